Source: an optimization exercise on an open RTL-to-GDS flow (aim: small area). Production flows keep margins and buffers that such runs may drop.
Only simulation tests tie the RTL to the original design; equivalence was not proved.
Runs are listed by start time; runs that overlapped did not see each other's results, and the first one shown may already differ from the original design.
Some runs may be left out. An edit can pass the tests and still lose a function that they never use.
Power and IR drop assume default switching activity.

File: design/flow/run.sh
#!/bin/bash
# synth_recipe.tcl (not shown) runs the flow's synth.tcl, then flattens the netlist and writes it again
# the make line also repeats each setting of config.mk as NAME=value (left out here)
make -C /OpenROAD-flow-scripts/flow DESIGN_CONFIG=/design/flow/config.mk WORK_HOME=/design/flow/orfs CLKGATE_MAP_FILE= SYNTH_SCRIPT=/design/flow/synth_recipe.tcl finish
File: design/flow/config.mk
export PLATFORM = sky130hd
export DESIGN_NAME = BRANCH_PREDICTOR
export DESIGN_NICKNAME = BRANCH_PREDICTOR
export VERILOG_FILES = /design/flow/design.v
export SDC_FILE = /design/flow/constraint.sdc
export NUM_CORES = 4
export LEC_CHECK = 0
export CAP_MARGIN = 30
export CORE_MARGIN = 2
export CORE_UTILIZATION = 35
export PLACE_DENSITY = 0.45
export SLEW_MARGIN = 45
File: design/flow/constraint.sdc
create_clock -name core_clock -period 12.0 [get_ports {clk}]
set_input_delay 2.4000 -clock core_clock [delete_from_list [all_inputs] [get_ports {clk}]]
set_output_delay 2.4000 -clock core_clock [all_outputs]
set_load 0.01 [all_outputs]
File: design/flow/design.v
module FSM
    #(parameter WIDTH = 1024,
      parameter INDEX = 10)
    (input clk,
    input reset,
    input stall,
    input [INDEX - 1:0] pred_sel,
    input [INDEX - 1:0] update_sel,
    input update,
    input up_down,
    output reg pred);
    integer i;
    reg                 A [WIDTH - 1:0];
    reg                 B [WIDTH - 1:0];
    always @(posedge clk or negedge reset) begin
        if(!reset) begin
            for(i = 0; i < WIDTH; i = i + 1) begin
                A[i] <= 0;
                B[i] <= 0;
            end
        end
        else if(!stall) begin
            if (update) begin
                A[update_sel] <= (A[update_sel] & B[update_sel]) | (A[update_sel] & up_down) | (B[update_sel] & up_down);
                B[update_sel] <= (A[update_sel] & ~B[update_sel]) | (A[update_sel] & up_down) | (~B[update_sel] & up_down);
            end
        end
    end
    always @ * begin
        pred = A[pred_sel];
    end
endmodule
module GBP
    #(parameter DELAY = 7,
      parameter HBITS = 8)
    (input clk,
    input reset,
    input stall,
    input [31:0] if_pc,
    input [31:0] id_pc,
    input is_branch,
    input is_taken,
    output reg pred);
    integer i;
    reg   [HBITS - 1:0]  history;
    reg   [HBITS - 1:0]  past_histories [DELAY - 1:0];
    wire          fsm_pred;
    FSM #(.WIDTH(1 << HBITS), .INDEX(HBITS)) GBP_FSM (
        .clk(clk),
        .reset(reset),
        .stall(stall),
        .pred_sel(history),
        .update_sel(past_histories[0]),
        .update(is_branch),
        .up_down(is_taken),
        .pred(fsm_pred));
    always @(posedge clk or negedge reset) begin
        if(!reset) begin
            history <= 0;
            for(i = 0; i < DELAY; i = i + 1) begin
                past_histories[i]   <= 0;
            end
        end
        else if(!stall) begin
            history <= is_branch ? {is_taken, history[HBITS - 1:1]} : history;
            past_histories[DELAY - 1]     <= history;
            for(i = 0; i < DELAY - 1; i = i + 1) past_histories[i]   <= past_histories[i + 1];
        end
    end
    always @ * begin
        pred = fsm_pred;
    end
endmodule
module LBP
    #(parameter DELAY = 7,
      parameter ENTRIES = 64,
      parameter IBITS = 6,
      parameter HBITS = 8)
    (input clk,
    input reset,
    input stall,
    input [31:0] if_pc,
    input [31:0] id_pc,
    input is_branch,
    input is_taken,
    output reg pred);
    integer i;
        wire fsm_pred;
        wire  [IBITS - 1:0] pred_idx;
        wire  [IBITS - 1:0] update_idx;
        reg   [HBITS - 1:0] branch_history [ENTRIES - 1:0];
        wire  [HBITS - 1:0] history;
        reg   [HBITS - 1:0] past_histories [DELAY - 1:0];
        wire  [HBITS - 1:0] past_history;
        reg   [31:0] instr_histories [DELAY - 1:0];
    FSM #(.WIDTH(1 << HBITS), .INDEX(HBITS)) LBP_FSM(
        .clk(clk),
        .reset(reset),
        .stall(stall),
        .pred_sel(history),
        .update_sel(past_history),
        .update(is_branch),
        .up_down(is_taken),
        .pred(fsm_pred));
        assign pred_idx = if_pc[IBITS + 1:2];
        assign update_idx = instr_histories[0][IBITS + 1:2];
        assign history = branch_history[pred_idx];
        assign past_history = past_histories[0];
    always @(posedge clk or negedge reset) begin
        if(!reset) begin
            for(i = 0; i < ENTRIES; i = i + 1) begin
                branch_history[i] <= 0;
            end
            for(i = 0; i < DELAY; i = i + 1) begin
                past_histories[i]   <= 0;
                instr_histories[i]  <= 0;
            end
        end
        else if(!stall)begin
            instr_histories[DELAY - 1]    <= if_pc;
            for(i = 0; i < DELAY - 1; i = i + 1) instr_histories[i]  <= instr_histories[i + 1];
            past_histories[DELAY - 1]     <= history;
            for(i = 0; i < DELAY - 1; i = i + 1) past_histories[i]   <= past_histories[i + 1];
            branch_history[update_idx]    <= is_branch ? {is_taken, past_history[HBITS - 1:1]} : branch_history[update_idx];
        end
    end
    always @ * begin
        pred = fsm_pred;
    end
endmodule
module META
    #(parameter DELAY = 7,
      parameter IBITS = 6)
    (input clk,
    input reset,
    input stall,
    input [31:0] if_pc,
    input [31:0] id_pc,
    input is_branch,
    input is_taken,
    input gbp_pred,
    input lbp_pred,
    output reg take);
    integer i;
    wire fsm_pred;
    wire up_down;
    wire update;
    reg [31:0] instr_histories[DELAY - 1:0];
    wire [31:0] past_instr;
    reg gbp_histories[DELAY - 1:0];
    reg lbp_histories[DELAY - 1:0];
    wire past_gbp;
    wire past_lbp;
    FSM #(.WIDTH(1 << IBITS), .INDEX(IBITS)) META_FSM(
        .clk(clk),
        .reset(reset),
        .stall(stall),
        .pred_sel(if_pc[IBITS + 1:2]),
        .update_sel(past_instr[IBITS + 1:2]),
        .update(is_branch & update),
        .up_down(up_down),
        .pred(fsm_pred));
    assign past_instr = instr_histories[0];
    assign past_gbp   = gbp_histories[0];
    assign past_lbp   = lbp_histories[0];
    assign update     = past_gbp ^ past_lbp;
    assign up_down    = is_taken ? past_gbp : past_lbp;
    always @(posedge clk, negedge reset) begin
        if(!reset) begin
            for(i = 0; i < DELAY; i = i + 1) begin
                instr_histories[i]  <= 0;
                gbp_histories[i]    <= 0;
                lbp_histories[i]    <= 0;
            end
        end
        else if(!stall) begin
            instr_histories[DELAY - 1]   <= if_pc;
            for(i = 0; i < DELAY - 1; i = i + 1) instr_histories[i] <= instr_histories[i + 1];
            gbp_histories[DELAY - 1]     <= gbp_pred;
            for(i = 0; i < DELAY - 1; i = i + 1) gbp_histories[i]   <= gbp_histories[i + 1];
            lbp_histories[DELAY - 1]     <= lbp_pred;
            for(i = 0; i < DELAY - 1; i = i + 1) lbp_histories[i]   <= lbp_histories[i + 1];
        end
    end
    always @ * begin
        take = fsm_pred ? gbp_pred : lbp_pred;
    end
endmodule
module BTB
    #(parameter DELAY = 7,
      parameter IBITS = 4,
      parameter TBITS = 30 - IBITS,
      parameter WAY = 1 + TBITS + 32)
    (input clk,
    input reset,
    input stall,
    input [31:0] if_pc,
    input [31:0] id_pc,
    input [31:0] alt_address,
    input is_branch,
    input is_taken,
    output reg hit,
    output reg [31:0] alt_pc);
    integer i;
    reg                 lru_bits [(1 << IBITS) - 1:0];
    reg                 valid_1  [(1 << IBITS) - 1:0];
    reg                 valid_0  [(1 << IBITS) - 1:0];
    reg   [WAY - 2:0]   way_1    [(1 << IBITS) - 1:0];    
    reg   [WAY - 2:0]   way_0    [(1 << IBITS) - 1:0];    
    wire  [IBITS - 1:0] if_idx;                       
    wire  [TBITS - 1:0] if_tag;                       
    reg   [31:0]  instr_histories [DELAY - 1:0];
    wire  [IBITS - 1:0] past_idx;
    wire tag_1_match;
    wire tag_2_match;
    wire update;
    wire lru;
    assign past_idx     = instr_histories[0][IBITS + 1:2];
    assign lru          = lru_bits[past_idx];
    assign if_idx       = if_pc[IBITS + 1:2];
    assign if_tag       = if_pc[31:IBITS + 2];
    assign tag_1_match  = (way_1[if_idx][WAY - 2:32] == if_tag) & valid_1[if_idx];
    assign tag_2_match  = (way_0[if_idx][WAY - 2:32] == if_tag) & valid_0[if_idx];
    assign update       = is_branch & is_taken;
    always @(posedge clk or negedge reset) begin
        if(!reset) begin
            for(i = 0; i < (1 << IBITS); i = i + 1) begin
                lru_bits[i] <= 0;
                valid_1[i]  <= 0;
                valid_0[i]  <= 0;
            end
            for(i = 0; i < DELAY; i = i + 1) begin
                instr_histories[i] <= 0;
            end
        end
        else if(!stall) begin
            instr_histories[DELAY - 1]    <= if_pc;
            for(i = 0; i < DELAY - 1; i = i + 1) instr_histories[i]  <= instr_histories[i + 1];
            valid_1[past_idx] <= update ? (lru ? valid_1[past_idx] : 1'b1) : valid_1[past_idx];
            valid_0[past_idx] <= update ? (lru ? 1'b1 : valid_0[past_idx]) : valid_0[past_idx];
            lru_bits[past_idx] <= ~lru;
            lru_bits[if_idx] <= tag_1_match ? 1 : (tag_2_match ? 0 : lru_bits[if_idx]);
        end
    end
    always @(posedge clk) begin
        if(!stall) begin
            way_1[past_idx] <= update ? (lru ? way_1[past_idx] : {id_pc[31:IBITS + 2], alt_address}) : way_1[past_idx];
            way_0[past_idx] <= update ? (lru ? {id_pc[31:IBITS + 2], alt_address} : way_0[past_idx]) : way_0[past_idx];
        end
    end
    always @ * begin
        hit     = tag_1_match || tag_2_match;
        alt_pc  = tag_1_match ? way_1[if_idx][31:0] : way_0[if_idx][31:0];
    end
endmodule
module STACK
    #(parameter SIZE = 8,
      parameter WIDTH = 32)
    (input clk,
    input reset,
    input stall,
    input pop,
    input push,
    input [WIDTH - 1:0] data,
    output reg [WIDTH - 1:0] top);
    integer i;
    integer pointer;
    wire [31:0] increment;
    reg [WIDTH - 1:0] stack [SIZE - 1:0];
    wire push_val;
    wire pop_val;
    assign push_val   = (pointer < SIZE) ? push : 0;
    assign pop_val    = (pointer > 0) ? (0 - pop) : 0;
    assign increment  = 0 + {31'b0, push_val} - {31'b0, pop_val};
    always @(posedge clk or negedge reset) begin
        if(!reset) begin
            for(i = 0; i < SIZE; i = i + 1) begin
                stack[i]  <= 0;
            end
            pointer <= 0;
        end
        else if(!stall) begin
            pointer <= pointer + increment;
            if(push) begin
                if(pointer < SIZE) begin
                    stack[pointer] <= data;
                end
                else begin
                    stack[SIZE - 1]   <= data;
                    for(i = 0; i < SIZE - 1; i = i + 1) stack[i] <= stack[i + 1];
                end
            end
        end
    end
    always @ * begin
        top = (pointer > 0) ? stack[pointer - 1] : 0;
    end
endmodule
module RAS
    #(parameter SIZE = 8)
    (input clk,
    input reset,
    input stall,
    input [31:0] if_pc,
    input [31:0] if_instr,
    input [31:0] id_pc,
    input is_link,
    output reg hit,
    output reg [31:0] alt_pc);
       	wire [5:0] opcode;
    wire [5:0] funct;
    wire [4:0] rs;
    wire [31:0] top;
    wire push;
    wire pop;
    wire special;
    wire available;
    STACK #(.SIZE(SIZE)) RAS_STACK(
        .clk(clk),
        .reset(reset),
        .stall(stall),
        .push(push),
        .pop(pop),
        .data(id_pc + 32'd8),
        .top(top));
    assign opcode   = if_instr[31:26];
	  assign funct    = if_instr[5:0];
    assign rs       = if_instr[25:21];
    assign special  = is_link & hit;           
    assign push     = special ? 0 : is_link;
    assign pop      = special ? 0 : hit;
    assign available = top != 32'b0;
    always @(posedge clk or negedge reset) begin
        if(!reset) begin
        end
        else begin
        end
    end
    always @ * begin
        hit     = (opcode == 6'b000000) & (funct == 6'b001000) & (rs == 5'b11111) & available;
        alt_pc  = special ? id_pc + 32'd8 : top;
    end
endmodule
module BRANCH_PREDICTOR
    #(parameter DELAY = 7)
    (input clk,
    input reset,
    input stall,
    input [31:0] if_pc,
    input [31:0] if_instr,
    input [31:0] id_pc,
    input [31:0] alt_address,
    input is_link,
    input is_branch,
    input is_taken,
    output reg take,
    output reg flush,
    output reg [31:0] alt_pc);
    integer i;
    wire gbp_pred;
    wire lbp_pred;
    wire meta_pred;
    wire btb_hit;
    wire ras_hit;
    wire [31:0] btb_alt_pc;
    wire [31:0] ras_alt_pc;
    wire req_alt;
    wire [31:0] req_alt_pc;
    reg past_decisions [DELAY - 1:0];
    reg [31:0] past_pcs [DELAY - 1:0];
    wire mispred;
    assign req_alt      = (btb_hit & meta_pred) | ras_hit;
    assign req_alt_pc   = ras_hit ? ras_alt_pc : btb_alt_pc;
    assign mispred      = is_branch ? (is_taken ? ~(past_pcs[0] == alt_address) : ~(past_pcs[0] == id_pc + 32'd4)) : 0;
    always @(posedge clk or negedge reset) begin
        if(!reset) begin
            for(i = 0; i < DELAY; i = i + 1) begin
                past_decisions[i] <= 0;
                past_pcs[i]       <= 0;
            end
            take    <= 0;
            flush   <= 0;
            alt_pc  <= 0;
        end
        else if(!stall) begin
            if(!flush) begin
                past_decisions[DELAY - 1]   <= req_alt | mispred;
                for(i = 0; i < DELAY - 1; i = i + 1) past_decisions[i] <= past_decisions[i + 1];
                past_pcs[DELAY - 1]         <= mispred ? (is_taken ? alt_address : id_pc + 32'd8) : (req_alt ? req_alt_pc : if_pc + 32'd4);
                for(i = 0; i < DELAY - 1; i = i + 1) past_pcs[i]       <= past_pcs[i + 1];
                take    <= req_alt | mispred;
                flush   <= mispred;
                alt_pc  <= mispred ? (is_taken ? alt_address : id_pc + 32'd8) : (req_alt ? req_alt_pc : if_pc + 32'd4);
            end
            else begin
                take    <= 0;
                flush   <= mispred;
                alt_pc  <= 0;
            end
        end
    end
    META META(
        .clk(clk),
        .reset(reset),
        .stall(stall),
        .if_pc(if_pc),
        .id_pc(id_pc),
        .is_branch(is_branch),
        .is_taken(is_taken),
        .gbp_pred(gbp_pred),
        .lbp_pred(lbp_pred),
        .take(meta_pred));
    GBP GBP(
        .clk(clk),
        .reset(reset),
        .stall(stall),
        .if_pc(if_pc),
        .id_pc(id_pc),
        .is_branch(is_branch),
        .is_taken(is_taken),
        .pred(gbp_pred));
    LBP LBP(
        .clk(clk),
        .reset(reset),
        .stall(stall),
        .if_pc(if_pc),
        .id_pc(id_pc),
        .is_branch(is_branch),
        .is_taken(is_taken),
        .pred(lbp_pred));
    BTB BTB(
        .clk(clk),
        .reset(reset),
        .stall(stall),
        .if_pc(if_pc),
        .id_pc(id_pc),
        .alt_address(alt_address),
        .is_branch(is_branch),
        .is_taken(is_taken),
        .hit(btb_hit),
        .alt_pc(btb_alt_pc));
    RAS RAS(
        .clk(clk),
        .reset(reset),
        .stall(stall),
        .if_pc(if_pc),
        .if_instr(if_instr),
        .id_pc(id_pc),
        .is_link(is_link),
        .hit(ras_hit),
        .alt_pc(ras_alt_pc));
endmodule
==> metrics.md, run 1 <==
| Metric | Value |
|---|---|
| Ys flop type | `dfrtp_1` |
| DRC Markers | `0` |
| Synthesized net count | `16.3k` |
| GPL Wtd Cong | `around 1.0` |
| Warnings from Yosys | `28` |
| Startpoint type of the worst setup path | `primary input` |
| Crit Path Class | `in -> reg` |
| Layout fillers | `52.3k` |
| CTS root buf | `clkbuf_16` |
| Clock Path Buffers | `4` |
| Crit Path Max Fanout | `48` |
| Synth Instances | `16.2k` |
| Largest net degree at the start of global routing | `136` |
| TritonRoute pass-1 iters | `11` |
| Most common cell in the netlist | `nand2_1` |
| VDD IR-drop max | `0.414 mV` |
| Crit path time final | `between 9 and 10 ns` |
| Site row count | `273` |
| Adder-cell share of the synthesized area | `0.281%` |
| Status | `timing/DRC/antenna clean` |
| Via count | `about 150k` |
| Post-Route WL | `about 900000 um` |
| Worst Clk Skew | `0.105 ns` |
| Max-slew violations | `0` |
| Initial drt markers | `20.1k` |
| Max Clk Rate | `104 MHz` |
| Clk sinks | `4290` |
| Die Ht | `748 um` |
| Number of synthesized flops with an enable pin | `between 1.5k and 2k` |
| Crit. Startpoint | `if_pc[3]` |
| TNS Setup | `0 ns` |
| Post-Synth Simple-Gate Area | `11.7%` |
| Synthesized area | `194000 um2` |
| Core ar. | `between 500000 and 600000 um2` |
| Hold Slack | `0.437 ns` |
| Setup Fix Bufs, Post-CTS | `0` |
| Max_cap viols | `0` |
| Pleak | `around 0.086 uW` |
| Total routing usage reported by global routing | `31.0%` |
| Final Cycle Share | `80.5%` |
| Layout Nets | `16.5k` |
| Global-route wire length before repair | `1220000 um` |
| Area share of the largest cell type after synthesis | `31.4%` |
| Post-DP HPWL | `583000 um` |
| Critical Path Max Stage Delay | `0.71 ns` |
| Compound-Gate Fraction of Synth Area | `11.7%` |
| Power per standard cell area | `202 nW/um2` |
| Layout cells sized above 1 | `around 20%` |
| Clock latency on the worst-skew pair | `1.10 ns` |
| Hold Buf Count CTS | `0` |
| Kind of cell adding the most delay to the critical path | `simple AND/OR/NAND/NOR gates` |
| XOR/XNOR share of the synthesized area | `0.904%` |
| Area occupied by multi-input gates | `74000 um2` |
| Mux contribution to synthesized area | `12.6%` |
| CP Buf/Inv Count | `9` |
| Critical Path AT | `10.55 ns` |
| Number of port buffers | `152` |
| ANT nets after route | `0` |
| Top cells by area, synth | `dfrtp_1 31%, edfxtp_1 29%, mux4_2 7.0%, mux2_2 5.1%, nand2_1 5.1%` |
| Mean Syn Cell Area | `12.0 um2` |
| Worst Tran Pin Value | `0.911 ns` |
| # resized after CTS | `0` |
| Post-synth top cells | `2612 x nand2_1, 2434 x dfrtp_1, 1856 x edfxtp_1, 1458 x o21ai_0, 903 x nor2_1` |
| RSZ-0062 raised after global routing | `no` |
| Reg2Reg Launch Point | `RAS.RAS_STACK.pointer[0]$_DFFE_PN0N_` |
| Area leader, netlist | `dfrtp_1` |
| Vias in the first global route | `between 100k and 150k` |
| Crit-path most repeated cell | `buf_4` |
| Die area | `around 560000 um2` |
| Hold Fails Final Rpt | `0` |
| Largest family of logic cells by synthesized area | `multiplexers` |
| Yosys reg bits | `4290` |
| Area delta synth->final | `15.6%` |
| Initial antenna violation count | `57` |
| Die W | `around 750 um` |
| Post-synth ARST share | `56.7%` |
| Sequential-to-total area share from yosys stat | `60.2%` |
| # H-tree levels | `5` |
| Total CTS buffers | `about 480` |
| Total gr overflow | `0` |
| Hold Crit Start | `past_pcs[5][18]$_DFFE_PN0P_` |
| Initial core utilization | `roughly a third` |
| Distinct cells, synth | `95` |
| Final setup viols | `0` |
| Worst-path clk slew | `roughly 0.060 ns` |
| Critical Path Sink Type | `flip-flop` |
| CTS tree | `built` |
| Hold crit path type | `reg -> reg` |
| Worst path slowest cell | `or4_1` |
| Slew headroom | `around two fifths` |
| Avg WL per Cell | `36.9 um` |
| Data required time of the critical path | `12.89 ns` |
| FF+latch area | `117000 um2` |
| I/O pin total | `168` |
| Vias per inst | `a little over 6` |
## state kept, by name, indices dropped and copies added, names as in the netlist, 56 cells and up
signal,cells
GBP.GBP_FSM.A,256
LBP.past_histories,56
RAS.RAS_STACK.stack,256
META.META_FSM.B,64
BTB.way_1,928
past_pcs,224
LBP.branch_history,512
BTB.way_0,928
META.META_FSM.A,64
LBP.LBP_FSM.A,256
GBP.past_histories,56
LBP.LBP_FSM.B,256
GBP.GBP_FSM.B,256
## routing by layer
layer  GRT usage [%]  share of wire [%]
met1            41.7                 41
met2            45.9                 43
met3            8.06                9.5
met4            16.4                6.5
met5               0              0.043
## cell families (layout without fill, tap and decap cells)
logic type / Yosys count / in the layout
AO/OA/AOI/OAI: 3628 / 3628
adder cells (fa/ha/maj): 44 / 44
multiplexers: 1586 / 1586
flip-flops: 4290 / 4290
AND/OR/NAND/NOR: 5184 / 5184
other: 0 / 35
buffers and inverters: 1229 / 1803
XOR/XNOR: 200 / 200
## tightest hold or removal path: stages (launching register included)
cell     delay [ns]
dfrtp_1        0.34
nand2_1        0.05
nand2_1        0.04
## placed cells by master, fill, tap and decap left out, types with 483 or more instances in the layout
cell	instances
a21oi_1	587
a22oi_1	620
buf_4	599
clkbuf_16	483
dfrtp_1	2428
edfxtp_1	1856
mux2_2	871
mux4_2	599
nand2_1	2570
nand3_1	730
nor2_1	795
o21ai_0	1457
## cell type report
cell class | count | share of cell area [%]
Inverter | 34 | 0.0570
Antenna cell | 35 | 0.0391
Sequential cell | 4290 | 52.1
Tap cell | 7287 | 4.07
Clock inverter | 223 | 0.991
Clock buffer | 659 | 6.00
Timing Repair Buffer | 887 | 3.71
Multi-Input combinational cell | 10600 | 33.0
## worst paths after layout
| check | end | depth (start not counted) | slack [ns] |
|---|---|---|---|
| worst max-delay path | alt_pc[4]$_DFFE_PN0N_ | 26 | 2.34 |
| worst min-delay path | past_pcs[4][18]$_DFFE_PN0P_ | 2 | 0.44 |
| worst max register to register | RAS.RAS_STACK.pointer[30]$_DFFE_PN0N_ | 29 | 2.52 |
| worst min register to register | past_pcs[4][18]$_DFFE_PN0P_ | 2 | 0.44 |
| max in group asynchronous | past_pcs[1][1]$_DFFE_PN0P_ | 5 | 8.41 |
| min in group asynchronous | META.META_FSM.A[20]$_DFFE_PN0P_ | 1 | 1.23 |
## power by group
| part | switching, uW | total, uW | internal, uW | leakage, uW |
|---|---|---|---|---|
| sequential | 1730 | 18800 | 17100 | 0.0496 |
| combinational | 8660 | 11700 | 3040 | 0.0285 |
| clock | 6360 | 14900 | 8500 | 0.00769 |
## metrics by stage
step	area (um2)	setup slack, ns	power, uW	instances	util, %
floorplan	194000	3.06	24600	16200	-
CTS	223000	2.43	45200	24000	40.4
detailed placement	208000	1.73	30300	23100	37.6
global route	224000	2.01	47000	24000	40.5
global placement	206000	1.24	30000	23100	37.3
finish	224000	2.34	45300	24100	40.5
==> inputs of run 2 (changes only) <==
==> design/flow/design.v (replaced) <==
module BRANCH_PREDICTOR
    #(parameter DELAY = 7)
    (input clk,
    input reset,
    input stall,
    input [31:0] if_pc,
    input [31:0] if_instr,
    input [31:0] id_pc,
    input [31:0] alt_address,
    input is_link,
    input is_branch,
    input is_taken,
    output reg take,
    output reg flush,
    output reg [31:0] alt_pc);
    integer i;
    wire adv = ~stall;
    reg clr;
    always @(posedge clk or negedge reset)
        if (!reset) clr <= 1'b1;
        else        clr <= 1'b0;
    wire nclr  = ~clr;
    wire s_mv  = adv & nclr;       
    wire s_hld = stall & nclr;     
    reg  [41:0] ipc;
    always @(posedge clk)
        ipc <= ({{6{adv}}, {36{s_mv}}} & {if_pc[7:2], ipc[41:6]}) | ({42{s_hld}} & ipc);
    wire [5:0] u_idx = ipc[5:0] & {6{nclr}};
    reg  [14:0] ghr;
    reg  [6:0]  gbr;
    always @(posedge clk or negedge reset) begin
        if (!reset) begin
            ghr <= 15'd0;
            gbr <= 7'd0;
        end
        else if (adv) begin
            if (is_branch) ghr <= {is_taken, ghr[14:1]};
            gbr <= {is_branch, gbr[6:1]};
        end
    end
    wire [2:0] gnb = gbr[0] + gbr[1] + gbr[2] + gbr[3] + gbr[4] + gbr[5] + gbr[6];
    wire [14:0] gsh = ghr >> (3'd7 - gnb);
    wire [7:0] ghist = ghr[14:7];
    wire [7:0] gu    = gsh[7:0];
    reg  [255:0] GA, GB;
    wire g_pred = GA[ghist] & nclr;
    wire ga_u   = GA[gu] & nclr;
    wire gb_u   = GB[gu] & nclr;
    wire gna    = (ga_u & gb_u) | (ga_u & is_taken) | (gb_u & is_taken);
    wire gnb_   = (ga_u & ~gb_u) | (ga_u & is_taken) | (~gb_u & is_taken);
    wire [255:0] gdec = (adv & is_branch) ? (256'd1 << gu) : 256'd0;
    wire [255:0] gkeep = ~gdec & {256{nclr}};
    always @(posedge clk) begin
        GA <= (gdec & {256{gna}})  | (gkeep & GA);
        GB <= (gdec & {256{gnb_}}) | (gkeep & GB);
    end
    reg  [511:0] LH;                       
    wire [7:0] lh_rd = LH[if_pc[7:2] * 8 +: 8] & {8{nclr}};
    reg  [55:0] lpp;                       
    always @(posedge clk)
        lpp <= ({{8{adv}}, {48{s_mv}}} & {lh_rd, lpp[55:8]}) | ({56{s_hld}} & lpp);
    wire [7:0] lu = lpp[7:0] & {8{nclr}};
    wire [7:0] lh_new = {is_taken, lu[7:1]};
    wire [63:0] ldec = (adv & is_branch) ? (64'd1 << u_idx) : 64'd0;
    reg  [511:0] lh_d;
    always @* begin
        for (i = 0; i < 64; i = i + 1)
            lh_d[i*8 +: 8] = ({8{ldec[i]}} & lh_new) | ({8{~ldec[i] & nclr}} & LH[i*8 +: 8]);
    end
    always @(posedge clk) LH <= lh_d;
    reg  [255:0] LA, LB;
    wire l_pred = LA[lh_rd] & nclr;
    wire la_u   = LA[lu] & nclr;
    wire lb_u   = LB[lu] & nclr;
    wire lna    = (la_u & lb_u) | (la_u & is_taken) | (lb_u & is_taken);
    wire lnb    = (la_u & ~lb_u) | (la_u & is_taken) | (~lb_u & is_taken);
    wire [255:0] ltdec = (adv & is_branch) ? (256'd1 << lu) : 256'd0;
    wire [255:0] ltkeep = ~ltdec & {256{nclr}};
    always @(posedge clk) begin
        LA <= (ltdec & {256{lna}}) | (ltkeep & LA);
        LB <= (ltdec & {256{lnb}}) | (ltkeep & LB);
    end
    reg  [6:0] pg, pl;
    always @(posedge clk) begin
        pg <= ({adv, {6{s_mv}}} & {g_pred, pg[6:1]}) | ({7{s_hld}} & pg);
        pl <= ({adv, {6{s_mv}}} & {l_pred, pl[6:1]}) | ({7{s_hld}} & pl);
    end
    wire pg0 = pg[0] & nclr;
    wire pl0 = pl[0] & nclr;
    reg  [63:0] MA, MB;
    wire m_sel  = MA[if_pc[7:2]] & nclr;
    wire meta_pred = m_sel ? g_pred : l_pred;
    wire m_up   = is_taken ? pg0 : pl0;
    wire ma_u   = MA[u_idx] & nclr;
    wire mb_u   = MB[u_idx] & nclr;
    wire mna    = (ma_u & mb_u) | (ma_u & m_up) | (mb_u & m_up);
    wire mnb    = (ma_u & ~mb_u) | (ma_u & m_up) | (~mb_u & m_up);
    wire [63:0] mdec = (adv & is_branch & (pg0 ^ pl0)) ? (64'd1 << u_idx) : 64'd0;
    wire [63:0] mkeep = ~mdec & {64{nclr}};
    always @(posedge clk) begin
        MA <= (mdec & {64{mna}}) | (mkeep & MA);
        MB <= (mdec & {64{mnb}}) | (mkeep & MB);
    end
    reg  [15:0] lru;
    reg  [15:0] v1, v0;
    reg  [57:0] W1 [0:15];
    reg  [57:0] W0 [0:15];
    wire [3:0]  b_if = if_pc[5:2];
    wire [3:0]  b_up = u_idx[3:0];
    wire        lru_u = lru[b_up];
    wire        b_upd = adv & is_branch & is_taken;
    wire [57:0] w1_rd = W1[b_if];
    wire [57:0] w0_rd = W0[b_if];
    wire        t1 = (w1_rd[57:32] == if_pc[31:6]) & v1[b_if] & nclr;
    wire        t2 = (w0_rd[57:32] == if_pc[31:6]) & v0[b_if] & nclr;
    wire        btb_hit = t1 | t2;
    wire [31:0] btb_pc  = t1 ? w1_rd[31:0] : w0_rd[31:0];
    wire [15:0] bdec  = b_upd ? (16'd1 << b_up) : 16'd0;
    wire [15:0] bw1   = bdec & ~lru;
    wire [15:0] bw0   = bdec & lru;
    always @(posedge clk) begin
        v1 <= bw1 | (v1 & {16{nclr}});
        v0 <= bw0 | (v0 & {16{nclr}});
        for (i = 0; i < 16; i = i + 1) begin
            if (bw1[i]) W1[i] <= {id_pc[31:6], alt_address};
            if (bw0[i]) W0[i] <= {id_pc[31:6], alt_address};
        end
    end
    always @(posedge clk or negedge reset) begin
        if (!reset) lru <= 16'd0;
        else if (adv) begin
            for (i = 0; i < 16; i = i + 1) begin
                if (i == b_if) begin
                    if (t1)      lru[i] <= 1'b1;
                    else if (t2) lru[i] <= 1'b0;
                end
                else if (i == b_up) lru[i] <= ~lru[i];
            end
        end
    end
    reg  [31:0] RS [0:7];
    reg  [2:0]  rtp;
    reg  [3:0]  rn;
    wire [31:0] id8   = id_pc + 32'd8;
    wire [31:0] r_top = RS[rtp];
    wire        r_avail = (rn != 4'd0) & (r_top != 32'd0);
    wire        jr31  = (if_instr[31:26] == 6'b000000) & (if_instr[5:0] == 6'b001000) & (if_instr[25:21] == 5'b11111);
    wire        ras_hit = jr31 & r_avail;
    wire        r_push = is_link & ~ras_hit;
    wire        r_pop  = ras_hit & ~is_link;
    wire [31:0] ras_pc = is_link ? id8 : r_top;
    wire [2:0]  r_wp = rtp + 3'd1;
    always @(posedge clk)
        for (i = 0; i < 8; i = i + 1)
            if (adv & r_push & (r_wp == i)) RS[i] <= id8;
    always @(posedge clk or negedge reset) begin
        if (!reset) begin
            rtp <= 3'd0;
            rn  <= 4'd0;
        end
        else if (adv) begin
            if (r_push) begin
                rtp <= r_wp;
                if (rn != 4'd8) rn <= rn + 4'd1;
            end
            else if (r_pop) begin
                rtp <= rtp - 3'd1;
                rn  <= rn - 4'd1;
            end
        end
    end
    reg  [223:0] pp;
    wire padv = adv & ~flush;
    wire p_mv  = padv & nclr;
    wire p_hld = ~padv & nclr;
    wire [31:0] pp0 = pp[31:0] & {32{nclr}};
    wire [31:0] id4 = id_pc + 32'd4;
    wire mispred = is_branch & (is_taken ? (pp0 != alt_address) : (pp0 != id4));
    wire req_alt = (btb_hit & meta_pred) | ras_hit;
    wire [31:0] req_pc = ras_hit ? ras_pc : btb_pc;
    wire [31:0] next_pc = mispred ? (is_taken ? alt_address : id8) :
                          (req_alt ? req_pc : if_pc + 32'd4);
    always @(posedge clk)
        pp <= ({{32{padv}}, {192{p_mv}}} & {next_pc, pp[223:32]}) | ({224{p_hld}} & pp);
    always @(posedge clk or negedge reset) begin
        if (!reset) begin
            take   <= 1'b0;
            flush  <= 1'b0;
            alt_pc <= 32'd0;
        end
        else if (adv) begin
            if (!flush) begin
                take   <= req_alt | mispred;
                flush  <= mispred;
                alt_pc <= next_pc;
            end
            else begin
                take   <= 1'b0;
                flush  <= mispred;
                alt_pc <= 32'd0;
            end
        end
    end
endmodule
==> metrics.md, run 2 <==
| Metric | Value |
|---|---|
| Ys flop type | `edfxtp_1` |
| Initial core utilization | `35.2% (+0.080 points)` |
| Clock Path Buffers | `4 (unchanged)` |
| Most common cell in the netlist | `nand2_1` |
| TritonRoute pass-1 iters | `8 (-3)` |
| Core ar. | `510000 um2 (-7.7%)` |
| Number of synthesized flops with an enable pin | `2112 (+14%)` |
| Hold Buf Count CTS | `0 (unchanged)` |
| Status | `timing/DRC/antenna clean` |
| Area leader, netlist | `edfxtp_1` |
| Crit Path Max Fanout | `18 (-63%)` |
| GPL Wtd Cong | `0.862 (-17%)` |
| Most frequent cells in the layout | `2824 x nand2_1, 2112 x edfxtp_1, 2023 x dfxtp_1, 1326 x mux2i_1, 1130 x a21oi_1` |
| Mean Syn Cell Area | `10.9 um2 (-9.2%)` |
| Area occupied by multi-input gates | `68800 um2 (-7.0%)` |
| Max Clk Rate | `118 MHz (+14%)` |
| Total routing usage reported by global routing | `26.4% (-4.6 points)` |
| Warnings from Yosys | `4 (-86%)` |
| Data required time of the critical path | `12.91 ns (+0.02 ns)` |
| Distinct cells, synth | `111 (+17%)` |
| Post-synth ARST share | `1.89% (-55 points)` |
| Post-DP HPWL | `428000 um (-27%)` |
| Max-slew violations | `0 (unchanged)` |
| Leading cell type in the layout, fill and taps excluded | `nand2_1` |
| Post-Route WL | `711000 um (-20%)` |
| Largest registers | `W0: 928 flops, W1: 928 flops, LH: 512 flops` |
| Synthesized area | `179000 um2 (-7.5%)` |
| Total gr overflow | `0 (unchanged)` |
| Area delta synth->final | `14.6%` |
| CTS root buf | `clkbuf_16` |
| Initial drt markers | `13.5k (-33%)` |
| Die area | `518000 um2 (-7.5%)` |
| RSZ-0062 raised after global routing | `no` |
| Pleak | `0.0688 uW (-20%)` |
| Via count | `135k (-8.8%)` |
| Avg WL per Cell | `30.3 um (-18%)` |
| DRC Markers | `0 (unchanged)` |
| Post-synth top cells | `2833 x nand2_1, 2112 x edfxtp_1, 2032 x dfxtp_1, 1331 x mux2i_1, 1134 x a21oi_1` |
| ANT nets after route | `0 (unchanged)` |
| Final setup viols | `0 (unchanged)` |
| Sequential-to-total area share from yosys stat | `59.2% (-1.0 points)` |
| Largest net degree at the start of global routing | `128 (-5.9%)` |
| Hold crit path type | `reg -> reg` |
| Initial antenna violation count | `38 (-33%)` |
| Synth Instances | `16.5k (+1.9%)` |
| Vias in the first global route | `128k (-11%)` |
| Max_cap viols | `0 (unchanged)` |
| # resized after CTS | `0 (unchanged)` |
| Clk sinks | `4224 (-1.5%)` |
| Power per standard cell area | `171 nW/um2 (-16%)` |
| Die Ht | `720 um (-3.8%)` |
| Site row count | `262 (-4.0%)` |
| Slew headroom | `39.2% (+0.16 points)` |
| I/O pin total | `168 (unchanged)` |
| Critical Path AT | `9.36 ns (-1.19 ns)` |
| Non-filler cells, final | `23.5k (-2.5%)` |
| Total CTS buffers | `469 (-1.7%)` |
| Layout Nets | `16.5k (-0.15%)` |
| TNS Setup | `0 ns (unchanged)` |
| Die W | `720 um (-3.8%)` |
| Final Worst Setup Slack | `3.55 ns (+1.21 ns)` |
| Placed cells | `22.6k (-2.4%)` |
| DP Worst Slack | `2.59 ns (+0.860 ns)` |
| Layout cells sized above 1 | `11.3% (-8.6 points)` |
| VDD IR-drop max | `0.204 mV (-51%)` |
| Number of port buffers | `152 (unchanged)` |
| Layout Utilization | `40.3% (-0.24 points)` |
| Synthesized net count | `16.6k (+1.8%)` |
| CTS tree | `built` |
| Critical Path Sink Type | `flip-flop` |
| Crit path time final | `8.45 ns (-1.21 ns)` |
| Final Cycle Share | `70.4% (-10 points)` |
| Hold Fails Final Rpt | `0 (unchanged)` |
| Yosys reg bits | `4224 (-1.5%)` |
| FF+latch area | `106000 um2 (-9.0%)` |
| Crit Path Class | `in -> reg` |
| Top cells by area, synth | `edfxtp_1 35%, dfxtp_1 23%, mux2i_1 7.4%, nand2_1 5.9%, a21oi_1 3.2%` |
| Worst Clk Skew | `0.106 ns (+0.00112 ns)` |
| Startpoint type of the worst setup path | `primary input` |
| Global-route wire length before repair | `996000 um (-18%)` |
| Layout fillers | `49.0k (-6.3%)` |
| Clock latency on the worst-skew pair | `1.07 ns (-0.03 ns)` |
| Setup Fix Bufs, Post-CTS | `0 (unchanged)` |
| Area share of the largest cell type after synthesis | `35.4% (+3.9 points)` |
| Vias per inst | `5.75 (-6.5%)` |
| Worst Tran Pin Value | `0.909 ns (-0.00189 ns)` |
| # H-tree levels | `5 (unchanged)` |
| Worst-path clk slew | `0.06 ns (about the same)` |
==> run 2: cell types whose count changed in the layout (fill, tap and decap cells not counted), sizes merged, moves of 336 or more <==
cell / before / now
a21oi: 597 / 1134
a22oi: 620 / 284
dfrtp: 2434 / 79
dfxtp: 0 / 2032
mux2: 872 / 96
mux2i: 115 / 1331
mux4: 599 / 230
o21ai: 1467 / 1007
==> run 2: final cells by class <==
cell class / instances / area share [%]
tap: 6732 / 4.10
timing repair buffer: 694 / 3.14
clock inverter: 198 / 0.955
multi-input combinational: 10900 / 33.5
antenna: 16 / 0.0195
clock buffer: 665 / 6.54
sequential: 4224 / 51.7
inverter: 51 / 0.100
==> run 2: cell families after synthesis <==
group                    Yosys count  synth area share (%)
other                              1               0.00209
multiplexers                    1657                  10.9
flip-flops                      4224                  59.2
AND/OR/NAND/NOR                 5370                  12.8
XOR/XNOR                         149                 0.728
adder cells (fa/ha/maj)           29                 0.212
AO/OA/AOI/OAI                   3676                  13.0
buffers and inverters           1362                  3.09
==> run 2: final timing paths <==
| kind | from | end | slack, ns | cells past startpoint |
|---|---|---|---|---|
| setup / recovery | if_pc[6] | pp[215]$_DFF_P_ | 3.55 | 18 |
| hold / removal | pp[71]$_DFF_P_ | pp[39]$_DFF_P_ | 0.39 | 2 |
| setup reg to reg | gbr[4]$_DFFE_PN0N_ | GA[150]$_DFF_P_ | 3.60 | 25 |
| hold reg to reg | pp[71]$_DFF_P_ | pp[39]$_DFF_P_ | 0.39 | 2 |
| max in group asynchronous | reset | alt_pc[25]$_DFFE_PN0N_ | 9.52 | 2 |
| min in group asynchronous | reset | alt_pc[0]$_DFFE_PN0N_ | 1.37 | 1 |
==> run 2: power breakdown <==
group	total (uW)	internal (uW)	switching, uW
logic	5020	1480	3540
clock network	14600	8440	6180
registers	15500	15300	142
total	35100	25200	9860
==> run 2: metrics by stage <==
| stage | instance area [um2] | total power, uW | hold slack [ns] |
|---|---|---|---|
| finish | 205000 | 35100 | 0.393 |
| global route | 205000 | 36100 | 0.434 |
| CTS | 205000 | 35300 | 0.414 |
| detailed placement | 190000 | 20700 | 0.434 |
| global placement | 189000 | 20700 | 0.429 |
| floorplan | 179000 | 18600 | 0.421 |
==> run 2: worst max-delay path: stages <==
cell and delay, ns:
clkdlybuf4s50_1 0.79, inv_1 0.58, buf_4 0.51, nor3_1 0.16
or3_1 0.58, nand2_2 0.22, buf_4 0.42, mux2i_1 0.27
mux2i_1 0.13, a221oi_1 0.44, nand4_1 0.40, and3_1 0.49
or4b_4 0.67, o21ai_4 0.43, buf_8 0.23, buf_4 0.14
mux2i_1 0.32, nand2_1 0.10
==> run 2: routing by layer <==
layer	track usage, %	wire [um]	up-vias
met2	43.1	330000	4774
met3	3.39	43100	1147
met4	10.1	31300	12
li1	-	-	60500
met5	0	92	-
met1	35.6	306000	68300
==> inputs of run 3 (changes only) <==
--- a/design/flow/design.v
+++ b/design/flow/design.v
@@ -14,3 +14,3 @@
     output reg flush,
-    output reg [31:0] alt_pc);
+    output [31:0] alt_pc);
     integer i;
@@ -22,8 +22,11 @@
     wire nclr  = ~clr;
-    wire s_mv  = adv & nclr;       
-    wire s_hld = stall & nclr;     
+    reg  [6:0] va;
+    always @(posedge clk or negedge reset)
+        if (!reset)   va <= 7'd0;
+        else if (adv) va <= {1'b1, va[6:1]};
+    wire v0 = va[0];
     reg  [41:0] ipc;
     always @(posedge clk)
-        ipc <= ({{6{adv}}, {36{s_mv}}} & {if_pc[7:2], ipc[41:6]}) | ({42{s_hld}} & ipc);
-    wire [5:0] u_idx = ipc[5:0] & {6{nclr}};
+        if (adv) ipc <= {if_pc[7:2], ipc[41:6]};
+    wire [5:0] u_idx = ipc[5:0] & {6{v0}};
     reg  [14:0] ghr;
@@ -51,7 +54,9 @@
     wire [255:0] gdec = (adv & is_branch) ? (256'd1 << gu) : 256'd0;
-    wire [255:0] gkeep = ~gdec & {256{nclr}};
-    always @(posedge clk) begin
-        GA <= (gdec & {256{gna}})  | (gkeep & GA);
-        GB <= (gdec & {256{gnb_}}) | (gkeep & GB);
-    end
+    wire [255:0] gen  = gdec | {256{clr}};
+    always @(posedge clk)
+        for (i = 0; i < 256; i = i + 1)
+            if (gen[i]) begin
+                GA[i] <= gna;
+                GB[i] <= gnb_ & (nclr | ((i == 0) & gdec[0]));
+            end
     reg  [511:0] LH;                       
@@ -60,12 +65,10 @@
     always @(posedge clk)
-        lpp <= ({{8{adv}}, {48{s_mv}}} & {lh_rd, lpp[55:8]}) | ({56{s_hld}} & lpp);
-    wire [7:0] lu = lpp[7:0] & {8{nclr}};
+        if (adv) lpp <= {lh_rd, lpp[55:8]};
+    wire [7:0] lu = lpp[7:0] & {8{v0}};
     wire [7:0] lh_new = {is_taken, lu[7:1]};
     wire [63:0] ldec = (adv & is_branch) ? (64'd1 << u_idx) : 64'd0;
-    reg  [511:0] lh_d;
-    always @* begin
+    wire [63:0] lhen = ldec | {64{clr}};
+    always @(posedge clk)
         for (i = 0; i < 64; i = i + 1)
-            lh_d[i*8 +: 8] = ({8{ldec[i]}} & lh_new) | ({8{~ldec[i] & nclr}} & LH[i*8 +: 8]);
-    end
-    always @(posedge clk) LH <= lh_d;
+            if (lhen[i]) LH[i*8 +: 8] <= {lh_new[7] & (nclr | ((i == 0) & ldec[0])), lh_new[6:0]};
     reg  [255:0] LA, LB;
@@ -77,14 +80,17 @@
     wire [255:0] ltdec = (adv & is_branch) ? (256'd1 << lu) : 256'd0;
-    wire [255:0] ltkeep = ~ltdec & {256{nclr}};
-    always @(posedge clk) begin
-        LA <= (ltdec & {256{lna}}) | (ltkeep & LA);
-        LB <= (ltdec & {256{lnb}}) | (ltkeep & LB);
-    end
+    wire [255:0] lten  = ltdec | {256{clr}};
+    always @(posedge clk)
+        for (i = 0; i < 256; i = i + 1)
+            if (lten[i]) begin
+                LA[i] <= lna;
+                LB[i] <= lnb & (nclr | ((i == 0) & ltdec[0]));
+            end
     reg  [6:0] pg, pl;
-    always @(posedge clk) begin
-        pg <= ({adv, {6{s_mv}}} & {g_pred, pg[6:1]}) | ({7{s_hld}} & pg);
-        pl <= ({adv, {6{s_mv}}} & {l_pred, pl[6:1]}) | ({7{s_hld}} & pl);
-    end
-    wire pg0 = pg[0] & nclr;
-    wire pl0 = pl[0] & nclr;
+    always @(posedge clk)
+        if (adv) begin
+            pg <= {g_pred, pg[6:1]};
+            pl <= {l_pred, pl[6:1]};
+        end
+    wire pg0 = pg[0] & v0;
+    wire pl0 = pl[0] & v0;
     reg  [63:0] MA, MB;
@@ -98,9 +104,11 @@
     wire [63:0] mdec = (adv & is_branch & (pg0 ^ pl0)) ? (64'd1 << u_idx) : 64'd0;
-    wire [63:0] mkeep = ~mdec & {64{nclr}};
-    always @(posedge clk) begin
-        MA <= (mdec & {64{mna}}) | (mkeep & MA);
-        MB <= (mdec & {64{mnb}}) | (mkeep & MB);
-    end
+    wire [63:0] men  = mdec | {64{clr}};
+    always @(posedge clk)
+        for (i = 0; i < 64; i = i + 1)
+            if (men[i]) begin
+                MA[i] <= mna;
+                MB[i] <= mnb;
+            end
     reg  [15:0] lru;
-    reg  [15:0] v1, v0;
+    reg  [15:0] bv1, bv0;
     reg  [57:0] W1 [0:15];
@@ -113,4 +121,4 @@
     wire [57:0] w0_rd = W0[b_if];
-    wire        t1 = (w1_rd[57:32] == if_pc[31:6]) & v1[b_if] & nclr;
-    wire        t2 = (w0_rd[57:32] == if_pc[31:6]) & v0[b_if] & nclr;
+    wire        t1 = (w1_rd[57:32] == if_pc[31:6]) & bv1[b_if];
+    wire        t2 = (w0_rd[57:32] == if_pc[31:6]) & bv0[b_if];
     wire        btb_hit = t1 | t2;
@@ -120,5 +128,12 @@
     wire [15:0] bw0   = bdec & lru;
+    always @(posedge clk or negedge reset)
+        if (!reset) begin
+            bv1 <= 16'd0;
+            bv0 <= 16'd0;
+        end
+        else begin
+            bv1 <= bv1 | bw1;
+            bv0 <= bv0 | bw0;
+        end
     always @(posedge clk) begin
-        v1 <= bw1 | (v1 & {16{nclr}});
-        v0 <= bw0 | (v0 & {16{nclr}});
         for (i = 0; i < 16; i = i + 1) begin
@@ -172,6 +187,8 @@
     reg  [223:0] pp;
+    reg  [6:0]   vp;
     wire padv = adv & ~flush;
-    wire p_mv  = padv & nclr;
-    wire p_hld = ~padv & nclr;
-    wire [31:0] pp0 = pp[31:0] & {32{nclr}};
+    always @(posedge clk or negedge reset)
+        if (!reset)    vp <= 7'd0;
+        else if (padv) vp <= {1'b1, vp[6:1]};
+    wire [31:0] pp0 = pp[31:0] & {32{vp[0]}};
     wire [31:0] id4 = id_pc + 32'd4;
@@ -183,22 +200,17 @@
     always @(posedge clk)
-        pp <= ({{32{padv}}, {192{p_mv}}} & {next_pc, pp[223:32]}) | ({224{p_hld}} & pp);
-    always @(posedge clk or negedge reset) begin
-        if (!reset) begin
-            take   <= 1'b0;
-            flush  <= 1'b0;
-            alt_pc <= 32'd0;
-        end
-        else if (adv) begin
-            if (!flush) begin
-                take   <= req_alt | mispred;
-                flush  <= mispred;
-                alt_pc <= next_pc;
-            end
-            else begin
-                take   <= 1'b0;
-                flush  <= mispred;
-                alt_pc <= 32'd0;
-            end
-        end
-    end
+        if (padv) pp <= {next_pc, pp[223:32]};
+    reg az;
+    always @(posedge clk or negedge reset) begin
+        if (!reset) begin
+            take  <= 1'b0;
+            flush <= 1'b0;
+            az    <= 1'b1;
+        end
+        else if (adv) begin
+            take  <= ~flush & (req_alt | mispred);
+            flush <= mispred;
+            az    <= flush;
+        end
+    end
+    assign alt_pc = pp[223:192] & {32{~az}};
 endmodule
--- a/design/flow/config.mk
+++ b/design/flow/config.mk
@@ -9,4 +9,5 @@
 export CORE_MARGIN = 2
-export CORE_UTILIZATION = 35
-export PLACE_DENSITY = 0.45
+export CORE_UTILIZATION = 50
+export CTS_BUF_LIST = sky130_fd_sc_hd__clkbuf_8
+export PLACE_DENSITY = 0.6
 export SLEW_MARGIN = 45
==> metrics.md, run 3 <==
| Metric | Value |
|---|---|
| Die W | `590 um (-18%)` |
| Vias in the first global route | `110k (-14%)` |
| Setup Fix Bufs, Post-CTS | `0 (unchanged)` |
| Met2 WL post-DR | `261000 um (-21%)` |
| Clock latency on the worst-skew pair | `1.27 ns (+0.20 ns)` |
| Critical path cell sequence | `clkdlybuf4s50_1 -> nand4_1 -> or3_1 -> nor4_1 -> xnor2_1 -> a21boi_0 -> or4b_1 -> a21oi_1 -> nand4_1 -> o41ai_4 -> buf_4 -> and2_4 -> o211ai_1 -> mux2i_1 -> a21oi_1` |
| Yosys reg bits | `4207 (-0.40%)` |
| Post-synth top cells | `4112 x edfxtp_1, 1632 x nand2_1, 628 x clkbuf_1, 457 x o21ai_0, 445 x nor2_1` |
| TNS Setup | `0 ns (unchanged)` |
| Leading cell type in the layout, fill and taps excluded | `edfxtp_1` |
| Number of port buffers | `152 (unchanged)` |
| Area leader, netlist | `edfxtp_1` |
| Startpoint type of the worst setup path | `primary input` |
| Synthesized area | `172000 um2 (-4.1%)` |
| Sequential-to-total area share from yosys stat | `73.2% (+14 points)` |
| Clock Path Buffers | `4 (unchanged)` |
| Critical Path Sink Type | `flip-flop` |
| Die Ht | `590 um (-18%)` |
| # H-tree levels | `6 (+1)` |
| CTS root buf | `clkbuf_8` |
| Warnings from Yosys | `4 (unchanged)` |
| # resized after CTS | `0 (unchanged)` |
| Hold Buf Count CTS | `0 (unchanged)` |
| Total gr overflow | `0 (unchanged)` |
| Ys flop type | `edfxtp_1` |
| VDD IR-drop max | `0.435 mV (+110%)` |
| Layout Utilization | `56.2% (+16 points)` |
| DP Worst Slack | `2.40 ns (-0.193 ns)` |
| CP Buf/Inv Count | `2 (-4)` |
| Largest registers | `W0: 928 flops, W1: 928 flops, LH: 512 flops` |
| Hold Fails Final Rpt | `0 (unchanged)` |
| Post-DP HPWL | `328000 um (-23%)` |
| Power per standard cell area | `200 nW/um2 (+17%)` |
| Kind of cell adding the most delay to the critical path | `simple AND/OR/NAND/NOR gates` |
| Final Worst Setup Slack | `3.20 ns (-0.357 ns)` |
| RSZ-0062 raised after global routing | `no` |
| Crit path time final | `8.80 ns (+0.357 ns)` |
| TritonRoute pass-1 iters | `8 (unchanged)` |
| Met3 WL | `66000 um (+53%)` |
| Non-filler cells, final | `17.0k (-28%)` |
| Layout cells sized above 1 | `14.9% (+3.6 points)` |
| Core ar. | `343000 um2 (-33%)` |
| I/O pin total | `168 (unchanged)` |
| Crit Path Class | `in -> reg` |
| CTS tree | `built` |
| Die area | `349000 um2 (-33%)` |
| Top cells by area, synth | `edfxtp_1 72%, nand2_1 3.6%, mux4_2 2.9%, a22oi_1 1.7%, mux2i_1 1.4%` |
| Crit Path Max Fanout | `64 (+46)` |
| Worst-path clk slew | `0.06 ns (about the same)` |
| Final Cycle Share | `73.4% (+3.0 points)` |
| Synth Instances | `11.5k (-30%)` |
| Max Clk Rate | `114 MHz (-4.1%)` |
| Layout Nets | `12.0k (-27%)` |
| Post-synth ARST share | `2.26% (+0.36 points)` |
| Max-slew violations | `0 (unchanged)` |
| Max_cap viols | `0 (unchanged)` |
| Worst Tran Pin Value | `0.929 ns (+0.0200 ns)` |
| Critical Path AT | `9.73 ns (+0.37 ns)` |
| ANT nets after route | `0 (unchanged)` |
| Initial core utilization | `50.2% (+15 points)` |
| DRC Markers | `0 (unchanged)` |
| DR top layer | `met5` |
| Total CTS buffers | `676 (+44%)` |
| Post-Route WL | `569000 um (-20%)` |
| Most common cell in the netlist | `edfxtp_1` |
| Worst path slowest cell | `clkdlybuf4s50_1` |
| M1 wire length | `210000 um (-31%)` |
| Area delta synth->final | `11.9%` |
| Area share of the largest cell type after synthesis | `71.8% (+36 points)` |
| Avg WL per Cell | `33.5 um (+11%)` |
| Data required time of the critical path | `12.93 ns (+0.02 ns)` |
| Clk sinks | `4207 (-0.40%)` |
| Via count | `113k (-16%)` |
| Critical Path Max Stage Delay | `0.84 ns (+0.05 ns)` |
| Largest net degree at the start of global routing | `174 (+36%)` |
| Synthesized net count | `11.6k (-30%)` |
| Most frequent cells in the layout | `4112 x edfxtp_1, 1614 x nand2_1, 702 x clkbuf_8, 448 x o21ai_0, 418 x nor2_1` |
| GPL Wtd Cong | `0.922 (+7.0%)` |
| Initial antenna violation count | `30 (-21%)` |
| Hold Slack | `0.394 ns (+0.000979 ns)` |
| Pleak | `0.0644 uW (-6.4%)` |
| Placed cells | `15.7k (-30%)` |
| Final setup viols | `0 (unchanged)` |
| Mean Syn Cell Area | `15.0 um2 (+38%)` |
| Global-route wire length before repair | `802000 um (-20%)` |
| Initial drt markers | `16.6k (+23%)` |
| Number of synthesized flops with an enable pin | `4112 (+95%)` |
| Site row count | `215 (-18%)` |
| Vias per inst | `6.66 (+16%)` |
| Total routing usage reported by global routing | `32.0% (+5.6 points)` |
| Slew headroom | `37.5% (-1.7 points)` |
| Worst Clk Skew | `0.0888 ns (-0.0176 ns)` |
| Distinct cells, synth | `103 (-7.2%)` |
| Status | `timing/DRC/antenna clean` |
| Hold crit path type | `reg -> reg` |
==> run 3: changes by cell type in the layout (fill, tap and decap cells not counted), sizes merged, moves of 683 or more <==
cell / change
edfxtp: +2000
mux2i: -1082
a21oi: -967
nand3: -683
dfxtp: -2032
nand2: -1202
==> run 3: layout make-up <==
type | instances | area [um2]
antenna | 22 | 55.1
clock buffer | 701 | 9650
clock inverter | 504 | 2580
fill | 27300 | 150000
inverter | 64 | 270
multi-input combinational | 6362 | 43300
sequential | 4207 | 126000
tap | 4557 | 5700
timing repair buffer | 542 | 5020
==> run 3: metrics by stage <==
step / area (um2) / total power (uW)
after floorplan: 172000 / 24000
after global placement: 179000 / 26800
after detailed placement: 180000 / 27100
after CTS: 192000 / 38400
after global routing: 192000 / 39700
final: 192000 / 38400
==> run 3: worst paths after layout <==
path,startpoint,to,slack (ns),depth (start not counted)
hold reg to reg,lpp[35]$_DFFE_PN_,lpp[27]$_DFFE_PN_,0.39,0
setup / recovery,id_pc[16],pp[219]$_DFFE_PP_,3.20,15
min in group asynchronous,reset,bv1[13]$_DFF_PN0_,1.14,1
hold / removal,lpp[35]$_DFFE_PN_,lpp[27]$_DFFE_PN_,0.39,0
max in group asynchronous,reset,az$_DFFE_PN1N_,9.86,3
setup reg to reg,gbr[4]$_DFFE_PN0N_,GA[56]$_DFFE_PP_,4.23,22
==> run 3: power by group <==
group | total [uW] | internal, uW | leakage [uW] | switching [uW]
registers | 19300 | 18600 | 0.0401 | 627
clock network | 11400 | 5670 | 0.00707 | 5750
logic | 7740 | 2270 | 0.0172 | 5470
total | 38400 | 26600 | 0.0644 | 11800
==> run 3: worst reg2reg max path: stages, from the launching register on <==
cell and delay [ns]:
dfrtp_1 0.34, inv_1 0.06, fa_1 0.53, inv_1 0.04, ha_1 0.20, fa_1 0.46
ha_1 0.56, mux4_2 0.62, mux2i_4 0.20, buf_4 0.46, buf_4 0.64, nand2_1 0.15
and3_1 0.19, a311oi_1 0.27, a311oi_1 0.11, a311oi_1 0.59, a211oi_1 0.15, a31oi_1 0.18
a22o_1 0.19, or2_2 0.13, maj3_4 0.51, buf_12 0.29, buf_4 0.59
==> run 3: cells by family after synthesis <==
| kind of cell | after synthesis | share of synthesized area, % |
|---|---|---|
| flops | 4207 | 73.2 |
| compound gates | 2411 | 10.3 |
| other cells | 1 | 0.00218 |
| fa+ha+maj | 30 | 0.221 |
| mux | 569 | 4.99 |
| simple gates | 3218 | 8.39 |
| buf+inv | 918 | 2.23 |
| xor+xnor | 133 | 0.677 |
==> run 3: routing by layer <==
metal	track usage, %	vias to the layer above
li1	-	46500
met1	42.7	57200
met3	6.72	1523
met2	50.0	7796
met5	0	-
met4	15.9	18
==> inputs of run 4 (changes only) <==
--- a/design/flow/config.mk
+++ b/design/flow/config.mk
@@ -7,7 +7,8 @@
 export LEC_CHECK = 0
-export CAP_MARGIN = 30
+export CAP_MARGIN = 20
 export CORE_MARGIN = 2
 export CORE_UTILIZATION = 50
-export CTS_BUF_LIST = sky130_fd_sc_hd__clkbuf_8
+export CTS_CLUSTER_DIAMETER = 60
+export CTS_CLUSTER_SIZE = 24
 export PLACE_DENSITY = 0.6
-export SLEW_MARGIN = 45
+export SLEW_MARGIN = 20
==> metrics.md, run 4 <==
| Metric | Value |
|---|---|
| Total routing usage reported by global routing | `31.6% (-0.41 points)` |
| Layout cells sized above 1 | `12.2% (-2.8 points)` |
| Setup Fix Bufs, Post-CTS | `0 (unchanged)` |
| Clock Path Buffers | `4 (unchanged)` |
| CTS tree | `built` |
| Synth Instances | `11.5k (unchanged)` |
| Via count | `111k (-1.8%)` |
| Post-synth ARST share | `2.26% (unchanged)` |
| Initial drt markers | `17.3k (+4.1%)` |
| Die W | `590 um (unchanged)` |
| Vias per inst | `6.82 (+2.4%)` |
| Core ar. | `343000 um2 (unchanged)` |
| Ys flop type | `edfxtp_1` |
| RSZ-0062 raised after global routing | `no` |
| TNS Setup | `0 ns (unchanged)` |
| Vias in the first global route | `106k (-3.6%)` |
| CTS root buf | `clkbuf_16` |
| Worst Clk Skew | `0.0635 ns (-0.0253 ns)` |
| Post-Route WL | `561000 um (-1.3%)` |
| Global-route wire length before repair | `789000 um (-1.6%)` |
| Initial antenna violation count | `37 (+23%)` |
| Worst-path clk slew | `0.08 ns (+0.02 ns)` |
| Hold Slack | `0.395 ns (+0.00141 ns)` |
| # resized after CTS | `0 (unchanged)` |
| Synthesized area | `172000 um2 (unchanged)` |
| DP Worst Slack | `2.36 ns (-0.0376 ns)` |
| Layout Nets | `11.6k (-3.4%)` |
| Mean Syn Cell Area | `15.0 um2 (unchanged)` |
| TritonRoute pass-1 iters | `9 (+1)` |
| Top cells by area, synth | `edfxtp_1 72%, nand2_1 3.6%, mux4_2 2.9%, a22oi_1 1.7%, mux2i_1 1.4%` |
| Max-slew violations | `0 (unchanged)` |
| Largest registers | `W0: 928 flops, W1: 928 flops, LH: 512 flops` |
| Area leader, netlist | `edfxtp_1` |
| Max_cap viols | `0 (unchanged)` |
| Crit path time final | `9.15 ns (+0.348 ns)` |
| Site row count | `215 (unchanged)` |
| Worst Tran Pin Value | `1.28 ns (+0.346 ns)` |
| Layout fillers | `27.2k (-0.34%)` |
| Power per standard cell area | `199 nW/um2 (-0.11%)` |
| Area occupied by multi-input gates | `42900 um2 (-1.0%)` |
| Area delta synth->final | `10.2%` |
| Area share of the largest cell type after synthesis | `71.8% (unchanged)` |
| Final Cycle Share | `76.3% (+2.9 points)` |
| Avg WL per Cell | `34.5 um (+2.9%)` |
| Number of synthesized flops with an enable pin | `4112 (unchanged)` |
| Die Ht | `590 um (unchanged)` |
| Flop2flop setup slack | `3.96 ns (-0.27 ns)` |
| # H-tree levels | `5 (-1)` |
| Yosys reg bits | `4207 (unchanged)` |
| Crit Path Max Fanout | `64 (unchanged)` |
| Startpoint type of the worst setup path | `primary input` |
| Critical Path AT | `9.78 ns (+0.05 ns)` |
| GPL Wtd Cong | `0.922 (unchanged)` |
| Data required time of the critical path | `12.62 ns (-0.31 ns)` |
| Leading cell type in the layout, fill and taps excluded | `edfxtp_1` |
| Largest net degree at the start of global routing | `179 (+2.9%)` |
| Placed cells | `15.7k (-0.11%)` |
| Number of port buffers | `152 (unchanged)` |
| Most common cell in the netlist | `edfxtp_1` |
| Pleak | `0.0619 uW (-3.9%)` |
| Warnings from Yosys | `4 (unchanged)` |
| Clk sinks | `4207 (unchanged)` |
| Final setup viols | `0 (unchanged)` |
| Clock latency on the worst-skew pair | `0.97 ns (-0.30 ns)` |
| DRC Markers | `0 (unchanged)` |
| Total gr overflow | `0 (unchanged)` |
| ANT nets after route | `0 (unchanged)` |
| FF+latch area | `126000 um2 (about the same)` |
| Layout Utilization | `55.3% (-0.88 points)` |
| Post-synth top cells | `4112 x edfxtp_1, 1632 x nand2_1, 628 x clkbuf_1, 457 x o21ai_0, 445 x nor2_1` |
| Initial core utilization | `50.2% (unchanged)` |
| Status | `timing/DRC/antenna clean` |
| Hold Buf Count CTS | `0 (unchanged)` |
| Max Clk Rate | `109 MHz (-3.8%)` |
| Die area | `349000 um2 (unchanged)` |
| Non-filler cells, final | `16.3k (-4.1%)` |
| Hold Fails Final Rpt | `0 (unchanged)` |
| Slew headroom | `15.0% (-23 points)` |
| Most frequent cells in the layout | `4112 x edfxtp_1, 1624 x nand2_1, 457 x o21ai_0, 425 x nor2_1, 392 x a22oi_1` |
| Post-DP HPWL | `325000 um (-1.0%)` |
| Distinct cells, synth | `103 (unchanged)` |
| Final Worst Setup Slack | `2.85 ns (-0.348 ns)` |
| Hold crit path type | `reg -> reg` |
| VDD IR-drop max | `0.417 mV (-3.9%)` |
| Sequential-to-total area share from yosys stat | `73.2% (unchanged)` |
| Synthesized net count | `11.6k (unchanged)` |
| I/O pin total | `168 (unchanged)` |
| Crit Path Class | `in -> reg` |
| Total CTS buffers | `295 (-56%)` |
| Critical Path Sink Type | `flip-flop` |
run 4: cell counts after synthesis:
No cell type changed its count.
run 4: metal layers:
layer	GRT usage [%]	vias up	share of wire, %
met4	15.8	16	5.9
li1	-	45500	-
met5	0	-	0.019
met2	49.5	7587	46
met1	42.6	56400	37
met3	5.83	1465	11
run 4: power breakdown:
part	total, uW	switching [uW]	internal [uW]	leakage (uW)
registers	19200	642	18600	0.0401
logic	7610	5400	2200	0.0168
clock network	10900	5650	5270	0.00500
run 4: layout make-up:
cell class,instances,share of cell area (%)
clock buffer,317,4.02
timing repair buffer,517,2.30
antenna,29,0.0383
inverter,64,0.137
sequential,4207,66.4
multi-input combinational,6362,22.6
clock inverter,214,1.42
tap,4557,3.01
run 4: path summary, 6_finish.rpt:
path                                         start            endpoint  cells after the start
max in group asynchronous                    reset  rtp[2]$_DFFE_PN0P_                      2
worst max-delay path                     id_pc[10]   pp[219]$_DFFE_PP_                     13
worst min-delay path              pp[82]$_DFFE_PP_    pp[50]$_DFFE_PP_                      0
min in group asynchronous                    reset    bv1[3]$_DFF_PN0_                      1
worst max register to register  gbr[4]$_DFFE_PN0N_   GB[234]$_DFFE_PP_                     21
worst min register to register    pp[82]$_DFFE_PP_    pp[50]$_DFFE_PP_                      0
run 4: per-stage QoR:
step | area, um2 | total power [uW]
finish | 189000 | 37800
global route | 189000 | 39000
CTS | 189000 | 37800
detailed placement | 179000 | 27100
global placement | 179000 | 26800
floorplan | 172000 | 24000
run 4: worst max-delay path, cell delays in order:
cell and delay (ns):
clkdlybuf4s50_1 1.21, nand4_1 0.70, nor4_1 0.85, and4bb_2 0.47, a21oi_1 0.09, o21ai_0 0.86
a41oi_1 0.32, o41ai_4 0.38, buf_4 0.54, and2_4 0.68, o211ai_1 0.26, mux2i_1 0.73
a21oi_1 0.21
run 4: kinds of logic (layout without fill, tap and decap cells):
group           count (synthesis)  count (layout)  synth area share (%)
flops                        4207            4207                  73.2
simple gates                 3218            3218                  8.39
compound gates               2411            2411                  10.3
buf+inv                       918            1112                  2.23
mux                           569             569                  4.99
xor+xnor                      133             133                 0.677
fa+ha+maj                      30              30                 0.221
other cells                     1              30               0.00218
==> inputs of run 5 (changes only) <==
--- a/design/flow/config.mk
+++ b/design/flow/config.mk
@@ -10,4 +10,5 @@
 export CORE_UTILIZATION = 50
-export CTS_CLUSTER_DIAMETER = 60
-export CTS_CLUSTER_SIZE = 24
+export CTS_BUF_LIST = sky130_fd_sc_hd__clkbuf_8
+export CTS_CLUSTER_DIAMETER = 50
+export CTS_CLUSTER_SIZE = 20
 export PLACE_DENSITY = 0.6
==> metrics.md, run 5 <==
| Metric | Value |
|---|---|
| Slew headroom | `11.1% (-3.9 points)` |
| Max-slew violations | `0 (unchanged)` |
| Most common cell in the netlist | `edfxtp_1` |
| Status | `timing/DRC/antenna clean` |
| Initial drt markers | `17.1k (-1.3%)` |
| Number of synthesized flops with an enable pin | `4112 (unchanged)` |
| CTS tree | `built` |
| TritonRoute pass-1 iters | `7 (-2)` |
| Critical Path Sink Type | `flip-flop` |
| RSZ-0062 raised after global routing | `no` |
| Post-synth ARST share | `2.26% (unchanged)` |
| Layout Nets | `11.7k (+1.1%)` |
| Critical Path Max Stage Delay | `1.17 ns (-0.04 ns)` |
| Worst-path clk slew | `0.10 ns (+0.02 ns)` |
| VDD IR-drop max | `0.400 mV (-4.2%)` |
| Post-Route WL | `564000 um (+0.54%)` |
| Layout cells sized above 1 | `14.1% (+1.9 points)` |
| Critical path cell sequence | `clkdlybuf4s50_1 -> nand4_1 -> nor4_1 -> and4bb_2 -> a21oi_1 -> o21ai_0 -> a41oi_1 -> o41ai_4 -> buf_4 -> and2_4 -> o211ai_1 -> mux2i_1 -> a21oi_1` |
| Largest registers | `W0: 928 flops, W1: 928 flops, LH: 512 flops` |
| Final setup viols | `0 (unchanged)` |
| I/O pin total | `168 (unchanged)` |
| Global-route wire length before repair | `795000 um (+0.73%)` |
| Sequential-to-total area share from yosys stat | `73.2% (unchanged)` |
| Vias per inst | `6.74 (-1.2%)` |
| CTS root buf | `clkbuf_8` |
| Initial core utilization | `50.2% (unchanged)` |
| Clock Path Buffers | `4 (unchanged)` |
| Final Cycle Share | `74.2% (-2.0 points)` |
| Die W | `590 um (unchanged)` |
| Pleak | `0.0621 uW (+0.26%)` |
| Met3 GRT Util | `5.99% (+0.16 points)` |
| Largest net degree at the start of global routing | `179 (unchanged)` |
| DRC Markers | `0 (unchanged)` |
| Distinct cells, synth | `103 (unchanged)` |
| Die area | `349000 um2 (unchanged)` |
| Max Clk Rate | `112 MHz (+2.7%)` |
| Via count | `111k (+0.42%)` |
| ANT nets after route | `0 (unchanged)` |
| Clock latency on the worst-skew pair | `1.20 ns (+0.23 ns)` |
| Total CTS buffers | `427 (+45%)` |
| Area leader, netlist | `edfxtp_1` |
| Mean Syn Cell Area | `15.0 um2 (unchanged)` |
| Ys flop type | `edfxtp_1` |
| Power per standard cell area | `198 nW/um2 (-0.89%)` |
| Tot Pwr | `37400 uW (-0.95%)` |
| Post-synth top cells | `4112 x edfxtp_1, 1632 x nand2_1, 628 x clkbuf_1, 457 x o21ai_0, 445 x nor2_1` |
| Crit path time final | `8.91 ns (-0.244 ns)` |
| Leading cell type in the layout, fill and taps excluded | `edfxtp_1` |
| Yosys reg bits | `4207 (unchanged)` |
| # resized after CTS | `0 (unchanged)` |
| Area share of the largest cell type after synthesis | `71.8% (unchanged)` |
| Hold Buf Count CTS | `0 (unchanged)` |
| Avg WL per Cell | `34.1 um (-1.1%)` |
| DP Worst Slack | `2.36 ns (unchanged)` |
| Synth Instances | `11.5k (unchanged)` |
| Layout Utilization | `55.2% (about the same)` |
| Crit Path Max Fanout | `64 (unchanged)` |
| Initial antenna violation count | `36 (-2.7%)` |
| Hold crit path type | `reg -> reg` |
| Crit Path Class | `in -> reg` |
| Hold Fails Final Rpt | `0 (unchanged)` |
| Worst Tran Pin Value | `1.33 ns (+0.0585 ns)` |
| Synthesized area | `172000 um2 (unchanged)` |
| Core ar. | `343000 um2 (unchanged)` |
| Max_cap viols | `0 (unchanged)` |
| Synthesized net count | `11.6k (unchanged)` |
| Clk sinks | `4207 (unchanged)` |
| Crit-path most repeated cell | `a21oi_1` |
| Post-DP HPWL | `325000 um (unchanged)` |
| Most frequent cells in the layout | `4112 x edfxtp_1, 1625 x nand2_1, 456 x o21ai_0, 438 x clkbuf_8, 425 x nor2_1` |
| Total gr overflow | `0 (unchanged)` |
| Met2 Use GR | `49.6% (+0.055 points)` |
| Die Ht | `590 um (unchanged)` |
| Startpoint type of the worst setup path | `primary input` |
| Total routing usage reported by global routing | `31.8% (+0.22 points)` |
| Final Worst Setup Slack | `3.09 ns (+0.244 ns)` |
| Area delta synth->final | `10.1% (about the same)` |
| Top cells by area, synth | `edfxtp_1 72%, nand2_1 3.6%, mux4_2 2.9%, a22oi_1 1.7%, mux2i_1 1.4%` |
| Worst Clk Skew | `0.0864 ns (+0.0228 ns)` |
| Critical Path AT | `9.76 ns (-0.02 ns)` |
| Data required time of the critical path | `12.86 ns (+0.24 ns)` |
| Worst path slowest cell | `clkdlybuf4s50_1` |
| Setup Fix Bufs, Post-CTS | `0 (unchanged)` |
| # H-tree levels | `5 (unchanged)` |
| Site row count | `215 (unchanged)` |
| Vias in the first global route | `107k (+1.1%)` |
| Met1 usage | `42.9% (+0.31 points)` |
| Warnings from Yosys | `4 (unchanged)` |
| Number of port buffers | `152 (unchanged)` |
| Most Crowded Layer GR | `met2` |
| TNS Setup | `0 ns (unchanged)` |
| GPL Wtd Cong | `0.922 (unchanged)` |
[run 5: layer usage]
layer  up-vias  share of wire, %  wire length [um]
li1      45800                 -                 -
met1     56600                37            210000
met2      7489                46            258000
met3      1504                11             63400
met4        22               5.9             33500
met5         -             0.028               157
[run 5: per-stage QoR]
step / hold WS [ns] / cell area [um2] / std cells
finish: 0.402 / 189000 / 16500
global route: 0.406 / 189000 / 16500
CTS: 0.392 / 189000 / 16500
detailed placement: 0.405 / 179000 / 15700
global placement: 0.400 / 179000 / 15700
floorplan: 0.400 / 172000 / 11500
[run 5: where the power goes]
part           leakage (uW)  switching, uW  internal [uW]  total (uW)
Combinational        0.0168           5420           2200        7620
Clock               0.00516           5870           4680       10600
Sequential           0.0401            643          18600       19200
[run 5: final timing paths]
path / cells past startpoint / end / slack, ns / start
hold reg to reg: 0 / pp[113]$_DFFE_PP_ / 0.40 / pp[145]$_DFFE_PP_
hold / removal: 0 / pp[113]$_DFFE_PP_ / 0.40 / pp[145]$_DFFE_PP_
min in group asynchronous: 1 / bv1[3]$_DFF_PN0_ / 1.30 / reset
max in group asynchronous: 2 / ghr[8]$_DFFE_PN0P_ / 9.40 / reset
setup / recovery: 13 / pp[219]$_DFFE_PP_ / 3.09 / id_pc[10]
setup reg to reg: 20 / GB[92]$_DFFE_PP_ / 3.91 / gbr[4]$_DFFE_PN0N_
[run 5: layout make-up]
cell class	count	area [um2]
Timing Repair Buffer	518	4360
Fill cell	27300	153000
Multi-Input combinational cell	6362	42900
Tap cell	4557	5700
Inverter	64	259
Clock buffer	438	6030
Antenna cell	22	55.1
Clock inverter	369	4190
Sequential cell	4207	126000
[run 5: kinds of logic after synthesis]
logic type                 after synthesis  share of synthesized area (%)
buffers and inverters                  918                           2.23
and+or+nand+nor                       3218                           8.39
DFF                                   4207                           73.2
other                                    1                        0.00218
AOI/OAI and AO/OA                     2411                           10.3
adders and majority gates               30                          0.221
xor gates and xnor gates               133                          0.677
muxes                                  569                           4.99
[run 5: worst max-delay path, delay by kind of cell]
kind	cells	cell delay [ns]
AO/OA/AOI/OAI	6	2.10
buffers and inverters	2	1.70
multiplexers	1	0.76
AND/OR/NAND/NOR	4	2.68
==> inputs of run 6 (changes only) <==
==> design/flow/flow/run.sh (new file) <==
#!/bin/bash
# The standard layout (standard.sh, unchanged synthesis and steps), with one
# change in clock tree synthesis: no dummy loads, and larger sink clusters.
# make's full output goes to standard.log in this folder; ORFS keeps each
# step's own log under orfs/logs.
set -euo pipefail
export CTS_ARGS="-sink_clustering_enable -repair_clock_nets -dont_use_dummy_load -buf_list sky130_fd_sc_hd__clkbuf_16 -sink_clustering_size 28 -sink_clustering_max_diameter 60"
bash standard.sh > standard.log 2>&1
==> design/flow/standard.sh (new file) <==
#!/bin/bash
# synth_recipe.tcl (not shown) runs the flow's synth.tcl, then flattens the netlist and writes it again
# the make line also repeats each setting of config.mk as NAME=value (left out here)
make -C /OpenROAD-flow-scripts/flow DESIGN_CONFIG=/design/flow/config.mk WORK_HOME=/design/flow/orfs CLKGATE_MAP_FILE= SYNTH_SCRIPT=/design/flow/synth_recipe.tcl "${@:-finish}"
--- a/design/flow/config.mk
+++ b/design/flow/config.mk
@@ -10,5 +10,2 @@
 export CORE_UTILIZATION = 50
-export CTS_BUF_LIST = sky130_fd_sc_hd__clkbuf_8
-export CTS_CLUSTER_DIAMETER = 50
-export CTS_CLUSTER_SIZE = 20
 export PLACE_DENSITY = 0.6
removed: design/flow/run.sh
==> metrics.md, run 6 <==
| Metric | Value |
|---|---|
| Met2 WL post-DR | `257000 um (about the same)` |
| Distinct cells, synth | `103 (unchanged)` |
| Die Ht | `590 um (unchanged)` |
| Area leader, netlist | `edfxtp_1` |
| Hold Buf Count CTS | `0 (unchanged)` |
| Power per standard cell area | `192 nW/um2 (-2.7%)` |
| Die area | `349000 um2 (unchanged)` |
| Worst-path clk slew | `0.09 ns (about the same)` |
| Max_cap viols | `0 (unchanged)` |
| Avg WL per Cell | `35.0 um (+2.5%)` |
| Crit path time final | `9.14 ns (+0.227 ns)` |
| DRC Markers | `0 (unchanged)` |
| Most common cell in the netlist | `edfxtp_1` |
| GPL Wtd Cong | `0.922 (unchanged)` |
| # resized after CTS | `0 (unchanged)` |
| Synthesized net count | `11.6k (unchanged)` |
| Hold Fails Final Rpt | `0 (unchanged)` |
| Data required time of the critical path | `12.65 ns (-0.21 ns)` |
| Mean Syn Cell Area | `15.0 um2 (unchanged)` |
| Vias in the first global route | `106k (-1.5%)` |
| Hold crit path type | `reg -> reg` |
| Slew headroom | `13.4% (+2.4 points)` |
| Clock Path Buffers | `4 (unchanged)` |
| Vias per inst | `6.88 (+2.1%)` |
| Total gr overflow | `0 (unchanged)` |
| Warnings from Yosys | `4 (unchanged)` |
| Total CTS buffers | `292 (-32%)` |
| Pleak | `0.0605 uW (-2.5%)` |
| Initial antenna violation count | `36 (unchanged)` |
| Crit Path Class | `in -> reg` |
| Post-synth top cells | `4112 x edfxtp_1, 1632 x nand2_1, 628 x clkbuf_1, 457 x o21ai_0, 445 x nor2_1` |
| Post-DP HPWL | `325000 um (unchanged)` |
| ANT nets after route | `0 (unchanged)` |
| Total routing usage reported by global routing | `31.5% (-0.28 points)` |
| Layout Utilization | `54.4% (-0.85 points)` |
| Final setup viols | `0 (unchanged)` |
| FF+latch area | `126000 um2 (unchanged)` |
| CTS tree | `built` |
| Flop2flop setup slack | `3.97 ns (+0.06 ns)` |
| # H-tree levels | `5 (unchanged)` |
| Tot Pwr | `35800 uW (-4.2%)` |
| Worst Clk Skew | `0.119 ns (+0.0324 ns)` |
| CTS root buf | `clkbuf_16` |
| Post-synth ARST share | `2.26% (unchanged)` |
| Initial core utilization | `50.2% (unchanged)` |
| Critical path endpoint | `pp[196]$_DFFE_PP_` |
| Top cells by area, synth | `edfxtp_1 72%, nand2_1 3.6%, mux4_2 2.9%, a22oi_1 1.7%, mux2i_1 1.4%` |
| Clk sinks | `4207 (unchanged)` |
| Clock latency on the worst-skew pair | `0.96 ns (-0.24 ns)` |
| TNS Setup | `0 ns (unchanged)` |
| Setup Fix Bufs, Post-CTS | `0 (unchanged)` |
| Initial drt markers | `17.4k (+2.0%)` |
| Reg2Reg Launch Point | `gbr[4]$_DFFE_PN0N_` |
| Critical Path AT | `9.79 ns (+0.03 ns)` |
| I/O pin total | `168 (unchanged)` |
| Global-route wire length before repair | `787000 um (-0.99%)` |
| Leading cell type in the layout, fill and taps excluded | `edfxtp_1` |
| Final Cycle Share | `76.1% (+1.9 points)` |
| Largest registers | `W0: 928 flops, W1: 928 flops, LH: 512 flops` |
| Via count | `110k (-1.1%)` |
| Number of synthesized flops with an enable pin | `4112 (unchanged)` |
| Non-filler cells, final | `16.0k (-3.1%)` |
| Site row count | `215 (unchanged)` |
| Area share of the largest cell type after synthesis | `71.8% (unchanged)` |
| Layout fillers | `27.4k (+0.38%)` |
| FF-to-FF End | `GB[74]$_DFFE_PP_` |
| Critical Path Sink Type | `flip-flop` |
| Crit. Startpoint | `id_pc[10]` |
| Number of port buffers | `152 (unchanged)` |
| Synthesized area | `172000 um2 (unchanged)` |
| VDD IR-drop max | `0.418 mV (+4.4%)` |
| Largest net degree at the start of global routing | `179 (unchanged)` |
| Placed cells | `15.7k (unchanged)` |
| Ys flop type | `edfxtp_1` |
| Synth Instances | `11.5k (unchanged)` |
| RSZ-0062 raised after global routing | `no` |
| Die W | `590 um (unchanged)` |
| Core ar. | `343000 um2 (unchanged)` |
| Status | `timing/DRC/antenna clean` |
| Yosys reg bits | `4207 (unchanged)` |
| Area delta synth->final | `8.39%` |
| Met3 WL | `62400 um (-1.6%)` |
| Startpoint type of the worst setup path | `primary input` |
| Max-slew violations | `0 (unchanged)` |
| Max Clk Rate | `109 MHz (-2.5%)` |
| Layout Nets | `11.6k (-1.2%)` |
| FF-to-FF path depth | `21 (+5.0%)` |
| DR top layer | `met5` |
| TritonRoute pass-1 iters | `7 (unchanged)` |
| M1 wire length | `208000 um (-0.88%)` |
| Worst Tran Pin Value | `1.29 ns (-0.0401 ns)` |
| Layout cells sized above 1 | `10.5% (-3.5 points)` |
| Post-Route WL | `560000 um (-0.73%)` |
| Crit Path Max Fanout | `64 (unchanged)` |
| Sequential-to-total area share from yosys stat | `73.2% (unchanged)` |
| Area occupied by multi-input gates | `42900 um2 (unchanged)` |
| Most frequent cells in the layout | `4112 x edfxtp_1, 1624 x nand2_1, 457 x o21ai_0, 426 x nor2_1, 392 x a22oi_1` |
run 6: cell counts after synthesis:
Identical to the previous run, type by type.
run 6: area by class of cell:
cell class / count / area share, %
multi-input cells: 6362 / 23.0
well taps: 4557 / 3.06
repair buffers: 517 / 2.33
inverters: 64 / 0.139
clock buffers: 292 / 3.92
diodes: 24 / 0.0322
flip-flops and latches: 4207 / 67.5
run 6: worst max-delay path, cell delays in order:
cell and delay, ns:
clkdlybuf4s50_1 1.22, nand4_1 0.71, nor4_1 0.84, and4bb_2 0.46, nand3_1 0.12, xor2_1 0.16, a21boi_0 0.59, xnor2_1 0.19
a41oi_1 0.19, o41ai_4 0.38, buf_4 0.53, and2_4 0.67, buf_4 0.38, o211ai_1 0.14, mux2i_1 0.61, a211oi_2 0.09
run 6: where the power goes:
group          switching [uW]  internal [uW]  leakage (uW)
Clock                    4670           4310       0.00360
Sequential                641          18600        0.0401
Combinational            5410           2200        0.0168
Total                   10700          25100        0.0605
run 6: cell families (layout without fill, tap and decap cells):
family / after synthesis / after routing / share of synthesized area (%)
AND/OR/NAND/NOR: 3218 / 3218 / 8.39
XOR/XNOR: 133 / 133 / 0.677
AO/OA/AOI/OAI: 2411 / 2411 / 10.3
other: 1 / 25 / 0.00218
multiplexers: 569 / 569 / 4.99
adder cells (fa/ha/maj): 30 / 30 / 0.221
flip-flops: 4207 / 4207 / 73.2
buffers and inverters: 918 / 873 / 2.23
run 6: per-stage QoR:
stage	hold slack (ns)	setup slack (ns)	instance area, um2
6_report	0.367	2.86	186000
5_1_grt	0.365	2.87	186000
4_1_cts	0.367	3.30	186000
3_5_place_dp	0.405	2.36	179000
3_3_place_gp	0.400	2.42	179000
2_1_floorplan	0.400	2.55	172000
run 6: worst min-delay path by stage:
stage / from / cells past startpoint / endpoint
final: lpp[8]$_DFFE_PN_ / 0 / lpp[0]$_DFFE_PN_
after global routing: lpp[28]$_DFFE_PN_ / 0 / lpp[20]$_DFFE_PN_
after CTS: lpp[28]$_DFFE_PN_ / 0 / lpp[20]$_DFFE_PN_
after detailed placement: ipc[19]$_DFFE_PN_ / 0 / ipc[13]$_DFFE_PN_
after global placement: pp[161]$_DFFE_PP_ / 0 / pp[129]$_DFFE_PP_
after floorplan: ipc[6]$_DFFE_PN_ / 0 / ipc[0]$_DFFE_PN_
run 6: routing by layer:
metal,up-vias,global-route usage (%)
met3,1410,5.80
met1,56200,42.5
met5,-,0
li1,45200,-
met4,12,15.6
met2,7394,49.5
==> inputs of run 7 (changes only) <==
--- a/design/flow/design.v
+++ b/design/flow/design.v
@@ -53,9 +53,10 @@
     wire gnb_   = (ga_u & ~gb_u) | (ga_u & is_taken) | (~gb_u & is_taken);
-    wire [255:0] gdec = (adv & is_branch) ? (256'd1 << gu) : 256'd0;
-    wire [255:0] gen  = gdec | {256{clr}};
+    wire [15:0] ghi = ((adv & is_branch) ? (16'd1 << gu[7:4]) : 16'd0) | {16{clr}};
+    wire [15:0] glo = (16'd1 << gu[3:0]) | {16{clr}};
+    wire        gw0 = adv & is_branch & (gu == 8'd0);
     always @(posedge clk)
         for (i = 0; i < 256; i = i + 1)
-            if (gen[i]) begin
+            if (ghi[i / 16] & glo[i % 16]) begin
                 GA[i] <= gna;
-                GB[i] <= gnb_ & (nclr | ((i == 0) & gdec[0]));
+                GB[i] <= gnb_ & (nclr | ((i == 0) & gw0));
             end
@@ -68,7 +69,8 @@
     wire [7:0] lh_new = {is_taken, lu[7:1]};
-    wire [63:0] ldec = (adv & is_branch) ? (64'd1 << u_idx) : 64'd0;
-    wire [63:0] lhen = ldec | {64{clr}};
+    wire [7:0] ulo = (8'd1 << u_idx[2:0]) | {8{clr}};
+    wire [7:0] lhi = ((adv & is_branch) ? (8'd1 << u_idx[5:3]) : 8'd0) | {8{clr}};
+    wire       lw0 = adv & is_branch & (u_idx == 6'd0);
     always @(posedge clk)
         for (i = 0; i < 64; i = i + 1)
-            if (lhen[i]) LH[i*8 +: 8] <= {lh_new[7] & (nclr | ((i == 0) & ldec[0])), lh_new[6:0]};
+            if (lhi[i / 8] & ulo[i % 8]) LH[i*8 +: 8] <= {lh_new[7] & (nclr | ((i == 0) & lw0)), lh_new[6:0]};
     reg  [255:0] LA, LB;
@@ -79,9 +81,10 @@
     wire lnb    = (la_u & ~lb_u) | (la_u & is_taken) | (~lb_u & is_taken);
-    wire [255:0] ltdec = (adv & is_branch) ? (256'd1 << lu) : 256'd0;
-    wire [255:0] lten  = ltdec | {256{clr}};
+    wire [15:0] lthi = ((adv & is_branch) ? (16'd1 << lu[7:4]) : 16'd0) | {16{clr}};
+    wire [15:0] ltlo = (16'd1 << lu[3:0]) | {16{clr}};
+    wire        ltw0 = adv & is_branch & (lu == 8'd0);
     always @(posedge clk)
         for (i = 0; i < 256; i = i + 1)
-            if (lten[i]) begin
+            if (lthi[i / 16] & ltlo[i % 16]) begin
                 LA[i] <= lna;
-                LB[i] <= lnb & (nclr | ((i == 0) & ltdec[0]));
+                LB[i] <= lnb & (nclr | ((i == 0) & ltw0));
             end
@@ -103,7 +106,6 @@
     wire mnb    = (ma_u & ~mb_u) | (ma_u & m_up) | (~mb_u & m_up);
-    wire [63:0] mdec = (adv & is_branch & (pg0 ^ pl0)) ? (64'd1 << u_idx) : 64'd0;
-    wire [63:0] men  = mdec | {64{clr}};
+    wire [7:0] mhi = ((adv & is_branch & (pg0 ^ pl0)) ? (8'd1 << u_idx[5:3]) : 8'd0) | {8{clr}};
     always @(posedge clk)
         for (i = 0; i < 64; i = i + 1)
-            if (men[i]) begin
+            if (mhi[i / 8] & ulo[i % 8]) begin
                 MA[i] <= mna;
==> design/flow/run.sh (new file) <==
#!/bin/bash
# synth_recipe.tcl (not shown) runs the flow's synth.tcl, then flattens the netlist and writes it again
# the make line also repeats each setting of config.mk as NAME=value (left out here)
make -C /OpenROAD-flow-scripts/flow DESIGN_CONFIG=/design/flow/config.mk WORK_HOME=/design/flow/orfs CLKGATE_MAP_FILE= SYNTH_SCRIPT=/design/flow/synth_recipe.tcl finish
--- a/design/flow/config.mk
+++ b/design/flow/config.mk
@@ -10,2 +10,4 @@
 export CORE_UTILIZATION = 50
+export CTS_CLUSTER_DIAMETER = 60
+export CTS_CLUSTER_SIZE = 24
 export PLACE_DENSITY = 0.6
removed: design/flow/flow/run.sh
removed: design/flow/standard.sh
==> metrics.md, run 7 <==
| Metric | Value |
|---|---|
| Status | `timing/DRC/antenna clean` |
| TritonRoute pass-1 iters | `9 (+2)` |
| Worst Clk Skew | `0.0860 ns (-0.0328 ns)` |
| Worst Tran Pin Value | `1.29 ns (-0.00638 ns)` |
| Die Ht | `587 um (-0.52%)` |
| Max-slew violations | `0 (unchanged)` |
| Warnings from Yosys | `4 (unchanged)` |
| Post-DP HPWL | `323000 um (-0.61%)` |
| Clock Path Buffers | `4 (unchanged)` |
| Slew headroom | `13.3% (-0.16 points)` |
| Mean Syn Cell Area | `15.6 um2 (+3.9%)` |
| Synth Instances | `10.9k (-4.7%)` |
| Layout Nets | `11.2k (-3.5%)` |
| Global-route wire length before repair | `778000 um (-1.2%)` |
| Site row count | `214 (-0.47%)` |
| Clock latency on the worst-skew pair | `1.02 ns (+0.06 ns)` |
| Most frequent cells in the layout | `4112 x edfxtp_1, 912 x nand2_1, 905 x nor2_1, 382 x buf_4, 320 x clkbuf_16` |
| Via count | `108k (-2.1%)` |
| Max_cap viols | `0 (unchanged)` |
| Finished Cell Area | `189000 um2 (+1.6%)` |
| ANT nets after route | `0 (unchanged)` |
| Most common cell in the netlist | `edfxtp_1` |
| Hold Slack | `0.391 ns (+0.0243 ns)` |
| I/O pin total | `168 (unchanged)` |
| Post-synth ARST share | `2.26% (unchanged)` |
| Pleak | `0.0617 uW (+1.9%)` |
| Synthesized net count | `11.1k (-4.7%)` |
| Placed cell area | `178000 um2 (-0.46%)` |
| Initial drt markers | `18.3k (+4.8%)` |
| Critical Path AT | `10.02 ns (+0.23 ns)` |
| Layout Utilization | `55.8% (+1.5 points)` |
| Post-synth top cells | `4112 x edfxtp_1, 916 x nor2_1, 913 x nand2_1, 550 x clkbuf_1, 327 x a21oi_1` |
| Vias per inst | `6.81 (-0.99%)` |
| Crit Path Class | `in -> reg` |
| Ys flop type | `edfxtp_1` |
| Core ar. | `339000 um2 (-1.0%)` |
| Layout fillers | `26.5k (-3.4%)` |
| Hold Buf Count CTS | `0 (unchanged)` |
| Top cells by area, synth | `edfxtp_1 73%, mux4_2 3.3%, nor2_1 2.0%, nand2_1 2.0%, mux2i_1 1.9%` |
| Data required time of the critical path | `12.65 ns (about the same)` |
| Area delta synth->final | `11.3%` |
| Critical Path Sink Type | `flip-flop` |
| Clk sinks | `4207 (unchanged)` |
| Hold Fails Final Rpt | `0 (unchanged)` |
| Avg WL per Cell | `35.2 um (+0.67%)` |
| Area share of the largest cell type after synthesis | `72.6% (+0.76 points)` |
| Synthesized area | `170000 um2 (-1.0%)` |
| Total routing usage reported by global routing | `31.5% (about the same)` |
| Vias in the first global route | `103k (-2.8%)` |
| Startpoint type of the worst setup path | `primary input` |
| DRC Markers | `0 (unchanged)` |
| Distinct cells, synth | `101 (-1.9%)` |
| Initial antenna violation count | `48 (+33%)` |
| FF-to-FF path depth | `21 (unchanged)` |
| Die W | `587 um (-0.52%)` |
| Max Clk Rate | `107 MHz (-2.5%)` |
| Power per standard cell area | `197 nW/um2 (+2.4%)` |
| Layout cells sized above 1 | `13.5% (+3.0 points)` |
| Total CTS buffers | `309 (+5.8%)` |
| Yosys reg bits | `4207 (unchanged)` |
| Hold crit path type | `reg -> reg` |
| Final setup viols | `0 (unchanged)` |
| CTS root buf | `clkbuf_16` |
| Crit path time final | `9.37 ns (+0.230 ns)` |
| Post-Route WL | `557000 um (-0.50%)` |
| # resized after CTS | `0 (unchanged)` |
| CTS tree | `built` |
| Largest registers | `W0: 928 flops, W1: 928 flops, LH: 512 flops` |
| Number of port buffers | `152 (unchanged)` |
| Final Cycle Share | `78.0% (+1.9 points)` |
| GPL Wtd Cong | `0.908 (-1.4%)` |
| Worst-path clk slew | `0.09 ns (about the same)` |
| Largest net degree at the start of global routing | `195 (+8.9%)` |
| Die area | `345000 um2 (-1.0%)` |
| TNS Setup | `0 ns (unchanged)` |
| Sequential-to-total area share from yosys stat | `74.0% (+0.77 points)` |
| VDD IR-drop max | `0.252 mV (-40%)` |
| Leading cell type in the layout, fill and taps excluded | `edfxtp_1` |
| Total gr overflow | `0 (unchanged)` |
| RSZ-0062 raised after global routing | `no` |
| Setup Fix Bufs, Post-CTS | `0 (unchanged)` |
| # H-tree levels | `5 (unchanged)` |
| Area leader, netlist | `edfxtp_1` |
| Initial core utilization | `50.2% (about the same)` |
| Hold path depth | `0 (unchanged)` |
| Crit Path Max Fanout | `57 (-11%)` |
| Number of synthesized flops with an enable pin | `4112 (unchanged)` |
## run 7: changes by cell type in the layout (fill, tap and decap cells not counted), moves of 47 or more
cell,delta
a21oi_1,+126
a22oi_1,-121
clkinv_8,+47
mux2i_1,+74
nand2_1,-712
nand3_1,-102
nor2_1,+479
o21ai_0,-149
o31ai_1,-65
## run 7: cell type report
| type | instances | area (um2) | share of cell area [%] |
|---|---|---|---|
| Clock buffer | 330 | 8050 | 4.25 |
| Inverter | 60 | 234 | 0.124 |
| Clock inverter | 233 | 3030 | 1.60 |
| Tap cell | 4536 | 5680 | 3.00 |
| Timing Repair Buffer | 557 | 4810 | 2.54 |
| Multi-Input combinational cell | 5899 | 41700 | 22.0 |
| Antenna cell | 15 | 37.5 | 0.0198 |
| Sequential cell | 4207 | 126000 | 66.4 |
## run 7: where the power goes
part           switching, uW  total (uW)  internal (uW)
combinational           4990        7180           2200
clock                   5840       11400           5600
sequential               528       18700          18100
## run 7: logic make-up (layout without fill, tap and decap cells)
logic type	Yosys count	in the layout	share of synthesized area, %
flip-flops	4207	4207	74.0
AND/OR/NAND/NOR	2775	2775	7.31
AO/OA/AOI/OAI	2268	2268	9.71
buffers and inverters	838	1180	2.10
multiplexers	676	676	5.93
XOR/XNOR	150	150	0.772
adder cells (fa/ha/maj)	29	29	0.218
other	1	16	0.00220
## run 7: metal layers
metal  GRT usage (%)  up-vias  wire (um)
met3            6.97     1182      73700
li1                -    43800          -
met4            11.1       20      23100
met1            45.5    55300     213000
met5               0        -        147
met2            47.4     7540     248000
## run 7: worst paths after layout
path | start | end | slack, ns
max reg2reg | gbr[4]$_DFFE_PN0N_ | GA[50]$_DFFE_PP_ | 3.78
min reg2reg | ipc[32]$_DFFE_PN_ | ipc[26]$_DFFE_PN_ | 0.39
max | if_pc[2] | pp[204]$_DFFE_PP_ | 2.63
min | ipc[32]$_DFFE_PN_ | ipc[26]$_DFFE_PN_ | 0.39
max in group asynchronous | reset | ghr[8]$_DFFE_PN0P_ | 9.05
min in group asynchronous | reset | ghr[1]$_DFFE_PN0P_ | 1.51
## run 7: critical path, cell delays in order
cell and delay (ns):
buf_8 0.40, buf_4 0.55, mux4_2 0.59, a32oi_1 0.25, nand4_1 0.33, a21oi_1 0.42
a311o_2 0.58, clkinv_2 0.76, mux2i_1 0.40, o22ai_1 0.11, a32o_1 0.21, or4_1 0.48
a311oi_1 0.50, o22a_1 0.51, o31a_4 0.70, mux2i_1 0.44, a211oi_1 0.14
## run 7: through the flow
step,cells,total power [uW],worst slack (ns)
final,15800,37300,2.63
after global routing,15800,38400,2.56
after CTS,15800,37200,2.90
after detailed placement,15300,26000,1.93
after global placement,15200,25800,2.01
after floorplan,10900,23200,2.15
==> inputs of run 8 (changes only) <==
==> design/flow/flow/run.sh (new file) <==
#!/bin/bash
# The standard layout (standard.sh, unchanged synthesis and steps), with one
# change in clock tree synthesis: no dummy loads, and larger sink clusters.
# make's full output goes to standard.log in this folder; ORFS keeps each
# step's own log under orfs/logs.
set -euo pipefail
export CTS_ARGS="-sink_clustering_enable -repair_clock_nets -dont_use_dummy_load -buf_list sky130_fd_sc_hd__clkbuf_16 -sink_clustering_size 28 -sink_clustering_max_diameter 60"
bash standard.sh > standard.log 2>&1
==> design/flow/standard.sh (new file) <==
#!/bin/bash
# synth_recipe.tcl (not shown) runs the flow's synth.tcl, then flattens the netlist and writes it again
# the make line also repeats each setting of config.mk as NAME=value (left out here)
make -C /OpenROAD-flow-scripts/flow DESIGN_CONFIG=/design/flow/config.mk WORK_HOME=/design/flow/orfs CLKGATE_MAP_FILE= SYNTH_SCRIPT=/design/flow/synth_recipe.tcl "${@:-finish}"
--- a/design/flow/config.mk
+++ b/design/flow/config.mk
@@ -10,4 +10,2 @@
 export CORE_UTILIZATION = 50
-export CTS_CLUSTER_DIAMETER = 60
-export CTS_CLUSTER_SIZE = 24
 export PLACE_DENSITY = 0.6
removed: design/flow/run.sh
==> metrics.md, run 8 <==
| Metric | Value |
|---|---|
| Mean Syn Cell Area | `15.6 um2 (unchanged)` |
| Via count | `107k (-0.54%)` |
| Max Clk Rate | `106 MHz (-0.91%)` |
| Max_cap viols | `0 (unchanged)` |
| Area leader, netlist | `edfxtp_1` |
| Hold Fails Final Rpt | `0 (unchanged)` |
| Largest registers | `W0: 928 flops, W1: 928 flops, LH: 512 flops` |
| Final setup viols | `0 (unchanged)` |
| Synthesized net count | `11.1k (unchanged)` |
| RSZ-0062 raised after global routing | `no` |
| Status | `timing/DRC/antenna clean` |
| Number of port buffers | `152 (unchanged)` |
| Post-synth top cells | `4112 x edfxtp_1, 916 x nor2_1, 913 x nand2_1, 550 x clkbuf_1, 327 x a21oi_1` |
| Worst path slowest cell | `clkinv_2` |
| Largest net degree at the start of global routing | `195 (unchanged)` |
| Startpoint type of the worst setup path | `primary input` |
| Vias in the first global route | `102k (-0.53%)` |
| Slew headroom | `15.3% (+2.0 points)` |
| CTS tree | `built` |
| Total CTS buffers | `307 (-0.65%)` |
| Power per standard cell area | `189 nW/um2 (-4.1%)` |
| Pleak | `0.0601 uW (-2.5%)` |
| Post-Route WL | `556000 um (-0.31%)` |
| Hold Buf Count CTS | `0 (unchanged)` |
| Die W | `587 um (unchanged)` |
| Critical path cell sequence | `buf_8 -> buf_4 -> mux4_2 -> a32oi_1 -> nand4_1 -> a21oi_1 -> a311o_2 -> clkinv_2 -> mux2i_1 -> o22ai_1 -> a32o_1 -> or4_1 -> a311oi_1 -> o22a_1 -> o31a_4 -> mux2i_1 -> a211oi_1` |
| Layout fillers | `26.8k (+1.2%)` |
| I/O pin total | `168 (unchanged)` |
| Worst Tran Pin Value | `1.26 ns (-0.0298 ns)` |
| VDD IR-drop max | `0.255 mV (+1.2%)` |
| Initial drt markers | `18.0k (-1.8%)` |
| CTS root buf | `clkbuf_16` |
| Sequential-to-total area share from yosys stat | `74.0% (unchanged)` |
| Final Cycle Share | `78.8% (+0.72 points)` |
| Distinct cells, synth | `101 (unchanged)` |
| Leading cell type in the layout, fill and taps excluded | `edfxtp_1` |
| Die Ht | `587 um (unchanged)` |
| Clock latency on the worst-skew pair | `1.01 ns (about the same)` |
| Area share of the largest cell type after synthesis | `72.6% (unchanged)` |
| Setup Fix Bufs, Post-CTS | `0 (unchanged)` |
| Worst-path clk slew | `0.10 ns (about the same)` |
| Initial antenna violation count | `49 (+2.1%)` |
| Critical Path Max Stage Delay | `0.76 ns (about the same)` |
| Number of synthesized flops with an enable pin | `4112 (unchanged)` |
| Site row count | `214 (unchanged)` |
| GPL Wtd Cong | `0.908 (unchanged)` |
| Total gr overflow | `0 (unchanged)` |
| Max-slew violations | `0 (unchanged)` |
| Layout Utilization | `54.8% (-1.0 points)` |
| # resized after CTS | `0 (unchanged)` |
| Top cells by area, synth | `edfxtp_1 73%, mux4_2 3.3%, nor2_1 2.0%, nand2_1 2.0%, mux2i_1 1.9%` |
| Critical Path AT | `10.07 ns (+0.05 ns)` |
| Hold crit path type | `reg -> reg` |
| Total routing usage reported by global routing | `31.4% (-0.11 points)` |
| Layout Nets | `11.2k (-0.018%)` |
| Critical Path Sink Type | `flip-flop` |
| Crit-path most repeated cell | `mux2i_1` |
| Crit Path Class | `in -> reg` |
| Vias per inst | `6.89 (+1.1%)` |
| TNS Setup | `0 ns (unchanged)` |
| Worst Clk Skew | `0.149 ns (+0.0629 ns)` |
| Crit path time final | `9.45 ns (+0.0861 ns)` |
| # H-tree levels | `5 (unchanged)` |
| Synthesized area | `170000 um2 (unchanged)` |
| Yosys reg bits | `4207 (unchanged)` |
| Clock Path Buffers | `4 (unchanged)` |
| Avg WL per Cell | `35.7 um (+1.3%)` |
| TritonRoute pass-1 iters | `8 (-1)` |
| Most frequent cells in the layout | `4112 x edfxtp_1, 912 x nand2_1, 906 x nor2_1, 383 x buf_4, 317 x mux2i_1` |
| Core ar. | `339000 um2 (unchanged)` |
| Ys flop type | `edfxtp_1` |
| Post-synth ARST share | `2.26% (unchanged)` |
| Data required time of the critical path | `12.62 ns (-0.03 ns)` |
| Area delta synth->final | `9.32%` |
| Die area | `345000 um2 (unchanged)` |
| Post-DP HPWL | `323000 um (unchanged)` |
| Global-route wire length before repair | `774000 um (-0.48%)` |
| Clk sinks | `4207 (unchanged)` |
| DRC Markers | `0 (unchanged)` |
| Layout cells sized above 1 | `11.8% (-1.8 points)` |
| Warnings from Yosys | `4 (unchanged)` |
| ANT nets after route | `0 (unchanged)` |
| Synth Instances | `10.9k (unchanged)` |
| Initial core utilization | `50.2% (unchanged)` |
| Crit Path Max Fanout | `57 (unchanged)` |
| Most common cell in the netlist | `edfxtp_1` |
-- run 8: changes by cell type in the layout (fill, tap and decap cells not counted), sizes merged --
cell,before,now
bufinv,17,0
clkbuf,332,309
clkinv,105,9
clkinvlp,18,0
diode,15,13
inv,153,51
-- run 8: per-stage QoR --
stage	total power, uW	hold slack, ns	setup slack (ns)	cell area, um2	instances
5_1_grt	36200	0.339	2.54	186000	15600
3_5_place_dp	26000	0.405	1.93	178000	15300
3_3_place_gp	25800	0.400	2.01	178000	15200
2_1_floorplan	23200	0.400	2.15	170000	10900
4_1_cts	35000	0.336	2.88	186000	15600
6_report	35100	0.328	2.55	186000	15600
-- run 8: kinds of logic (layout without fill, tap and decap cells) --
family	after synthesis	count (layout)	synth area share, %
buffers and inverters	838	924	2.10
DFF	4207	4207	74.0
xor gates and xnor gates	150	150	0.772
adders and majority gates	29	29	0.218
other	1	14	0.00220
AOI/OAI and AO/OA	2268	2268	9.71
muxes	676	676	5.93
and+or+nand+nor	2775	2775	7.31
-- run 8: final timing paths --
check | startpoint | endpoint | slack (ns) | depth (start not counted)
setup / recovery | if_pc[2] | pp[206]$_DFFE_PP_ | 2.55 | 17
hold / removal | ipc[32]$_DFFE_PN_ | ipc[26]$_DFFE_PN_ | 0.33 | 0
setup reg to reg | gbr[4]$_DFFE_PN0N_ | GA[126]$_DFFE_PP_ | 3.82 | 20
hold reg to reg | ipc[32]$_DFFE_PN_ | ipc[26]$_DFFE_PN_ | 0.33 | 0
max in group asynchronous | reset | ghr[8]$_DFFE_PN0P_ | 8.96 | 2
min in group asynchronous | reset | gbr[2]$_DFFE_PN0N_ | 1.55 | 1
-- run 8: report_power, final --
| group | switching [uW] | internal (uW) | total (uW) |
|---|---|---|---|
| Sequential | 528 | 18100 | 18700 |
| Clock | 4740 | 4520 | 9250 |
| Combinational | 4980 | 2200 | 7180 |
| Total | 10200 | 24900 | 35100 |
-- run 8: layout make-up --
cell class / instances / area (um2) / share of cell area (%)
clock buffer: 307 / 7680 / 4.13
multi-input combinational: 5899 / 41800 / 22.4
inverter: 60 / 234 / 0.126
tap: 4536 / 5680 / 3.05
antenna: 13 / 32.5 / 0.0175
sequential: 4207 / 126000 / 67.7
timing repair buffer: 557 / 4810 / 2.58
-- run 8: routing by layer --
metal,share of wire (%),track usage [%],vias up
li1,-,-,43500
met1,38,45.2,55200
met2,44,47.4,7415
met3,13,7.13,1144
met4,4.1,10.9,22
met5,0.030,0,-
-- run 8: worst max-delay path: cells and delay by family --
family,cells,cell delay [ns]
buffers and inverters,3,1.70
multiplexers,3,1.44
AND/OR/NAND/NOR,2,0.81
AO/OA/AOI/OAI,9,3.49
==> inputs of run 9 (changes only) <==
--- a/design/flow/design.v
+++ b/design/flow/design.v
@@ -196,3 +196,4 @@
     wire [31:0] id4 = id_pc + 32'd4;
-    wire mispred = is_branch & (is_taken ? (pp0 != alt_address) : (pp0 != id4));
+    wire [31:0] rpc = is_taken ? alt_address : id4;    
+    wire mispred = is_branch & (pp0 != rpc);
     wire req_alt = (btb_hit & meta_pred) | ras_hit;
--- a/design/flow/config.mk
+++ b/design/flow/config.mk
@@ -9,4 +9,4 @@
 export CORE_MARGIN = 2
-export CORE_UTILIZATION = 50
-export PLACE_DENSITY = 0.6
+export CORE_UTILIZATION = 60
+export PLACE_DENSITY = 0.7
 export SLEW_MARGIN = 20
==> metrics.md, run 9 <==
| Metric | Value |
|---|---|
| Layout cells sized above 1 | `11.2% (-0.55 points)` |
| Critical Path AT | `9.98 ns (-0.09 ns)` |
| # H-tree levels | `5 (unchanged)` |
| Crit-path most repeated cell | `a2111oi_0` |
| Initial core utilization | `60.4% (+10 points)` |
| Max Clk Rate | `107 MHz (+1.1%)` |
| Status | `timing/DRC/antenna clean` |
| Area share of the largest cell type after synthesis | `72.3% (-0.25 points)` |
| Final setup viols | `0 (unchanged)` |
| Startpoint type of the worst setup path | `primary input` |
| Crit Path Class | `in -> reg` |
| Largest net degree at the start of global routing | `257 (+32%)` |
| Area delta synth->final | `7.88%` |
| Critical path cell sequence | `clkbuf_8 -> clkinv_1 -> and2_0 -> a2111oi_0 -> nor3_1 -> a21oi_4 -> and2_1 -> nand3_1 -> o21a_1 -> o21ai_0 -> a21oi_1 -> o22ai_2 -> a31oi_2 -> a2111oi_0 -> o31ai_1` |
| DRC Markers | `0 (unchanged)` |
| Placed cell area | `177000 um2 (-0.47%)` |
| I/O pin total | `168 (unchanged)` |
| Initial antenna violation count | `28 (-43%)` |
| Leading cell type in the layout, fill and taps excluded | `edfxtp_1` |
| Synth Instances | `10.9k (+0.027%)` |
| Die Ht | `537 um (-8.5%)` |
| Post-synth ARST share | `2.26% (unchanged)` |
| Power per standard cell area | `192 nW/um2 (+1.9%)` |
| Yosys reg bits | `4207 (unchanged)` |
| Mean Syn Cell Area | `15.6 um2 (+0.32%)` |
| RSZ-0062 raised after global routing | `no` |
| GPL Wtd Cong | `0.948 (+4.3%)` |
| TNS Setup | `0 ns (unchanged)` |
| Sequential-to-total area share from yosys stat | `73.7% (-0.25 points)` |
| Initial drt markers | `17.7k (-1.7%)` |
| ANT nets after route | `0 (unchanged)` |
| Number of port buffers | `152 (unchanged)` |
| Clock latency on the worst-skew pair | `0.96 ns (-0.05 ns)` |
| Vias in the first global route | `103k (+0.75%)` |
| Layout Utilization | `65.2% (+10 points)` |
| Clock Path Buffers | `4 (unchanged)` |
| Worst Tran Pin Value | `1.27 ns (+0.00827 ns)` |
| Most common cell in the netlist | `edfxtp_1` |
| Pleak | `0.0596 uW (-0.89%)` |
| FF-to-FF path depth | `21 (+5.0%)` |
| Hold Fails Final Rpt | `0 (unchanged)` |
| Crit path time final | `9.35 ns (-0.103 ns)` |
| CTS root buf | `clkbuf_16` |
| Total gr overflow | `0 (unchanged)` |
| Total routing usage reported by global routing | `35.3% (+3.9 points)` |
| Hold Buf Count CTS | `0 (unchanged)` |
| Post-synth top cells | `4112 x edfxtp_1, 943 x nor2_1, 845 x nand2_1, 522 x clkbuf_1, 363 x a22oi_1` |
| Synthesized net count | `11.1k (+0.027%)` |
| Finished Cell Area | `184000 um2 (-0.98%)` |
| Area leader, netlist | `edfxtp_1` |
| Critical Path Max Stage Delay | `0.94 ns (+0.18 ns)` |
| Hold Crit Start | `pp[172]$_DFFE_PP_` |
| CTS tree | `built` |
| Worst path slowest cell | `clkinv_1` |
| # resized after CTS | `0 (unchanged)` |
| Post-DP HPWL | `296000 um (-8.4%)` |
| Final Cycle Share | `77.9% (-0.86 points)` |
| Distinct cells, synth | `115 (+14%)` |
| Slew headroom | `15.3% (+0.049 points)` |
| Worst-path clk slew | `0.09 ns (about the same)` |
| Hold crit path type | `reg -> reg` |
| Core ar. | `283000 um2 (-17%)` |
| FF-to-FF End | `GB[244]$_DFFE_PP_` |
| Largest registers | `W0: 928 flops, W1: 928 flops, LH: 512 flops` |
| Most frequent cells in the layout | `4112 x edfxtp_1, 939 x nor2_1, 842 x nand2_1, 363 x a22oi_1, 333 x mux2i_1` |
| Flop2flop setup slack | `3.94 ns (+0.12 ns)` |
| Top cells by area, synth | `edfxtp_1 72%, mux4_2 3.4%, nor2_1 2.1%, mux2i_1 2.0%, nand2_1 1.9%` |
| Vias per inst | `7.28 (+5.7%)` |
| Via count | `107k (-0.36%)` |
| Synthesized area | `171000 um2 (+0.34%)` |
| Number of synthesized flops with an enable pin | `4112 (unchanged)` |
| Layout Nets | `11.1k (-0.91%)` |
| Die W | `537 um (-8.5%)` |
| Data required time of the critical path | `12.63 ns (about the same)` |
| Worst Clk Skew | `0.112 ns (-0.0372 ns)` |
| Hold path depth | `0 (unchanged)` |
| TritonRoute pass-1 iters | `9 (+1)` |
| Total CTS buffers | `270 (-12%)` |
| Warnings from Yosys | `4 (unchanged)` |
| Site row count | `195 (-8.9%)` |
| Clk sinks | `4207 (unchanged)` |
| Avg WL per Cell | `35.2 um (-1.4%)` |
| Reg2Reg Launch Point | `gbr[4]$_DFFE_PN0N_` |
| Max_cap viols | `0 (unchanged)` |
| Setup Fix Bufs, Post-CTS | `0 (unchanged)` |
| Global-route wire length before repair | `730000 um (-5.6%)` |
| Hold Path End | `pp[140]$_DFFE_PP_` |
| Critical Path Sink Type | `flip-flop` |
| Die area | `289000 um2 (-16%)` |
| VDD IR-drop max | `0.765 mV (+200%)` |
| Crit Path Max Fanout | `47 (-18%)` |
| Ys flop type | `edfxtp_1` |
| Post-Route WL | `516000 um (-7.1%)` |
| Max-slew violations | `0 (unchanged)` |
run 9: cell count changes after synthesis, sizes merged, moves of 34 or more:
cell	change
buf	+46
a21oi	-47
a211oi	+34
a221oi	-49
nand2	-64
a22oi	+92
o21ai	-66
run 9: cell type report:
type / count / area, um2
clock buffer: 270 / 6760
tap: 3743 / 4680
antenna: 15 / 37.5
multi-input combinational: 5885 / 42200
sequential: 4207 / 126000
fill: 19300 / 98500
inverter: 66 / 258
timing repair buffer: 500 / 4390
run 9: through the flow:
step / std cells / hold slack (ns) / total power, uW / worst slack [ns]
floorplan: 10900 / 0.400 / 24100 / 1.57
global placement: 14400 / 0.401 / 26700 / 2.08
detailed placement: 14400 / 0.405 / 27000 / 2.05
CTS: 14700 / 0.372 / 35300 / 2.93
global route: 14700 / 0.377 / 36500 / 2.65
finish: 14700 / 0.378 / 35400 / 2.65
run 9: per-layer routing:
| layer | track usage [%] | wire, um |
|---|---|---|
| met1 | 47.5 | 178000 |
| met2 | 54.8 | 236000 |
| met3 | 7.92 | 70400 |
| met4 | 17.9 | 32100 |
| met5 | 0 | 97 |
run 9: how the worst max path moves through the flow:
stage	startpoint	end	slack [ns]	cells past startpoint
global route	if_pc[2]	pp[220]$_DFFE_PP_	2.65	15
floorplan	is_taken	bv1[2]$_DFF_PN0_	1.57	8
detailed placement	if_pc[2]	pp[210]$_DFFE_PP_	2.05	15
finish	if_pc[2]	pp[220]$_DFFE_PP_	2.65	15
global placement	if_pc[2]	pp[201]$_DFFE_PP_	2.08	18
CTS	if_pc[2]	pp[210]$_DFFE_PP_	2.93	15
run 9: where the power goes:
part / internal, uW / total (uW) / switching, uW
Clock: 4000 / 8520 / 4530
Combinational: 2280 / 7540 / 5260
Sequential: 18700 / 19300 / 605
Total: 25000 / 35400 / 10400
run 9: worst max-delay path, delay by kind of cell:
family / cells / cell delay, ns
simple gates: 4 / 1.45
buf+inv: 2 / 1.40
compound gates: 9 / 4.59
run 9: cells by family after synthesis:
group | Yosys count | synth area share (%)
AOI/OAI and AO/OA | 2273 | 9.93
buffers and inverters | 855 | 2.13
other | 1 | 0.00220
DFF | 4207 | 73.7
and+or+nand+nor | 2758 | 7.32
adders and majority gates | 27 | 0.205
xor gates and xnor gates | 143 | 0.733
muxes | 683 | 5.98
==> inputs of run 10 (changes only) <==
--- a/design/flow/config.mk
+++ b/design/flow/config.mk
@@ -9,4 +9,4 @@
 export CORE_MARGIN = 2
-export CORE_UTILIZATION = 60
-export PLACE_DENSITY = 0.7
+export CORE_UTILIZATION = 55
+export PLACE_DENSITY = 0.65
 export SLEW_MARGIN = 20
==> metrics.md, run 10 <==
| Metric | Value |
|---|---|
| Status | `timing/DRC/antenna clean` |
| TNS Setup | `0 ns (unchanged)` |
| Slew headroom | `15.0% (-0.30 points)` |
| Max-slew violations | `0 (unchanged)` |
| Die Ht | `561 um (+4.4%)` |
| ANT nets after route | `0 (unchanged)` |
| Number of synthesized flops with an enable pin | `4112 (unchanged)` |
| Critical Path AT | `9.82 ns (-0.16 ns)` |
| Final setup viols | `0 (unchanged)` |
| Initial core utilization | `55.3% (-5.1 points)` |
| Core ar. | `309000 um2 (+9.2%)` |
| Worst-path clk slew | `0.07 ns (-0.02 ns)` |
| Synthesized net count | `11.1k (unchanged)` |
| Yosys reg bits | `4207 (unchanged)` |
| # H-tree levels | `5 (unchanged)` |
| Clock Path Buffers | `4 (unchanged)` |
| Leading cell type in the layout, fill and taps excluded | `edfxtp_1` |
| Max_cap viols | `0 (unchanged)` |
| Largest net degree at the start of global routing | `210 (-18%)` |
| Hold crit path type | `reg -> reg` |
| Initial antenna violation count | `25 (-11%)` |
| Layout cells sized above 1 | `11.4% (+0.14 points)` |
| Post-synth ARST share | `2.26% (unchanged)` |
| Die area | `315000 um2 (+9.0%)` |
| Worst Clk Skew | `0.107 ns (-0.00500 ns)` |
| Area share of the largest cell type after synthesis | `72.3% (unchanged)` |
| Synth Instances | `10.9k (unchanged)` |
| Clock latency on the worst-skew pair | `0.94 ns (-0.02 ns)` |
| Largest registers | `W0: 928 flops, W1: 928 flops, LH: 512 flops` |
| Startpoint type of the worst setup path | `primary input` |
| Most frequent cells in the layout | `4112 x edfxtp_1, 938 x nor2_1, 842 x nand2_1, 363 x a22oi_1, 333 x mux2i_1` |
| GPL Wtd Cong | `0.925 (-2.4%)` |
| Post-Route WL | `522000 um (+1.1%)` |
| Flop2flop setup slack | `3.60 ns (-0.34 ns)` |
| Vias per inst | `7.04 (-3.3%)` |
| Hold Slack | `0.380 ns (+0.00179 ns)` |
| Area leader, netlist | `edfxtp_1` |
| Crit Path Max Fanout | `44 (-6.4%)` |
| Mean Syn Cell Area | `15.6 um2 (unchanged)` |
| CTS root buf | `clkbuf_16` |
| Critical Path Sink Type | `flip-flop` |
| Initial drt markers | `16.1k (-8.6%)` |
| Ys flop type | `edfxtp_1` |
| RSZ-0062 raised after global routing | `no` |
| I/O pin total | `168 (unchanged)` |
| Most common cell in the netlist | `edfxtp_1` |
| VDD IR-drop max | `0.330 mV (-57%)` |
| Vias in the first global route | `102k (-0.65%)` |
| Crit Path Class | `in -> reg` |
| Post-DP HPWL | `297000 um (+0.40%)` |
| DRC Markers | `0 (unchanged)` |
| Via count | `106k (-0.71%)` |
| Setup Fix Bufs, Post-CTS | `0 (unchanged)` |
| Total CTS buffers | `288 (+6.7%)` |
| Distinct cells, synth | `115 (unchanged)` |
| Number of port buffers | `152 (unchanged)` |
| Power per standard cell area | `192 nW/um2 (+0.14%)` |
| Worst Tran Pin Value | `1.27 ns (+0.00878 ns)` |
| Synthesized area | `171000 um2 (unchanged)` |
| Post-synth top cells | `4112 x edfxtp_1, 943 x nor2_1, 845 x nand2_1, 522 x clkbuf_1, 363 x a22oi_1` |
| Top cells by area, synth | `edfxtp_1 72%, mux4_2 3.4%, nor2_1 2.1%, mux2i_1 2.0%, nand2_1 1.9%` |
| Avg WL per Cell | `34.6 um (-1.6%)` |
| Sequential-to-total area share from yosys stat | `73.7% (unchanged)` |
| Total routing usage reported by global routing | `32.6% (-2.7 points)` |
| Pleak | `0.0598 uW (+0.38%)` |
| CTS tree | `built` |
| Data required time of the critical path | `12.66 ns (+0.03 ns)` |
| # resized after CTS | `0 (unchanged)` |
| Layout fillers | `23.1k (+20%)` |
| Final Cycle Share | `76.4% (-1.5 points)` |
| TritonRoute pass-1 iters | `10 (+1)` |
| Hold Fails Final Rpt | `0 (unchanged)` |
| Warnings from Yosys | `4 (unchanged)` |
| Layout Nets | `11.1k (+0.20%)` |
| Global-route wire length before repair | `738000 um (+1.0%)` |
| Area delta synth->final | `8.39%` |
| Crit path time final | `9.17 ns (-0.183 ns)` |
| Die W | `561 um (+4.4%)` |
| Site row count | `204 (+4.6%)` |
| Total gr overflow | `0 (unchanged)` |
| Max Clk Rate | `109 MHz (+2.0%)` |
| Hold Buf Count CTS | `0 (unchanged)` |
| Clk sinks | `4207 (unchanged)` |
==> run 10: path summary, 6_finish.rpt <==
check / start / end / depth (start not counted)
min in group asynchronous: reset / bv1[5]$_DFF_PN0_ / 1
worst min-delay path: pp[55]$_DFFE_PP_ / pp[23]$_DFFE_PP_ / 0
worst max register to register: gbr[4]$_DFFE_PN0N_ / GA[109]$_DFFE_PP_ / 21
max in group asynchronous: reset / ghr[7]$_DFFE_PN0P_ / 2
worst min register to register: pp[55]$_DFFE_PP_ / pp[23]$_DFFE_PP_ / 0
worst max-delay path: if_pc[2] / pp[204]$_DFFE_PP_ / 19
==> run 10: worst max-delay path, cell delays in order <==
cell,delay (ns)
clkbuf_8,0.29
clkinv_1,0.94
ha_4,0.75
buf_4,0.34
a2111oi_2,0.40
buf_4,0.27
buf_4,0.65
or2b_1,0.29
o31ai_1,0.08
xor2_1,0.32
nand4_1,0.14
nor3_1,0.32
nand4bb_1,0.23
o41ai_4,0.44
buf_4,0.27
and2_1,0.22
a41oi_2,0.45
or4_1,0.71
and3_1,0.18
==> run 10: routing by layer <==
layer	vias to the layer above	track usage (%)	wire length (um)
met5	-	0	76
met4	12	14.3	27600
met3	1447	6.84	64000
met2	7381	51.9	242000
met1	53900	43.7	188000
li1	43400	-	-
==> run 10: logic make-up after synthesis <==
| family | after synthesis | share of synthesized area, % |
|---|---|---|
| xor+xnor | 143 | 0.733 |
| compound gates | 2273 | 9.93 |
| other cells | 1 | 0.00220 |
| buf+inv | 855 | 2.13 |
| fa+ha+maj | 27 | 0.205 |
| mux | 683 | 5.98 |
| simple gates | 2758 | 7.32 |
| flops | 4207 | 73.7 |
==> run 10: layout make-up <==
cell class,instances,area [um2],area share (%)
tap,4120,5150,2.78
multi-input combinational,5885,42200,22.8
clock buffer,288,7210,3.89
timing repair buffer,504,4370,2.36
sequential,4207,126000,68.0
inverter,66,258,0.139
antenna,11,27.5,0.0149
==> run 10: power breakdown <==
group / switching (uW) / leakage, uW / internal [uW] / total [uW]
registers: 601 / 0.0393 / 18700 / 19300
clock network: 4580 / 0.00355 / 4250 / 8830
logic: 5170 / 0.0170 / 2290 / 7460
total: 10400 / 0.0598 / 25300 / 35600
==> run 10: metrics by stage <==
| stage | instances | instance area [um2] | setup WS, ns | util, % | power [uW] |
|---|---|---|---|---|---|
| 2_1_floorplan | 10900 | 171000 | 1.57 | - | 24100 |
| 3_3_place_gp | 14800 | 178000 | 2.26 | 57.6 | 26700 |
| 3_5_place_dp | 14800 | 178000 | 2.20 | 57.6 | 27000 |
| 4_1_cts | 15100 | 185000 | 3.07 | 59.9 | 35600 |
| 5_1_grt | 15100 | 185000 | 2.80 | 59.9 | 36800 |
| 6_report | 15100 | 185000 | 2.83 | 59.9 | 35600 |
==> inputs of run 11 (changes only) <==
--- a/design/flow/flow/run.sh
+++ b/design/flow/flow/run.sh
@@ -6,3 +6,3 @@
 set -euo pipefail
-export CTS_ARGS="-sink_clustering_enable -repair_clock_nets -dont_use_dummy_load -buf_list sky130_fd_sc_hd__clkbuf_16 -sink_clustering_size 28 -sink_clustering_max_diameter 60"
+export CTS_ARGS="-sink_clustering_enable -repair_clock_nets -dont_use_dummy_load -buf_list sky130_fd_sc_hd__clkbuf_16 -sink_clustering_size 32 -sink_clustering_max_diameter 55"
 bash standard.sh > standard.log 2>&1
--- a/design/flow/config.mk
+++ b/design/flow/config.mk
@@ -9,4 +9,4 @@
 export CORE_MARGIN = 2
-export CORE_UTILIZATION = 55
-export PLACE_DENSITY = 0.65
+export CORE_UTILIZATION = 60
+export PLACE_DENSITY = 0.7
 export SLEW_MARGIN = 20
==> metrics.md, run 11 <==
| Metric | Value |
|---|---|
| Max Clk Rate | `106 MHz (-3.3%)` |
| Largest net degree at the start of global routing | `257 (+22%)` |
| Worst Tran Pin Value | `1.30 ns (+0.0289 ns)` |
| Warnings from Yosys | `4 (unchanged)` |
| Area share of the largest cell type after synthesis | `72.3% (unchanged)` |
| Critical Path Sink Type | `flip-flop` |
| Synthesized net count | `11.1k (unchanged)` |
| Layout Utilization | `65.5% (+5.6 points)` |
| Worst Clk Skew | `0.108 ns (+0.000851 ns)` |
| Die area | `289000 um2 (-8.3%)` |
| Total gr overflow | `0 (unchanged)` |
| Mean Syn Cell Area | `15.6 um2 (unchanged)` |
| Post-synth top cells | `4112 x edfxtp_1, 943 x nor2_1, 845 x nand2_1, 522 x clkbuf_1, 363 x a22oi_1` |
| TNS Setup | `0 ns (unchanged)` |
| Layout Nets | `11.1k (+0.15%)` |
| Die W | `537 um (-4.2%)` |
| Power per standard cell area | `195 nW/um2 (+1.4%)` |
| Clk sinks | `4207 (unchanged)` |
| Post-synth ARST share | `2.26% (unchanged)` |
| Vias per inst | `7.27 (+3.3%)` |
| Top cells by area, synth | `edfxtp_1 72%, mux4_2 3.4%, nor2_1 2.1%, mux2i_1 2.0%, nand2_1 1.9%` |
| Total CTS buffers | `312 (+8.3%)` |
| Area delta synth->final | `8.46% (about the same)` |
| Setup Fix Bufs, Post-CTS | `0 (unchanged)` |
| Hold crit path type | `reg -> reg` |
| Part of the power in the clock network | `25.6% (+0.8 points)` |
| # H-tree levels | `5 (unchanged)` |
| Startpoint type of the worst setup path | `primary input` |
| Worst-path clk slew | `0.09 ns (+0.02 ns)` |
| Site row count | `195 (-4.4%)` |
| Flop pwr share | `53.5% (-0.8 points)` |
| VDD IR-drop max | `0.754 mV (+130%)` |
| Synthesized area | `171000 um2 (unchanged)` |
| Largest registers | `W0: 928 flops, W1: 928 flops, LH: 512 flops` |
| FF-to-FF path depth | `21 (unchanged)` |
| # resized after CTS | `0 (unchanged)` |
| Hold Buf Count CTS | `0 (unchanged)` |
| DP Worst Slack | `2.05 ns (-0.148 ns)` |
| Reg2Reg Launch Point | `gbr[4]$_DFFE_PN0N_` |
| FF-to-FF End | `GB[171]$_DFFE_PP_` |
| NetSw | `10500 uW (+1.8%)` |
| Slew headroom | `12.8% (-2.2 points)` |
| Hold Path End | `lpp[20]$_DFFE_PN_` |
| Post-DP HPWL | `296000 um (-0.40%)` |
| Distinct cells, synth | `115 (unchanged)` |
| Die Ht | `537 um (-4.2%)` |
| CTS root buf | `clkbuf_16` |
| Clock latency on the worst-skew pair | `0.98 ns (+0.04 ns)` |
| Crit Path Max Fanout | `47 (+6.8%)` |
| Flop2flop setup slack | `4.00 ns (+0.40 ns)` |
| Area leader, netlist | `edfxtp_1` |
| Total routing usage reported by global routing | `35.4% (+2.8 points)` |
| Ys flop type | `edfxtp_1` |
| Final Cycle Share | `79.0% (+2.6 points)` |
| Combinational power share | `20.9% (about the same)` |
| Data required time of the critical path | `12.60 ns (-0.06 ns)` |
| Hold Crit Start | `lpp[28]$_DFFE_PN_` |
| Sw frac | `29.2% (+0.095 points)` |
| Critical Path AT | `10.08 ns (+0.26 ns)` |
| GPL Wtd Cong | `0.948 (+2.4%)` |
| Final Worst Setup Slack | `2.53 ns (-0.309 ns)` |
| Final setup viols | `0 (unchanged)` |
| Via count | `107k (+0.85%)` |
| Most common cell in the netlist | `edfxtp_1` |
| Initial core utilization | `60.4% (+5.1 points)` |
| TritonRoute pass-1 iters | `9 (-1)` |
| Core ar. | `283000 um2 (-8.4%)` |
| Internal power | `25600 uW (+1.3%)` |
| DRC Markers | `0 (unchanged)` |
| ANT nets after route | `0 (unchanged)` |
| Avg WL per Cell | `35.1 um (+1.4%)` |
| Initial antenna violation count | `31 (+24%)` |
| Number of port buffers | `152 (unchanged)` |
| Number of synthesized flops with an enable pin | `4112 (unchanged)` |
| Clock Path Buffers | `4 (unchanged)` |
| I/O pin total | `168 (unchanged)` |
| RSZ-0062 raised after global routing | `no` |
| Most frequent cells in the layout | `4112 x edfxtp_1, 939 x nor2_1, 842 x nand2_1, 363 x a22oi_1, 333 x mux2i_1` |
| Global-route wire length before repair | `732000 um (-0.80%)` |
| Leading cell type in the layout, fill and taps excluded | `edfxtp_1` |
| Synth Instances | `10.9k (unchanged)` |
| CTS tree | `built` |
| Layout cells sized above 1 | `11.5% (+0.17 points)` |
| Crit path time final | `9.47 ns (+0.309 ns)` |
| Status | `timing/DRC/antenna clean` |
| Max_cap viols | `0 (unchanged)` |
| Sequential-to-total area share from yosys stat | `73.7% (unchanged)` |
| Hold Fails Final Rpt | `0 (unchanged)` |
| Vias in the first global route | `104k (+1.3%)` |
| Initial drt markers | `16.9k (+4.9%)` |
| Post-Route WL | `517000 um (-0.98%)` |
| Hold path depth | `0 (unchanged)` |
| Pleak | `0.0601 uW (+0.44%)` |
| Max-slew violations | `0 (unchanged)` |
| Crit Path Class | `in -> reg` |
| Yosys reg bits | `4207 (unchanged)` |
[run 11: cell counts after synthesis]
No cell type changed its count.
[run 11: routing by layer]
| metal | track usage [%] | wire, um | vias up |
|---|---|---|---|
| li1 | - | - | 43500 |
| met1 | 47.2 | 177000 | 53500 |
| met4 | 17.8 | 32400 | 10 |
| met2 | 54.9 | 236000 | 8346 |
| met3 | 8.53 | 71700 | 1743 |
| met5 | 0 | 82 | - |
[run 11: worst max-delay path by stage]
stage	start	end	slack [ns]
after global routing	if_pc[2]	pp[220]$_DFFE_PP_	2.64
after global placement	if_pc[2]	pp[201]$_DFFE_PP_	2.08
after CTS	if_pc[2]	pp[210]$_DFFE_PP_	2.89
after floorplan	is_taken	bv1[2]$_DFF_PN0_	1.57
final	if_pc[2]	pp[210]$_DFFE_PP_	2.53
after detailed placement	if_pc[2]	pp[210]$_DFFE_PP_	2.05
[run 11: layout make-up]
type | count | area (um2)
Inverter | 66 | 258
Multi-Input combinational cell | 5885 | 42200
Clock buffer | 312 | 7810
Tap cell | 3743 | 4680
Sequential cell | 4207 | 126000
Antenna cell | 16 | 40.0
Fill cell | 19200 | 97600
Timing Repair Buffer | 497 | 4320
[run 11: cell families after synthesis]
kind of cell / share of synthesized area (%)
DFF: 73.7
muxes: 5.98
AOI/OAI and AO/OA: 9.93
xor gates and xnor gates: 0.733
buffers and inverters: 2.13
other: 0.00220
adders and majority gates: 0.205
and+or+nand+nor: 7.32
[run 11: metrics by stage]
stage	power (uW)	instance area, um2	hold slack, ns	cells
4_1_cts	36000	185000	0.364	14700
3_5_place_dp	27000	177000	0.405	14400
5_1_grt	37200	185000	0.371	14700
2_1_floorplan	24100	171000	0.400	10900
3_3_place_gp	26700	177000	0.401	14400
6_report	36100	185000	0.356	14700
[run 11: power groups by stage]
stage	Sequential [uW]	Combinational [uW]	Clock (uW)
CTS	19400	7360	9270
floorplan	19600	4560	0
detailed placement	19700	7330	0
global route	19500	7960	9780
finish	19400	7540	9250
global placement	19600	7120	0
[run 11: critical path, stage by stage]
cell and delay (ns):
clkbuf_8 0.45, clkinv_1 0.90, and2_0 0.39, a2111oi_0 0.96, nor3_1 0.35, a21oi_4 0.87, and2_1 0.57, nand3_1 0.14
o21a_1 0.21, o21ai_0 0.07, a21oi_1 0.10, o22ai_2 0.94, a31oi_2 0.56, a2111oi_0 0.90, o31ai_1 0.13

==> what the ideal ports hide <==
How much do the figures lean on ideal ports? The routed layouts below were timed once more, with nothing changed but the port constraints.
Step 1: set_driving_cell puts a clkbuf_16 on clk and a buf_2 on each other input, an assumption about the parent block.
Step 2 times the ports against the registers' clock, not the clock port: input delays grow and output delays shrink by t, the midpoint of the rising clock arrivals with the driver on.
a / b / c = ideal ports / drivers / drivers and shift; a / b = the first two.
| run | t (ns) | slack for setup (ns) | worst slew at a driven data input, ns |
|---|---|---|---|
| run 1 | 1.179 | 2.341 / 2.416 / 1.237 | 0.25 |
| run 2 | 1.131 | 3.554 / 3.600 / 2.523 | 0.19 |
| run 3 | 1.334 | 3.197 / 3.273 / 1.938 | 0.23 |
| run 4 | 1.051 | 2.848 / 2.926 / 1.875 | 0.24 |
| run 5 | 1.263 | 3.092 / 3.173 / 1.910 | 0.22 |
| run 6 | 1.018 | 2.865 / 2.947 / 1.929 | 0.25 |
| run 7 | 1.071 | 2.635 / 2.684 / 1.613 | 0.24 |
| run 8 | 1.038 | 2.549 / 2.597 / 1.558 | 0.23 |
| run 9 | 1.015 | 2.651 / 2.729 / 1.714 | 0.29 |
| run 10 | 1.015 | 2.835 / 2.900 / 1.885 | 0.19 |
| run 11 | 1.026 | 2.525 / 2.596 / 1.570 | 0.31 |
After both steps setup and hold are still met in every run listed. The setup slack of run 3, which loses most, moves by +0.076 ns with the drivers and by -1.259 ns with both steps.
